What follows belongs to an exercise in optimizing a design on an open flow for small area and a short achievable clock period; a production flow would make more cautious choices.
Where RTL was checked, it was by simulation tests only, not by an equivalence proof against the original.
The runs stand in the order in which they began. Some may have run side by side, so a run need not build on the results above it, and the first need not be the original design.
Some runs may be left out. An edit can pass the tests and still lose a function that they never use.
Only the layout flow was run in run 2; the RTL was not checked for function there.

File: flow/design.v
module output_fifo (clk, reset, data_in, wr_en, capacity, AXIS_TDATA, AXIS_TVALID, AXIS_TREADY);
	parameter OUTW=32, DEPTH=64;
	localparam LOGDEPTH=$clog2(DEPTH);
	input clk, reset, wr_en, AXIS_TREADY;
	input [OUTW-1:0] data_in;
	output logic [OUTW-1:0] AXIS_TDATA;
	output logic AXIS_TVALID;
	output logic [($clog2(DEPTH+1))-1:0] capacity;
	logic clearhead, incrhead, cleartail, clearcap, incrcap, decrcap;
	logic incrtail;
	logic [LOGDEPTH-1:0] counthead;
	logic [LOGDEPTH-1:0] counttail, addr;
	logic rd_en;
	memory_dual_port #(OUTW, DEPTH) memdual(data_in, AXIS_TDATA, counthead, addr, clk, wr_en);
	head #(DEPTH) counterhead (clk, clearhead, incrhead, counthead);
	tail #(DEPTH) countertail (clk, cleartail, incrtail, counttail);
	capacity #(DEPTH) countercapacity (clk, clearcap, incrcap, decrcap, capacity);
	parameter START = 0, OPERATION = 1;
	logic state, nextState;
	always_ff @(posedge clk) begin
		if (reset == 1)
			state <= START;
		else
			state <= nextState;
	end
	always_comb begin
		if (state == START)
			nextState = OPERATION;
		else if (state == OPERATION)
			nextState = OPERATION;
		else 
			nextState = START;
	end
	always_comb begin
		if (rd_en)
			if (counttail==DEPTH-1)
				addr = 0;
			else 
				addr = counttail+1;
		else 
			addr = counttail;
	end
	assign AXIS_TVALID = ((state==OPERATION) && (capacity<DEPTH));
	assign rd_en = (AXIS_TREADY==1 && AXIS_TVALID==1);
	assign clearhead = (state==START);
	assign cleartail = (state==START);
	assign clearcap = (state==START);
	assign incrhead = (state==OPERATION && wr_en==1);
	assign incrtail = (state==OPERATION && rd_en==1);
	assign incrcap = (state==OPERATION && rd_en==1 && wr_en==0);
	assign decrcap = (state==OPERATION && wr_en==1 && rd_en==0);
endmodule 
module memory_dual_port #(
 parameter WIDTH=16, SIZE=64,
 localparam LOGSIZE=$clog2(SIZE)
 )(
 input [WIDTH-1:0] data_in,
 output logic [WIDTH-1:0] data_out,
 input [LOGSIZE-1:0] write_addr, read_addr,
 input clk, wr_en
 );
 logic [SIZE-1:0][WIDTH-1:0] mem;
 always_ff @(posedge clk) begin
 data_out <= mem[read_addr];
 if (wr_en) begin
 mem[write_addr] <= data_in;
 if (read_addr == write_addr)
 data_out <= data_in;
 end
 end
endmodule
module head(clk, clearhead, incrhead, counthead);
	parameter H = 8;
	localparam LOGSIZE = $clog2(H);
	input clk, clearhead, incrhead;
	output logic [LOGSIZE-1:0] counthead;
	always_ff @(posedge clk) begin
		if (clearhead == 1)
			counthead<=0;
		else if (incrhead==1) begin
			if (counthead==H-1)
				counthead<=0;
			else
				counthead<=counthead+1;
		end
	end
endmodule
module tail(clk, cleartail, incrtail, counttail);
	parameter T =8;
	localparam LOGSIZE = $clog2(T);
	input clk, cleartail, incrtail;
	output logic [LOGSIZE-1:0] counttail;
	always_ff @(posedge clk) begin
		if (cleartail == 1)
			counttail<=0;
		else if (incrtail==1) begin
			if (counttail==T-1)
				counttail<=0;
			else
				counttail<=counttail+1;
		end
	end
endmodule	
module capacity(clk, clearcap, incrcap, decrcap, countcap);
	parameter C =8;
	localparam LOGSIZE = $clog2(C);
	input clk, clearcap, incrcap, decrcap;
	output logic [($clog2(C+1))-1:0] countcap;
	always_ff @(posedge clk) begin
		if (clearcap == 1)
			countcap<=C;
		else if (incrcap==1)
			countcap<=countcap+1;
		else if (decrcap==1)
			countcap<=countcap-1;
	end
endmodule	
File: flow/run.sh
#!/bin/bash
# synth_recipe.tcl (not shown) runs the flow's synth.tcl, then flattens the netlist and writes it again
# the make line also repeats each setting of config.mk as NAME=value (left out here)
make -C /OpenROAD-flow-scripts/flow DESIGN_CONFIG=/design/flow/config.mk WORK_HOME=/design/flow/orfs CLKGATE_MAP_FILE= SYNTH_SCRIPT=/design/flow/synth_recipe.tcl finish
File: flow/config.mk
export PLATFORM = sky130hd
export DESIGN_NAME = output_fifo
export DESIGN_NICKNAME = output_fifo
export VERILOG_FILES = /design/flow/design.v
export SDC_FILE = /design/flow/constraint.sdc
export NUM_CORES = 4
export LEC_CHECK = 0
export CAP_MARGIN = 20
export CORE_MARGIN = 2
export CORE_UTILIZATION = 40
export SLEW_MARGIN = 20
File: flow/constraint.sdc
create_clock -name core_clock -period 5.5 [get_ports {clk}]
set_input_delay 1.1000 -clock core_clock [delete_from_list [all_inputs] [get_ports {clk}]]
set_output_delay 1.1000 -clock core_clock [all_outputs]
set_load 0.01 [all_outputs]
==> out/results.tsv, run 1 <==
metric	value	unit
Die Y	534	um
clk slew on worst S/H paths	60	ps
initial DRC count	9175	
RSZ-0062 raised after global routing	false	
final wirelength	351000	um
Yosys cell types	74	
main flop type after synthesis	edfxtp_1	
worst-path fanout max	48	
largest net degree at the start of global routing	197	
Syn Area/Cell	12.5	um^2
Via Count	76383	
Tmin final	5150	ps
post-CTS sizing	0	
Hold Path Origin	countercapacity.countcap[5]$_SDFFE_PN0P_	
worst setup path class	flop to flop	
area of the core	279000	um^2
Gate Count Post-Synth	8967	
Overflow after GRT	0	
GRT Resource Usage Total	0.239	
clock skew	59.4	ps
worst skew pair latency	900	ps
post-CTS setup buffer count	0	
CTS Buf Count	229	
filler cell count in the final layout	25042	
Seq/Total Area, Yosys	0.557	
Initial Util	0.402	
vias in the first global route	74228	
synth warn	5	
commonest cells after routing, fill and taps aside	mux2_2, edfxtp_1, nand2_1, mux2i_1, a31oi_1	
Critical Path RT	6280	ps
Post-Route Setup TNS	0	ps
setup violators final	0	
Synth Register Bits	2100	
PortBufs	75	
clock buffer depth	3	
full die area	285000	um^2
data arrival time of the worst path	5920	ps
Least-Margin Pin Slew	1210	ps
max_slew headroom	0.194	
CP Launch Type	flop	
sink of the worst hold path	countercapacity.countcap[5]$_SDFFE_PN0P_	
critical path cell sequence	ha_1, and3_4, a21o_4, buf_4, mux2_2, o21ai_0, a21boi_0, nor4_1, a31oi_1, a2111o_1	
post-cts hold buffer count	0	
post-synth top area share	0.548	
Min Hold Slack	550	ps
fin. max-slew vios	0	
status	no timing/DRC/antenna violations	
synth-to-layout area growth	11.7	%
root buf cell	clkbuf_16	
fraction of synthesis flops using an asynchronous set or reset pin	0	
Via density	6.03	
slowest cell on the critical path	nor4_1	
initial antenna violation count	16	
worst reg2reg startpoint	countertail.counttail[0]$_SDFFE_PN0P_	
syn_nets	9013	
drc violations	0	
Nets	8779	
Synth area leader	edfxtp_1	
hold depth	2	
Reg-to-Reg End	memdual.data_out[19]$_DFF_P_	
share of cells above drive strength 1	0.333	
dpl hpwl	211000	um
drt wl/cell	27.7	um
first drt pass iteration count	6	
cell area after synthesis	112000	um^2
nature of the critical path endpoint	flop	
Hold Crit Class	flop to flop	
final period utilization	0.935	
Hold Fails Final Rpt	0	
CTS tree	done	
DRT antenna net count	0	
synth top area cells	edfxtp_1, mux2_2, nand2_1	
# rows	194	
io pins	76	
CP max stage delay	970	ps
most common cell after layout, fill and taps aside	mux2_2	
worst r2r path cells	10	
flop-to-flop setup slack	350	ps
die width	534	um
H-tree level count	4	
fmax	0.194	GHz
max_cap viols	0	
routability congestion estimate	0.845	
first-pass GRT wire length	513000	um
CTS sink count	2100	
number of synthesized flops with an enable pin	2048	
-- cells by family after synthesis --
group / count (synthesis) / share of synthesized area
AOI/OAI and AO/OA: 1151 / 0.0646
buffers and inverters: 882 / 0.0341
adders and majority gates: 10 / 0.00118
xor gates and xnor gates: 25 / 0.00214
muxes: 2615 / 0.260
DFF: 2100 / 0.557
and+or+nand+nor: 2184 / 0.0814
-- state kept, by name, summed over array words and instances, names as in the netlist --
| signal | count |
|---|---|
| countercapacity.countcap | 7 |
| countertail.counttail | 6 |
| state | 1 |
| memdual.mem | 2048 |
| counterhead.counthead | 6 |
| memdual.data_out | 32 |
-- worst max-delay path by stage --
stage,from,end,slack [ps],depth (start not counted)
after CTS,countertail.counttail[0]$_SDFFE_PN0P_,memdual.data_out[19]$_DFF_P_,380,10
after global placement,AXIS_TREADY,memdual.data_out[19]$_DFF_P_,-160,10
after floorplan,AXIS_TREADY,countercapacity.countcap[6]$_SDFFE_PN1P_,1840,13
final,countertail.counttail[0]$_SDFFE_PN0P_,memdual.data_out[19]$_DFF_P_,350,10
after global routing,countertail.counttail[0]$_SDFFE_PN0P_,memdual.data_out[19]$_DFF_P_,270,10
after detailed placement,AXIS_TREADY,memdual.data_out[19]$_DFF_P_,-270,10
-- per-stage QoR --
step	setup slack [ps]	instance area [um^2]	util	cells
after detailed placement	-266	118000	0.421	12226
final	355	125000	0.449	12664
after floorplan	1840	112000	-	8967
after global placement	-162	118000	0.421	12223
after CTS	382	125000	0.449	12660
after global routing	272	125000	0.449	12664
-- metal layers --
layer,global-route usage,share of wire,vias up
met5,0,0.00072,-
met4,0.0836,0.035,2
met3,0.0331,0.069,561
met2,0.384,0.47,3061
met1,0.329,0.43,39553
li1,-,-,33206
-- Yosys cell counts, types with 7 or more instances --
master and count:
a32o_1 33, buf_6 8, mux2i_1 355, nand2_1 1482
a21oi_1 257, a2111o_1 19, o22ai_1 68, nor3_1 67
a211o_1 12, and2_1 12, inv_1 11, or4_1 12
ha_1 9, a221oi_1 20, xnor2_1 18, o21bai_1 13
buf_4 23, or3_1 13, and3_1 65, nor4b_1 14
o21ai_0 189, clkbuf_1 445, nand2b_1 8, o31a_1 12
o32ai_1 11, edfxtp_1 2048, a21boi_0 39, a211oi_1 13
nor2_1 218, mux2_2 2157, o21ai_1 64, a21o_1 7
nand3_1 221, mux2_1 91, o211ai_1 23, nor4_1 44
buf_2 294, a311oi_1 52, buf_1 101, mux4_2 12
dfxtp_1 52, o2111ai_1 14, a31oi_1 285
-- final cells by class --
cell class,count,area [um^2],share of cell area
diodes,4,10.0,0.0000799
clock buffers,304,6180,0.0493
multi-input cells,5985,46600,0.372
well taps,3724,4660,0.0372
repair buffers,406,3870,0.0309
flip-flops and latches,2100,62500,0.499
inverters,11,41.3,0.000329
clock inverters,130,1430,0.0114
-- critical path, delay by kind of cell (launching register included) --
family,cells,cell delay [ps]
adder cells (fa/ha/maj),1,410
AND/OR/NAND/NOR,2,1240
buffers and inverters,1,620
AO/OA/AOI/OAI,5,1490
flip-flops,1,750
multiplexers,1,400
Power of run 1 is not shown: the default activity estimate is doubtful for this run.
==> run 2: changes to the inputs <==
==> flow/design.v (replaced) <==
module output_fifo (clk, reset, data_in, wr_en, capacity, AXIS_TDATA, AXIS_TVALID, AXIS_TREADY);
	parameter OUTW=32, DEPTH=64;
	localparam LOGDEPTH=$clog2(DEPTH);
	input clk, reset, wr_en, AXIS_TREADY;
	input [OUTW-1:0] data_in;
	output logic [OUTW-1:0] AXIS_TDATA;
	output logic AXIS_TVALID;
	output logic [($clog2(DEPTH+1))-1:0] capacity;
	logic [OUTW-1:0] sh [0:DEPTH-2];
	logic [LOGDEPTH-1:0] ridx;    
	logic ge2;                    
	wire pop = AXIS_TVALID & AXIS_TREADY;
	wire inc = wr_en & ~pop;
	wire dec = pop & ~wr_en;
	always_ff @(posedge clk)
		if (wr_en) begin
			sh[0] <= data_in;
			for (int i = 1; i < DEPTH-1; i++)
				sh[i] <= sh[i-1];
		end
	always_ff @(posedge clk)
		if (pop | ~AXIS_TVALID)
			AXIS_TDATA <= ge2 ? sh[ridx] : data_in;
	always_ff @(posedge clk) begin
		if (reset) begin
			capacity <= DEPTH;
			AXIS_TVALID <= 1'b0;
			ridx <= DEPTH-2;
			ge2 <= 1'b0;
		end else if (inc) begin
			capacity <= capacity - 1'b1;
			AXIS_TVALID <= 1'b1;
			ridx <= ridx + 1'b1;
			ge2 <= AXIS_TVALID;
		end else if (dec) begin
			capacity <= capacity + 1'b1;
			AXIS_TVALID <= ge2;
			ridx <= ridx - 1'b1;
			ge2 <= ge2 & (ridx != 0);
		end
	end
endmodule
==> run 2 against run 1 <==
Net effect:
- critical path depth down 2
- highest routed layer unchanged
- first-iteration DRC count up 9.8%
- still clean on timing, DRC and antenna
- largest cell class unchanged
- die area down 33%
- synthesized cell count down 55%
==> out/results.tsv, run 2 <==
metric	value	unit
worst reg2reg startpoint	ridx[2]$_SDFFE_PP1P_	
CP Launch Type	flop	
Die Y	438	um
Critical Path Start	ridx[2]$_SDFFE_PP1P_	
synth-to-layout area growth	14.9	%
Least-Margin Pin Slew	1220	ps
area of the multi-input gates	12800	um^2
DRT antenna net count	0	
final wirelength	268000	um
Hold Path Origin	sh[3][10]$_DFFE_PP_	
main flop type after synthesis	edfxtp_1	
slowest cell on the critical path	dfxtp_2	
die width	438	um
post-CTS setup buffer count	0	
Gate Count Post-Synth	4041	
Reg with most FFs	sh	
Commonest cells post-synth	edfxtp_1, a22oi_1, a22o_1	
Overflow after GRT	0	
most common cell after layout, fill and taps aside	edfxtp_1	
initial DRC count	10078	
CTS Buf Count	195	
filler cell count in the final layout	15699	
routability congestion estimate	0.913	
fin area	86400	um^2
data arrival time of the worst path	5130	ps
Post-Route Setup TNS	0	ps
Critical Path RT	6070	ps
area of the core	187000	um^2
post-CTS sizing	0	
synth top area cells	edfxtp_1, a22oi_1, a22o_1	
Tmin final	4560	ps
post-cts hold buffer count	0	
Via Count	46765	
worst skew pair latency	870	ps
worst setup path class	flop to flop	
full die area	192000	um^2
syn_nets	4089	
status	no timing/DRC/antenna violations	
share of cells above drive strength 1	0.119	
# rows	159	
Seq/Total Area, Yosys	0.822	
post-synth top area share	0.818	
Worst Path Buf+Inv	1	
root buf cell	clkbuf_16	
Nets	4267	
Via density	6.80	
Syn Area/Cell	18.6	um^2
Synth area leader	edfxtp_1	
clk slew on worst S/H paths	70	ps
max_slew headroom	0.182	
Hold Crit Class	flop to flop	
Yosys cell types	65	
drt wl/cell	39.0	um
Top Registers	sh: 2016 flops, AXIS_TDATA: 32 flops, capacity: 7 flops	
setup violators final	0	
number of synthesized flops with an enable pin	2048	
clock skew	42.9	ps
CTS tree	done	
count leader, synth	edfxtp_1	
drc violations	0	
fmax	0.219	GHz
Area after DPL	80000	um^2
GRT Resource Usage Total	0.272	
io pins	76	
Crit path max-delay family	simple AND/OR/NAND/NOR gates	
commonest cells after routing, fill and taps aside	edfxtp_1, a22oi_1, a22o_1, clkbuf_16, a221oi_1	
Core Util, Final	0.461	
H-tree level count	4	
Min Hold Slack	425	ps
fin. max-slew vios	0	
clock buffer depth	3	
first-pass GRT wire length	360000	um
max_cap viols	0	
critical path cell sequence	nand2_1, buf_4, nor2_4, nor4_1, nand4_1, or3_4, a2bb2oi_1, o21ai_0	
worst-path fanout max	31	
largest net degree at the start of global routing	200	
nature of the critical path endpoint	flop	
FF+latch area	61800	um^2
max reg flops	2016	
Synth Register Bits	2063	
CTS sink count	2063	
fraction of synthesis flops using an asynchronous set or reset pin	0	
first drt pass iteration count	8	
PortBufs	75	
RSZ-0062 raised after global routing	false	
dpl hpwl	155000	um
initial antenna violation count	13	
synth warn	2	
Hold Fails Final Rpt	0	
cell area after synthesis	75200	um^2
CP max stage delay	820	ps
Initial Util	0.401	
final period utilization	0.829	
vias in the first global route	43632	
==> run 2: cell count changes in the layout (fill, tap and decap cells not counted), moves of 158 or more <==
cell,previous run,this run
nand2_1,1475,123
a22oi_1,0,506
a31oi_1,284,2
o21ai_0,189,31
a21oi_1,255,25
a22o_1,2,210
nand3_1,217,51
a221oi_1,20,195
mux2i_1,355,18
mux2_2,2157,5
==> run 2: cell type report <==
type,instances,share of cell area
Sequential cell,2063,0.715
Inverter,11,0.000507
Clock inverter,131,0.0160
Tap cell,2495,0.0361
Timing Repair Buffer,221,0.0256
Clock buffer,225,0.0586
Antenna cell,5,0.000145
Multi-Input combinational cell,1727,0.148
==> run 2: final timing paths <==
check / endpoint / slack [ps] / cells past startpoint
worst max-delay path: AXIS_TDATA[9]$_DFFE_PP_ / 940 / 8
worst max register to register: AXIS_TDATA[9]$_DFFE_PP_ / 940 / 8
worst min register to register: sh[4][10]$_DFFE_PP_ / 420 / 0
worst min-delay path: sh[4][10]$_DFFE_PP_ / 420 / 0
==> run 2: cell families after synthesis <==
| group | Yosys count | share of synthesized area |
|---|---|---|
| compound gates | 1075 | 0.114 |
| xor+xnor | 9 | 0.00105 |
| fa+ha+maj | 12 | 0.00210 |
| buf+inv | 251 | 0.0150 |
| flops | 2063 | 0.822 |
| mux | 23 | 0.00314 |
| simple gates | 608 | 0.0432 |
==> run 2: stage by stage <==
stage | std cells | setup WS, ps
global placement | 6514 | 1210
global route | 6873 | 1010
detailed placement | 6517 | 1140
floorplan | 4041 | 2410
finish | 6878 | 941
CTS | 6873 | 1110
==> run 2: per-layer routing <==
metal,part of all wire,track usage
met2,0.44,0.404
met3,0.14,0.0764
met5,0.00032,0
met4,0.051,0.122
met1,0.37,0.373
Power of run 2 is not shown: the default activity estimate is doubtful for this run.
==> run 3: changes to the inputs <==
--- a/flow/design.v
+++ b/flow/design.v
@@ -11,2 +11,3 @@
 	logic ge2;                    
+	logic [7:0] hi, lo;           
 	wire pop = AXIS_TVALID & AXIS_TREADY;
@@ -20,5 +21,28 @@
 		end
-	always_ff @(posedge clk)
-		if (pop | ~AXIS_TVALID)
-			AXIS_TDATA <= ge2 ? sh[ridx] : data_in;
+	logic [OUTW-1:0] rd;
+	always_comb begin
+		rd = ge2 ? {OUTW{1'b0}} : data_in;
+		for (int k = 0; k < DEPTH-1; k++)
+			rd = rd | ({OUTW{hi[k/8] & lo[k%8]}} & sh[k]);
+	end
+	logic [OUTW-1:0] head_b;
+	wire load = pop | ~AXIS_TVALID;
+	wire [OUTW-1:0] head_n = load ? rd : ~head_b;
+	always_ff @(posedge clk) begin
+		head_b <= ~head_n;
+		AXIS_TDATA <= head_n;
+	end
+	logic [LOGDEPTH-1:0] ridx_n;
+	logic ge2_n;
+	always_comb begin
+		ridx_n = ridx;
+		ge2_n = ge2;
+		if (inc) begin
+			ridx_n = ridx + 1'b1;
+			ge2_n = AXIS_TVALID;
+		end else if (dec) begin
+			ridx_n = ridx - 1'b1;
+			ge2_n = ge2 & (ridx != 0);
+		end
+	end
 	always_ff @(posedge clk) begin
@@ -29,12 +53,16 @@
 			ge2 <= 1'b0;
-		end else if (inc) begin
-			capacity <= capacity - 1'b1;
-			AXIS_TVALID <= 1'b1;
-			ridx <= ridx + 1'b1;
-			ge2 <= AXIS_TVALID;
-		end else if (dec) begin
-			capacity <= capacity + 1'b1;
-			AXIS_TVALID <= ge2;
-			ridx <= ridx - 1'b1;
-			ge2 <= ge2 & (ridx != 0);
+			hi <= 8'd0;
+			lo <= 8'd0;
+		end else begin
+			if (inc) begin
+				capacity <= capacity - 1'b1;
+				AXIS_TVALID <= 1'b1;
+			end else if (dec) begin
+				capacity <= capacity + 1'b1;
+				AXIS_TVALID <= ge2;
+			end
+			ridx <= ridx_n;
+			ge2 <= ge2_n;
+			hi <= ge2_n ? (8'd1 << ridx_n[5:3]) : 8'd0;
+			lo <= 8'd1 << ridx_n[2:0];
 		end
--- a/flow/config.mk
+++ b/flow/config.mk
@@ -10,2 +10,5 @@
 export CORE_UTILIZATION = 40
+export CTS_CLUSTER_DIAMETER = 100
+export CTS_CLUSTER_SIZE = 30
+export SETUP_SLACK_MARGIN = 3
 export SLEW_MARGIN = 20
==> run 3 against run 2 <==
Net effect:
- still clean on timing, DRC and antenna
- global-route usage fell by 5.1 points
- area after synthesis rose by 3.4%
- fmax rose by 82%
- critical path depth fell by 2
- critical endpoint is now AXIS_TDATA[9]$_DFF_P_
- cell area fell by 1.5%
- utilization fell by 2.0 points
- routed wire length fell by 12%
==> out/results.tsv, run 3 <==
metric	value	unit
full die area	198000	um^2
mux cell area share after synthesis	0.00232	
CTS tree	done	
initial DRC count	9010	
Nets	4506	
final period utilization	0.456	
dpl hpwl	112000	um
Synth Register Bits	2111	
synth-to-layout area growth	9.44	%
simple-gate area share of the yosys netlist	0.0443	
GRT Resource Usage Total	0.221	
synth top area cells	edfxtp_1, a22oi_1, nand3_1	
flop-to-flop setup slack	2990	ps
nature of the critical path endpoint	flop	
routability congestion estimate	0.814	
area of the core	193000	um^2
Post-Route Setup TNS	0	ps
syn_nets	4552	
Overflow after GRT	0	
die width	445	um
post-synth top area share	0.791	
drc violations	0	
clock skew	61.2	ps
root buf cell	clkbuf_16	
first-pass GRT wire length	320000	um
commonest cells after routing, fill and taps aside	edfxtp_1, a22oi_1, nand3_1, a21oi_1, o22ai_1	
first drt pass iteration count	7	
Commonest cells post-synth	edfxtp_1, a22oi_1, nand3_1	
Via density	6.63	
PortBufs	75	
Reg-to-Reg End	AXIS_TDATA[9]$_DFF_P_	
final wirelength	235000	um
clock buffer depth	3	
worst skew pair latency	760	ps
Via Count	46731	
CTS Buf Count	82	
Top Registers	sh: 2016 flops, AXIS_TDATA: 32 flops	
setup violators final	0	
Yosys cell types	68	
drt wl/cell	33.3	um
synth warn	2	
worst reg2reg startpoint	hi[7]$_SDFF_PP0_	
Tmin final	2510	ps
filler cell count in the final layout	16476	
data arrival time of the worst path	3140	ps
worst setup path class	flop to flop	
clk slew on worst S/H paths	110	ps
main flop type after synthesis	edfxtp_1	
Hold Fails Final Rpt	0	
Critical Path RT	6130	ps
Synth area leader	edfxtp_1	
CTS sink count	2111	
Initial Util	0.403	
# rows	161	
Gate Count Post-Synth	4505	
Reg with most FFs	sh	
DRT antenna net count	0	
share of cells above drive strength 1	0.0750	
area of the multi-input gates	13500	um^2
FF+latch area	62900	um^2
main combinational cell family by area after synthesis	compound AO/OA/AOI/OAI gates	
worst r2r path cells	6	
Least-Margin Pin Slew	1080	ps
max reg flops	2016	
Compound-Gate Fraction of Synth Area	0.123	
vias in the first global route	43900	
sink of the worst hold path	AXIS_TDATA[19]$_DFF_P_	
fraction of synthesis flops using an asynchronous set or reset pin	0	
io pins	76	
max_slew headroom	0.278	
RSZ-0062 raised after global routing	true	
status	no timing/DRC/antenna violations	
H-tree level count	3	
max_cap viols	0	
hold depth	1	
number of synthesized flops with an enable pin	2048	
cell area after synthesis	77800	um^2
fmax	0.399	GHz
largest net degree at the start of global routing	178	
Syn Area/Cell	17.3	um^2
worst-path fanout max	15	
initial antenna violation count	11	
most common cell after layout, fill and taps aside	edfxtp_1	
fin. max-slew vios	0	
Seq/Total Area, Yosys	0.807	
Die Y	445	um
Hold Crit Class	flop to flop	
area share of fa/ha/maj cells after synthesis	0.00187	
count leader, synth	edfxtp_1	
CP Launch Type	flop	
Post-Synth XOR/XNOR Area	0.000901	
post-cts hold buffer count	0	
-- run 3: routing by layer --
layer,vias to the layer above,GRT usage,part of all wire,wire (um)
met5,-,0,0.00032,74
met4,4,0.0580,0.030,6990
met1,24343,0.324,0.40,93600
met3,358,0.0433,0.12,28400
li1,18588,-,-,-
met2,3438,0.338,0.45,105000
-- run 3: logic make-up after synthesis --
logic type      count (synthesis)
compound gates               1331
xor+xnor                        8
fa+ha+maj                      11
buf+inv                       390
flops                        2111
mux                            18
simple gates                  636
-- run 3: worst max-delay path by stage --
| stage | start | to | slack [ps] | cells after the start |
|---|---|---|---|---|
| final | hi[7]$_SDFF_PP0_ | AXIS_TDATA[9]$_DFF_P_ | 2990 | 6 |
| after global routing | lo[0]$_SDFF_PP0_ | AXIS_TDATA[31]$_DFF_P_ | 2940 | 6 |
| after CTS | lo[7]$_SDFF_PP0_ | flop | 2980 | 6 |
| after detailed placement | AXIS_TREADY | capacity[6]$_SDFFE_PP1P_ | 1890 | 9 |
| after global placement | AXIS_TREADY | capacity[6]$_SDFFE_PP1P_ | 1940 | 9 |
| after floorplan | AXIS_TREADY | capacity[6]$_SDFFE_PP1P_ | 2870 | 10 |
-- run 3: area by class of cell --
| type | count | area share |
|---|---|---|
| timing repair buffer | 205 | 0.0326 |
| tap | 2526 | 0.0371 |
| multi-input combinational | 2004 | 0.158 |
| antenna | 2 | 0.0000588 |
| sequential | 2111 | 0.739 |
| clock inverter | 10 | 0.00184 |
| clock buffer | 137 | 0.0273 |
| inverter | 55 | 0.00397 |
-- run 3: timing repair --
| item | 4_1_cts | 5_1_grt |
|---|---|---|
| setup endpoints to repair | 127 | 93 |
| cloned | 8 | 6 |
| gates resized for setup | 226 | 36 |
| pin swaps | 0 | 1 |
| setup buffers | 19 | 19 |
-- run 3: metrics by stage --
| step | utilization | setup slack (ps) | std cells | instance area [um^2] | hold WS, ps |
|---|---|---|---|---|---|
| after global routing | 0.441 | 2940 | 7049 | 85100 | 436 |
| after floorplan | - | 2870 | 4505 | 77800 | 404 |
| after global placement | 0.422 | 1940 | 6849 | 81300 | 407 |
| after detailed placement | 0.422 | 1890 | 6849 | 81300 | 411 |
| after CTS | 0.439 | 2980 | 7023 | 84600 | 409 |
| final | 0.442 | 2990 | 7050 | 85100 | 416 |
-- run 3: worst max-delay path: stages (launching register included) --
cell and delay (ps):
dfxtp_4 490, inv_4 420, buf_6 360, o22ai_1 160
nor4_1 370, nand2_1 120, o41a_1 420
Power of run 3 is not shown: the default activity estimate is doubtful for this run.
==> run 4: changes to the inputs <==
--- a/flow/design.v
+++ b/flow/design.v
@@ -22,6 +22,13 @@
 	logic [OUTW-1:0] rd;
+	logic [OUTW-1:0] grp [0:7];
 	always_comb begin
+		for (int g = 0; g < 8; g++) begin
+			grp[g] = {OUTW{1'b0}};
+			for (int j = 0; j < 8; j++)
+				if (g*8+j < DEPTH-1)
+					grp[g] = grp[g] | ({OUTW{lo[j]}} & sh[g*8+j]);
+		end
 		rd = ge2 ? {OUTW{1'b0}} : data_in;
-		for (int k = 0; k < DEPTH-1; k++)
-			rd = rd | ({OUTW{hi[k/8] & lo[k%8]}} & sh[k]);
+		for (int g = 0; g < 8; g++)
+			rd = rd | ({OUTW{hi[g]}} & grp[g]);
 	end
--- a/flow/config.mk
+++ b/flow/config.mk
@@ -9,3 +9,3 @@
 export CORE_MARGIN = 2
-export CORE_UTILIZATION = 40
+export CORE_UTILIZATION = 55
 export CTS_CLUSTER_DIAMETER = 100
==> run 4 against run 3 <==
Net effect:
- via count shrank 14%
- die area fell by 29%
- routed wire length shrank 21%
- area after synthesis decreased by 3.1%
- first-iteration DRC count fell by 28%
- register-to-register slack barely moved
- utilization up 16 points
- synthesized cell count shrank 13%
- non-clock buffer count decreased by 30
- flip-flop and latch count is the same
==> out/results.tsv, run 4 <==
metric	value	unit
vias in the first global route	38277	
largest net degree at the start of global routing	191	
Syn Area/Cell	19.2	um^2
Synth Register Bits	2111	
M1 GR Usage	0.409	
final wirelength	184000	um
area share of fa/ha/maj cells after synthesis	0.00193	
Hold Crit Class	flop to flop	
Via density	7.02	
H-tree level count	3	
DRT antenna net count	0	
Critical Path RT	6090	ps
Seq/Total Area, Yosys	0.833	
M2 GR Usage	0.372	
drc violations	0	
first-pass GRT wire length	264000	um
# rows	135	
setup violators final	0	
routability congestion estimate	0.759	
Tmin final	2500	ps
mux cell area share after synthesis	0.00438	
worst skew pair latency	740	ps
Compound-Gate Fraction of Synth Area	0.127	
simple-gate area share of the yosys netlist	0.0176	
data arrival time of the worst path	3090	ps
first drt pass iteration count	6	
clock skew	40.9	ps
nature of the critical path endpoint	flop	
Reg with most FFs	sh	
count leader, synth	edfxtp_1	
number of synthesized flops with an enable pin	2048	
CP Launch Type	flop	
fin. max-slew vios	0	
Yosys cell types	47	
max_cap viols	0	
share of cells above drive strength 1	0.0691	
Die Y	374	um
Nets	3968	
Top Registers	sh: 2016 flops, AXIS_TDATA: 32 flops	
M3 GR Usage	0.0444	
dpl hpwl	88900	um
drt wl/cell	32.0	um
Overflow after GRT	0	
fraction of synthesis flops using an asynchronous set or reset pin	0	
synth warn	3	
Commonest cells post-synth	edfxtp_1, a22oi_1, clkbuf_1	
full die area	140000	um^2
initial antenna violation count	20	
Post-Route Setup TNS	0	ps
CTS sink count	2111	
main combinational cell family by area after synthesis	compound AO/OA/AOI/OAI gates	
RSZ-0062 raised after global routing	true	
Via Count	40422	
cell area after synthesis	75400	um^2
post-cts hold buffer count	0	
worst-path fanout max	58	
Synth area leader	edfxtp_1	
Hold Fails Final Rpt	0	
Gate Count Post-Synth	3921	
main flop type after synthesis	edfxtp_1	
PortBufs	75	
most common cell after layout, fill and taps aside	edfxtp_1	
Least-Margin Pin Slew	1140	ps
initial DRC count	6464	
fmax	0.400	GHz
GRT Resource Usage Total	0.255	
synth top area cells	edfxtp_1, a22oi_1, a41oi_1	
clk slew on worst S/H paths	110	ps
busiest layer in global routing	met1	
max_slew headroom	0.237	
final period utilization	0.455	
area of the core	136000	um^2
io pins	76	
CTS Buf Count	80	
syn_nets	3968	
status	no timing/DRC/antenna violations	
max reg flops	2016	
commonest cells after routing, fill and taps aside	edfxtp_1, a22oi_1, a41oi_1, clkbuf_16, nand4_1	
post-synth top area share	0.816	
CTS tree	done	
clock buffer depth	3	
Post-Synth XOR/XNOR Area	0.00115	
worst setup path class	flop to flop	
root buf cell	clkbuf_16	
Initial Util	0.555	
die width	374	um
synth-to-layout area growth	7.97	%
[run 4: cell types whose count changed after synthesis, sizes merged, moves of 33 or more]
cell	previous run	this run
nand3	307	34
nor4	89	33
a21oi	187	39
clkbuf	121	184
buf	214	74
a22o	51	0
inv	51	18
a22oi	760	960
o22ai	164	0
a222oi	29	64
a41oi	4	160
[run 4: timing repair]
item                       in CTS  in global routing
buffers inserted               13                 12
gates resized for setup       147                 27
gates cloned                    7                  2
pin swaps                       0                  3
setup endpoints to repair     125                 53
[run 4: final timing paths]
path / start / to / slack, ps / depth (start not counted)
setup / recovery: lo[1]$_SDFF_PP0_ / AXIS_TDATA[16]$_DFF_P_ / 3000 / 6
hold / removal: flop / AXIS_TDATA[31]$_DFF_P_ / 420 / 1
setup reg to reg: lo[1]$_SDFF_PP0_ / AXIS_TDATA[16]$_DFF_P_ / 3000 / 6
hold reg to reg: flop / AXIS_TDATA[31]$_DFF_P_ / 420 / 1
[run 4: metrics by stage]
stage	hold slack, ps	util	setup slack (ps)	area [um^2]	cells
5_1_grt	433	0.599	2970	81400	5760
6_report	424	0.599	3000	81400	5761
4_1_cts	418	0.597	2870	81100	5745
2_1_floorplan	404	-	2900	75400	3921
3_5_place_dp	409	0.576	2090	78200	5586
3_3_place_gp	406	0.576	2080	78200	5586
[run 4: area by class of cell]
type	count	area, um^2
Antenna cell	2	5.00
Clock buffer	134	2270
Timing Repair Buffer	175	2240
Inverter	19	95.1
Fill cell	9869	54400
Clock inverter	5	76.3
Sequential cell	2111	62900
Multi-Input combinational cell	1534	11600
Tap cell	1781	2230
[run 4: worst max-delay path, cell delays in order, from the launching register on]
cell	delay, ps
dfxtp_4	560
buf_12	270
a22oi_1	260
nand4_1	210
a222oi_1	520
and3_4	310
mux2i_1	80
[run 4: kinds of logic (layout without fill, tap and decap cells)]
kind of cell,count (synthesis),count (layout)
adder cells (fa/ha/maj),11,11
XOR/XNOR,9,9
buffers and inverters,277,333
flip-flops,2111,2111
AND/OR/NAND/NOR,234,235
AO/OA/AOI/OAI,1246,1246
multiplexers,33,33
other,0,2
[run 4: metal layers]
| metal | wire length (um) | part of all wire |
|---|---|---|
| met2 | 82000 | 0.45 |
| met5 | 13 | 0.000071 |
| met1 | 82100 | 0.45 |
| met3 | 17000 | 0.092 |
| met4 | 3010 | 0.016 |
Power of run 4 is not shown: the default activity estimate is doubtful for this run.
==> run 5: changes to the inputs <==
--- a/flow/config.mk
+++ b/flow/config.mk
@@ -9,5 +9,5 @@
 export CORE_MARGIN = 2
-export CORE_UTILIZATION = 55
-export CTS_CLUSTER_DIAMETER = 100
-export CTS_CLUSTER_SIZE = 30
+export CORE_UTILIZATION = 65
+export CTS_CLUSTER_DIAMETER = 90
+export CTS_CLUSTER_SIZE = 24
 export SETUP_SLACK_MARGIN = 3
==> run 5 against run 4 <==
Net effect:
- routed wire length decreased by 0.69%
- worst setup slack got worse by 1.8 ps
- global-route usage increased by 4.5 points
- flip-flop and latch count unchanged
- sequential share of layout area increased by 0.090 points
- area after synthesis unchanged
- non-clock buffer count decreased by 14
- die area decreased by 15%
- first-iteration DRC count increased by 4.4%
- utilization increased by 11 points
==> out/results.tsv, run 5 <==
metric	value	unit
commonest cells after routing, fill and taps aside	edfxtp_1, a22oi_1, a41oi_1, clkbuf_16, nand4_1	
CP Launch Type	flop	
fin. max-slew vios	0	
count leader, synth	edfxtp_1	
dpl hpwl	90500	um
Die Y	345	um
Hold Fails Final Rpt	0	
clock skew	25.9	ps
CTS Buf Count	97	
Seq/Total Area, Yosys	0.833	
first drt pass iteration count	8	
data arrival time of the worst path	2950	ps
Tmin final	2500	ps
status	no timing/DRC/antenna violations	
GRT Resource Usage Total	0.300	
slowest cell on the critical path	dfxtp_4	
worst skew pair latency	720	ps
routability congestion estimate	0.822	
fin area	81300	um^2
M1 WL	73000	um
pre-CTS WS	2070	ps
# rows	124	
synth top area cells	edfxtp_1, a22oi_1, a41oi_1	
fin cells	5507	
Overflow after GRT	0	
drt wl/cell	33.2	um
area of the core	115000	um^2
clock buffer depth	3	
met3 wire length	20600	um
fmax	0.400	GHz
Synth Register Bits	2111	
filler cell count in the final layout	6810	
max_cap viols	0	
drc violations	0	
RSZ-0062 raised after global routing	true	
post-cts hold buffer count	0	
Least-Margin Pin Slew	1160	ps
PortBufs	75	
Syn Area/Cell	19.2	um^2
Reg with most FFs	sh	
CTS sink count	2111	
CP max stage delay	720	ps
synth warn	3	
Nets	3970	
Hold Crit Class	flop to flop	
DRT antenna net count	0	
setup violators final	0	
synth-to-layout area growth	7.82	%
worst setup path class	flop to flop	
Initial Util	0.657	
met2 routed WL	84400	um
die width	345	um
final wirelength	183000	um
Via Count	41415	
worst setup margin	3000	ps
clk slew on worst S/H paths	90	ps
Critical Path RT	5950	ps
root buf cell	clkbuf_16	
Yosys cell types	47	
initial antenna violation count	7	
share of cells above drive strength 1	0.0689	
placed cells	5308	
CTS tree	done	
Post-Route Setup TNS	0	ps
largest net degree at the start of global routing	204	
number of synthesized flops with an enable pin	2048	
main flop type after synthesis	edfxtp_1	
max reg flops	2016	
full die area	119000	um^2
Synth area leader	edfxtp_1	
first-pass GRT wire length	263000	um
initial DRC count	6750	
most common cell after layout, fill and taps aside	edfxtp_1	
Highest Signal Layer	met5	
Top Registers	sh: 2016 flops, AXIS_TDATA: 32 flops	
Commonest cells post-synth	edfxtp_1, a22oi_1, clkbuf_1	
Area after DPL	77700	um^2
max_slew headroom	0.226	
vias in the first global route	40386	
Gate Count Post-Synth	3921	
Via density	7.52	
nature of the critical path endpoint	flop	
fraction of synthesis flops using an asynchronous set or reset pin	0	
H-tree level count	3	
post-synth top area share	0.816	
final period utilization	0.455	
cell area after synthesis	75400	um^2
worst-path fanout max	33	
io pins	76	
critical path cell sequence	buf_4, a22oi_1, a41oi_1, nor4_4, and3_2	
syn_nets	3968	
-- run 5: cell counts after synthesis --
Identical to the previous run, type by type.
-- run 5: repair_timing --
| action | 4_1_cts | 5_1_grt |
|---|---|---|
| endpoints found under the hold margin | 0 | 0 |
| pin swaps | 0 | 2 |
| gates cloned | 4 | 4 |
| endpoints found under the setup margin | 138 | 71 |
| setup buffers | 10 | 10 |
| resized for setup | 157 | 23 |
-- run 5: cell type report --
cell class | count | area (um^2) | area share
clock buffer | 166 | 2770 | 0.0341
clock inverter | 2 | 17.5 | 0.000216
tap | 1512 | 1890 | 0.0233
antenna | 3 | 7.51 | 0.0000924
inverter | 19 | 76.3 | 0.000939
sequential | 2111 | 62800 | 0.773
timing repair buffer | 161 | 2060 | 0.0254
multi-input combinational | 1533 | 11600 | 0.143
-- run 5: final timing paths --
check	cells after the start	from	slack, ps	to
hold reg to reg	1	flop	410	AXIS_TDATA[27]$_DFF_P_
setup / recovery	5	lo[5]$_SDFF_PP0_	3000	flop
hold / removal	1	flop	410	AXIS_TDATA[27]$_DFF_P_
setup reg to reg	5	lo[5]$_SDFF_PP0_	3000	flop
-- run 5: critical path, delay by kind of cell, from the launching register on --
kind,cells,cell delay (ps)
AO/OA/AOI/OAI,2,540
buffers and inverters,1,560
flip-flops,1,720
AND/OR/NAND/NOR,2,390
-- run 5: per-stage QoR --
stage	hold slack, ps	util
final	415	0.709
after global routing	441	0.709
after CTS	421	0.707
after detailed placement	412	0.678
after global placement	408	0.678
after floorplan	404	-
-- run 5: cells by family after synthesis --
kind of cell | after synthesis | synth area share
mux | 33 | 0.00438
xor+xnor | 9 | 0.00115
simple gates | 234 | 0.0176
compound gates | 1246 | 0.127
flops | 2111 | 0.833
fa+ha+maj | 11 | 0.00193
buf+inv | 277 | 0.0147
-- run 5: metal layers --
layer,up-vias,global-route usage
met5,-,0
met4,4,0.0848
met3,289,0.0559
met2,2917,0.449
met1,21431,0.462
li1,16774,-
Power of run 5 is not shown: the default activity estimate is doubtful for this run.
==> run 6: changes to the inputs <==
--- a/flow/config.mk
+++ b/flow/config.mk
@@ -12,3 +12,4 @@
 export CTS_CLUSTER_SIZE = 24
-export SETUP_SLACK_MARGIN = 3
+export SETUP_SLACK_MARGIN = 3.2
 export SLEW_MARGIN = 20
+export TNS_END_PERCENT = 5
==> run 6 against run 5 <==
Net effect:
- still clean
- flip-flop and latch count stayed put
- clock-buffer cell count is 7 lower
- fmax is 4.8% higher
- synthesized cell count stayed put
- non-clock buffer count is 25 higher
- routed wire length is 0.78% higher
- worst setup slack better by 110 ps
- critical path depth is 4 lower
- clock skew is 7.5 ps lower
- cell count is 0.27% higher
- register-to-register slack better by 130 ps
- largest cell class unchanged
- highest routed layer unchanged
==> out/results.tsv, run 6 <==
metric	value	unit
status	no timing/DRC/antenna violations	
DRT antenna net count	0	
max reg flops	2016	
RSZ-0062 raised after global routing	true	
clock buffer depth	3	
number of synthesized flops with an enable pin	2048	
Synth Register Bits	2111	
drt wl/cell	33.4	um
H-tree level count	3	
Post-Route Setup TNS	0	ps
setup violators final	0	
Via Count	41543	
largest net degree at the start of global routing	219	
Overflow after GRT	0	
io pins	76	
worst skew pair latency	720	ps
routability congestion estimate	0.822	
Least-Margin Pin Slew	1100	ps
filler cell count in the final layout	6782	
synth-to-layout area growth	8.14	%
Initial Util	0.657	
first-pass GRT wire length	267000	um
hold depth	1	
first drt pass iteration count	6	
initial DRC count	6531	
post-cts hold buffer count	0	
post-synth top area share	0.816	
PortBufs	75	
Synth area leader	edfxtp_1	
data arrival time of the worst path	1290	ps
fmax	0.419	GHz
worst setup path class	flop to output port	
area of the core	115000	um^2
Nets	3995	
Seq/Total Area, Yosys	0.833	
Via density	7.52	
Commonest cells post-synth	edfxtp_1, a22oi_1, clkbuf_1	
max_cap viols	0	
Crit path max-delay family	flip-flops	
Die Y	345	um
die width	345	um
Hold Fails Final Rpt	0	
main flop type after synthesis	edfxtp_1	
vias in the first global route	40383	
Hold Crit Class	flop to flop	
fraction of synthesis flops using an asynchronous set or reset pin	0	
critical path cell sequence	clkdlybuf4s15_2	
most common cell after layout, fill and taps aside	edfxtp_1	
Syn Area/Cell	19.2	um^2
Reg with most FFs	sh	
root buf cell	clkbuf_16	
worst reg2reg startpoint	lo[6]$_SDFF_PP0_	
worst-path fanout max	3	
# rows	124	
Critical Path RT	4400	ps
Critical Path Start	capacity[6]$_SDFFE_PP1P_	
placed cells	5322	
CP Launch Type	flop	
CTS sink count	2111	
dpl hpwl	92800	um
synth warn	3	
final period utilization	0.434	
syn_nets	3968	
fin cells	5522	
Tmin final	2390	ps
worst r2r path cells	5	
clock skew	18.4	ps
Gate Count Post-Synth	3921	
CP max stage delay	350	ps
initial antenna violation count	10	
Worst Path Buf+Inv	1	
clk slew on worst S/H paths	90	ps
final wirelength	184000	um
drc violations	0	
GRT Resource Usage Total	0.306	
share of cells above drive strength 1	0.0813	
max_slew headroom	0.269	
nature of the critical path endpoint	output port	
slowest cell on the critical path	dfxtp_2	
Crit path depth	1	
Yosys cell types	47	
CTS tree	done	
cell area after synthesis	75400	um^2
fin. max-slew vios	0	
CTS Buf Count	97	
Top Registers	sh: 2016 flops, AXIS_TDATA: 32 flops	
count leader, synth	edfxtp_1	
full die area	119000	um^2
commonest cells after routing, fill and taps aside	edfxtp_1, a22oi_1, a41oi_1, clkbuf_16, nand4_1	
synth top area cells	edfxtp_1, a22oi_1, a41oi_1	
run 6: what timing repair did:
action	CTS	global route
setup buffers	21	11
cloned	4	2
setup endpoints to repair	1013	782
gates resized for setup	262	13
hold endpoints to repair	0	0
run 6: stage by stage:
step | util | setup WS [ps] | instance area, um^2 | hold slack [ps]
3_5_place_dp | 0.679 | 2010 | 77900 | 409
6_report | 0.711 | 3110 | 81500 | 413
3_3_place_gp | 0.679 | 2090 | 77900 | 414
2_1_floorplan | - | 2900 | 75400 | 404
4_1_cts | 0.709 | 3080 | 81300 | 416
5_1_grt | 0.711 | 3060 | 81500 | 422
run 6: area by class of cell:
class,count,area (um^2),share of cell area
clock inverter,1,8.76,0.000107
multi-input combinational,1533,11600,0.142
clock buffer,159,2790,0.0342
sequential,2111,62900,0.771
timing repair buffer,186,2270,0.0278
tap,1512,1890,0.0232
inverter,19,86.3,0.00106
antenna,1,2.50,0.0000307
run 6: routing by layer:
metal  part of all wire  track usage  vias up
li1                   -            -    16812
met3               0.11       0.0584      321
met2               0.46        0.466     2876
met4              0.028       0.0899        6
met5            0.00022            0        -
met1               0.40        0.460    21528
run 6: cells by family after synthesis:
logic type | count (synthesis) | share of synthesized area
and+or+nand+nor | 234 | 0.0176
xor gates and xnor gates | 9 | 0.00115
AOI/OAI and AO/OA | 1246 | 0.127
muxes | 33 | 0.00438
adders and majority gates | 11 | 0.00193
buffers and inverters | 277 | 0.0147
DFF | 2111 | 0.833
run 6: path summary, 6_finish.rpt:
path | slack, ps | endpoint
worst max-delay path | 3110 | capacity[6]
worst min-delay path | 410 | AXIS_TDATA[4]$_DFF_P_
worst max register to register | 3130 | flop
worst min register to register | 410 | AXIS_TDATA[4]$_DFF_P_
Power of run 6 is not shown: the default activity estimate is doubtful for this run.
==> run 7: changes to the inputs <==
--- a/flow/design.v
+++ b/flow/design.v
@@ -34,9 +34,7 @@
 	end
-	logic [OUTW-1:0] head_b;
-	wire load = pop | ~AXIS_TVALID;
-	wire [OUTW-1:0] head_n = load ? rd : ~head_b;
-	always_ff @(posedge clk) begin
-		head_b <= ~head_n;
-		AXIS_TDATA <= head_n;
-	end
+	always_ff @(posedge clk)
+		if (reset)
+			AXIS_TDATA <= '0;
+		else if (pop | ~AXIS_TVALID)
+			AXIS_TDATA <= rd;
 	logic [LOGDEPTH-1:0] ridx_n;
==> run 7 against run 6 <==
Net effect:
- cell area fell by 0.93%
- first-iteration DRC count increased by 7.9%
- register-to-register slack improved by 60 ps
- non-clock buffer count decreased by 12
- global-route usage rose by 0.50 points
- flip-flop and latch count is 32 lower
- die area shrank 1.1%
- synthesized cell count is 2.5% higher
- via count up 0.88%
- critical path type unchanged
- routed wire length grew 1.6%
- hold slack improved by 33 ps
==> out/results.tsv, run 7 <==
metric	value	unit
cell area after synthesis	74500	um^2
most common cell after layout, fill and taps aside	edfxtp_1	
met2 routed WL	88100	um
Via density	7.46	
share of cells above drive strength 1	0.0765	
io pins	76	
dpl hpwl	86700	um
filler cell count in the final layout	6954	
GRT Resource Usage Total	0.311	
Seq/Total Area, Yosys	0.829	
Syn Area/Cell	18.6	um^2
final wirelength	187000	um
routability congestion estimate	0.781	
CTS sink count	2079	
Min Hold Slack	446	ps
PortBufs	75	
root buf cell	clkbuf_16	
initial DRC count	7047	
Nets	4074	
first-pass GRT wire length	270000	um
die width	343	um
main flop type after synthesis	edfxtp_1	
Top Registers	sh: 2016 flops, AXIS_TDATA: 32 flops	
synth-to-layout area growth	8.32	%
largest net degree at the start of global routing	213	
n_diodes	0	
data arrival time of the worst path	1340	ps
synth warn	3	
clk slew on worst S/H paths	100	ps
first drt pass iteration count	8	
fin. max-slew vios	0	
clock skew	26.1	ps
drc violations	0	
final period utilization	0.443	
M1 WL	73500	um
Crit path max-delay family	flip-flops	
worst setup path class	flop to output port	
status	no timing/DRC/antenna violations	
fraction of synthesis flops using an asynchronous set or reset pin	0	
clock buffer depth	3	
count leader, synth	edfxtp_1	
H-tree level count	3	
critical path cell sequence	clkdlybuf4s15_2	
Yosys cell types	45	
setup violators final	0	
# rows	124	
vias in the first global route	40840	
post-cts hold buffer count	0	
CP max stage delay	390	ps
Synth area leader	edfxtp_1	
Via Count	41908	
post-synth top area share	0.812	
Hold Crit Class	flop to flop	
Initial Util	0.654	
max_slew headroom	0.238	
worst-path fanout max	2	
Reg with most FFs	sh	
max_cap viols	0	
RSZ-0062 raised after global routing	true	
fin area	80700	um^2
full die area	117000	um^2
initial antenna violation count	7	
Die Y	343	um
Post-Route Setup TNS	0	ps
Critical Path RT	4400	ps
CTS tree	done	
Hold Fails Final Rpt	0	
Area after DPL	76900	um^2
max reg flops	2016	
nature of the critical path endpoint	output port	
met3 wire length	20500	um
CP Launch Type	flop	
slowest cell on the critical path	dfxtp_4	
Gate Count Post-Synth	4018	
fmax	0.410	GHz
Synth Register Bits	2079	
Highest Signal Layer	met5	
synth top area cells	edfxtp_1, a22oi_1, nand4_1	
Least-Margin Pin Slew	1140	ps
DRT antenna net count	0	
syn_nets	4065	
Overflow after GRT	0	
flop-to-flop setup slack	3190	ps
number of synthesized flops with an enable pin	2016	
worst skew pair latency	720	ps
Commonest cells post-synth	edfxtp_1, a22oi_1, nand4_1	
Tmin final	2440	ps
CTS Buf Count	96	
commonest cells after routing, fill and taps aside	edfxtp_1, a22oi_1, nand4_1, clkbuf_16, clkbuf_1	
area of the core	114000	um^2
drt wl/cell	33.3	um
Worst Path Buf+Inv	1	
## run 7: cell types whose count changed after synthesis, sizes merged, moves of 19 or more
cell and delta:
nand4 +160, edfxtp -32, a22oi +64, nor4 -32, clkbuf +26, a21oi +32, o21ai +64, mux2i -32
buf -19, a41oi -160, inv +23
## run 7: timing repair
| item | 4_1_cts | 5_1_grt |
|---|---|---|
| pin swaps | 1 | 1 |
| endpoints found under the setup margin | 609 | 199 |
| gates resized for setup | 275 | 11 |
| endpoints found under the hold margin | 0 | 0 |
| setup buffers | 19 | 20 |
| cloned | 8 | 4 |
## run 7: cell type report
class	count	area (um^2)	area share
Sequential cell	2079	62000	0.767
Multi-Input combinational cell	1633	11600	0.144
Clock buffer	174	2760	0.0342
Timing Repair Buffer	174	2300	0.0285
Tap cell	1512	1890	0.0234
Inverter	43	171	0.00212
Clock inverter	4	37.5	0.000465
## run 7: worst paths after layout
check,from,cells after the start,to
min,sh[15][1]$_DFFE_PP_,0,sh[16][1]$_DFFE_PP_
min reg2reg,sh[15][1]$_DFFE_PP_,0,sh[16][1]$_DFFE_PP_
max reg2reg,AXIS_TVALID$_SDFFE_PP0P_,9,capacity[6]$_SDFFE_PP1P_
max,AXIS_TDATA[8]$_SDFFE_PP0P_,1,AXIS_TDATA[8]
## run 7: logic make-up (layout without fill, tap and decap cells)
kind of cell / count (synthesis) / in the layout / synth area share
AOI/OAI and AO/OA: 1245 / 1245 / 0.123
muxes: 1 / 1 / 0.000134
buffers and inverters: 308 / 395 / 0.0161
adders and majority gates: 11 / 11 / 0.00195
and+or+nand+nor: 365 / 367 / 0.0288
DFF: 2079 / 2079 / 0.829
xor gates and xnor gates: 9 / 9 / 0.00116
## run 7: through the flow
stage,utilization,instances,setup slack (ps)
floorplan,-,4018,2900
global placement,0.675,5390,1720
detailed placement,0.675,5390,1730
CTS,0.705,5595,3040
global route,0.708,5619,3040
finish,0.708,5619,3060
## run 7: metal layers
layer,up-vias,GRT usage
li1,16999,-
met1,21656,0.453
met2,2941,0.488
met3,308,0.0629
met4,4,0.0870
met5,-,0
Power of run 7 is not shown: the default activity estimate is doubtful for this run.
==> run 8: changes to the inputs <==
--- a/flow/config.mk
+++ b/flow/config.mk
@@ -12,2 +12,3 @@
 export CTS_CLUSTER_SIZE = 24
+export PLACE_DENSITY = 0.8
 export SETUP_SLACK_MARGIN = 3.2
==> run 8 against run 7 <==
Net effect:
- still clean on timing, DRC and antenna
- die area is the same
- clock-buffer cell count shrank 12
- hold slack lost 13 ps
- fmax shrank 0.35%
- cell area shrank 0.63%
- register-to-register slack lost 30 ps
- non-clock buffer count shrank 15
==> out/results.tsv, run 8 <==
metric	value	unit
fin. max-slew vios	0	
first-pass GRT wire length	250000	um
Reg with most FFs	sh	
fmax	0.409	GHz
main flop type after synthesis	edfxtp_1	
RSZ-0062 raised after global routing	true	
H-tree level count	3	
worst skew pair latency	720	ps
Top Registers	sh: 2016 flops, AXIS_TDATA: 32 flops	
Commonest cells post-synth	edfxtp_1, a22oi_1, nand4_1	
post-cts hold buffer count	0	
nature of the critical path endpoint	flop	
Initial Util	0.654	
vias in the first global route	39800	
Synth area leader	edfxtp_1	
routability congestion estimate	0.797	
Least-Margin Pin Slew	1100	ps
max reg flops	2016	
max_slew headroom	0.267	
Yosys cell types	45	
worst-path fanout max	12	
Nets	4058	
Critical Path RT	6150	ps
Synth Register Bits	2079	
count leader, synth	edfxtp_1	
Hold Crit Class	flop to flop	
Seq/Total Area, Yosys	0.829	
syn_nets	4065	
synth-to-layout area growth	7.64	%
drt wl/cell	30.8	um
initial DRC count	7473	
share of cells above drive strength 1	0.0721	
# rows	124	
drc violations	0	
Post-Route Setup TNS	0	ps
root buf cell	clkbuf_16	
Via density	7.44	
Gate Count Post-Synth	4018	
PortBufs	75	
post-synth top area share	0.812	
area of the core	114000	um^2
Overflow after GRT	0	
setup violators final	0	
final period utilization	0.445	
number of synthesized flops with an enable pin	2016	
largest net degree at the start of global routing	183	
Die Y	343	um
initial antenna violation count	4	
dpl hpwl	85600	um
CTS Buf Count	96	
Tmin final	2450	ps
worst setup path class	input pin to flop	
io pins	76	
final wirelength	172000	um
commonest cells after routing, fill and taps aside	edfxtp_1, a22oi_1, nand4_1, clkbuf_16, a21oi_1	
full die area	117000	um^2
Syn Area/Cell	18.6	um^2
synth warn	3	
max_cap viols	0	
clock skew	31.9	ps
synth top area cells	edfxtp_1, a22oi_1, nand4_1	
clk slew on worst S/H paths	100	ps
die width	343	um
fraction of synthesis flops using an asynchronous set or reset pin	0	
cell area after synthesis	74500	um^2
CP Launch Type	input pin	
most common cell after layout, fill and taps aside	edfxtp_1	
GRT Resource Usage Total	0.284	
CTS sink count	2079	
data arrival time of the worst path	3090	ps
Via Count	41585	
CTS tree	done	
status	no timing/DRC/antenna violations	
clock buffer depth	3	
Hold Fails Final Rpt	0	
first drt pass iteration count	6	
DRT antenna net count	0	
run 8: cell counts after synthesis:
No cell type changed its count.
run 8: logic make-up after synthesis:
kind of cell    after synthesis  synth area share
simple gates                365            0.0288
mux                           1          0.000134
xor+xnor                      9           0.00116
fa+ha+maj                    11           0.00195
buf+inv                     308            0.0161
compound gates             1245             0.123
flops                      2079             0.829
run 8: final timing paths:
check,start,endpoint,slack [ps],cells past startpoint
max,AXIS_TREADY,capacity[6]$_SDFFE_PP1P_,3050,9
min,sh[7][4]$_DFFE_PP_,sh[8][4]$_DFFE_PP_,430,0
max reg2reg,lo[1]$_SDFF_PP0_,AXIS_TDATA[26]$_SDFFE_PP0P_,3160,7
min reg2reg,sh[7][4]$_DFFE_PP_,sh[8][4]$_DFFE_PP_,430,0
run 8: per-stage QoR:
step	utilization	cells	hold WS [ps]	setup slack, ps	area (um^2)
floorplan	-	4018	426	2900	74600
global route	0.704	5591	450	3040	80200
global placement	0.675	5403	427	2010	77000
detailed placement	0.675	5403	433	1900	77000
finish	0.704	5592	433	3050	80200
CTS	0.702	5584	429	3080	80100
run 8: what timing repair did:
action,CTS,global route
setup endpoints to repair,238,85
cloned,3,0
gates resized for setup,257,16
pin swaps,1,0
setup buffers,12,7
run 8: routing by layer:
| layer | global-route usage | wire, um |
|---|---|---|
| met5 | 0 | 0 |
| met4 | 0.0988 | 5320 |
| met3 | 0.0645 | 22800 |
| met2 | 0.435 | 79900 |
| met1 | 0.410 | 64400 |
run 8: cell type report:
type / instances / area (um^2)
Sequential cell: 2079 / 61900
Multi-Input combinational cell: 1632 / 11600
Clock buffer: 162 / 2710
Clock inverter: 4 / 66.3
Inverter: 43 / 179
Fill cell: 6593 / 33800
Antenna cell: 1 / 2.50
Tap cell: 1512 / 1890
Timing Repair Buffer: 159 / 1850
run 8: worst max-delay path, cell delays in order:
cell and delay [ps]:
clkdlybuf4s15_2 340, nand2_8 80, ha_4 220, ha_1 320, nor2b_1 150, o21a_1 220
o21a_1 220, o211ai_1 240, mux2i_1 210
Power of run 8 is not shown: the default activity estimate is doubtful for this run.
==> run 9: changes to the inputs <==
==> flow/design.v (replaced) <==
module output_fifo (clk, reset, data_in, wr_en, capacity, AXIS_TDATA, AXIS_TVALID, AXIS_TREADY);
	parameter OUTW=32, DEPTH=64;
	localparam LOGDEPTH=$clog2(DEPTH);
	input clk, reset, wr_en, AXIS_TREADY;
	input [OUTW-1:0] data_in;
	output logic [OUTW-1:0] AXIS_TDATA;
	output logic AXIS_TVALID;
	output logic [($clog2(DEPTH+1))-1:0] capacity;
	logic [OUTW-1:0] sh [0:DEPTH-2];
	logic [OUTW-1:0] dq;          
	logic wq;                     
	logic [LOGDEPTH-1:0] r;       
	logic mz;                     
	logic [7:0] hi, lo;           
	wire pop = AXIS_TVALID & AXIS_TREADY;
	wire load = pop | ~AXIS_TVALID;       
	wire inc = wr_en & ~pop;
	wire dec = pop & ~wr_en;
	always_ff @(posedge clk) begin
		dq <= data_in;
		if (wq) begin
			sh[0] <= dq;
			for (int i = 1; i < DEPTH-1; i++)
				sh[i] <= sh[i-1];
		end
	end
	logic [OUTW-1:0] grp [0:7];
	logic [OUTW-1:0] rd;
	always_comb begin
		for (int g = 0; g < 8; g++) begin
			grp[g] = {OUTW{1'b0}};
			for (int j = 0; j < 8; j++)
				if (g*8+j < DEPTH-1)
					grp[g] = grp[g] | ({OUTW{lo[j]}} & sh[g*8+j]);
		end
		rd = {OUTW{1'b0}};
		for (int g = 0; g < 8; g++)
			rd = rd | ({OUTW{hi[g]}} & grp[g]);
		if (mz)
			rd = wq ? dq : data_in;
	end
	always_ff @(posedge clk)
		if (reset)
			AXIS_TDATA <= '0;
		else if (load)
			AXIS_TDATA <= rd;
	logic [LOGDEPTH-1:0] r_n;
	logic mz_n;
	logic up, dn;
	always_comb begin
		dn = load & ~mz;                  
		up = wq & ~(load & mz);           
		r_n = r;
		mz_n = mz;
		if (up & ~dn) begin
			r_n = r + 1'b1;
			mz_n = 1'b0;
		end else if (dn & ~up) begin
			r_n = r - 1'b1;
			mz_n = (r == 0);
		end
	end
	always_ff @(posedge clk) begin
		if (reset) begin
			capacity <= DEPTH;
			AXIS_TVALID <= 1'b0;
			wq <= 1'b0;
			r <= '1;
			mz <= 1'b1;
			hi <= 8'd0;
			lo <= 8'd0;
		end else begin
			if (inc) begin
				capacity <= capacity - 1'b1;
				AXIS_TVALID <= 1'b1;
			end else if (dec) begin
				capacity <= capacity + 1'b1;
				AXIS_TVALID <= ~mz | wq;
			end
			wq <= wr_en & ~(load & mz & ~wq);
			r <= r_n;
			mz <= mz_n;
			hi <= mz_n ? 8'd0 : (8'd1 << r_n[5:3]);
			lo <= mz_n ? 8'd0 : (8'd1 << r_n[2:0]);
		end
	end
endmodule
--- a/flow/config.mk
+++ b/flow/config.mk
@@ -12,3 +12,2 @@
 export CTS_CLUSTER_SIZE = 24
-export PLACE_DENSITY = 0.8
 export SETUP_SLACK_MARGIN = 3.2
==> run 9 against run 8 <==
Net effect:
- still clean
- hold slack worse by 0.89 ps
- routed wire length up 5.6%
- cell count is 0.41% lower
- worst setup slack improved by 86 ps
- first-iteration DRC count shrank 17%
- clock-buffer cell count decreased by 40
- critical path depth decreased by 3
- utilization up 0.14 points
- sequential share of layout area shrank 0.58 points
- critical endpoint is now AXIS_TDATA[28]$_SDFFE_PP0N_
==> out/results.tsv, run 9 <==
metric	value	unit
status	no timing/DRC/antenna violations	
data arrival time of the worst path	3000	ps
Via density	7.49	
initial DRC count	6169	
CP max stage delay	750	ps
GRT Resource Usage Total	0.300	
Overflow after GRT	0	
root buf cell	clkbuf_16	
syn_nets	4057	
Top cell by count, worst path	a22oi_1	
count leader, synth	edfxtp_1	
synth-to-layout area growth	7.95	%
nature of the critical path endpoint	flop	
most common cell after layout, fill and taps aside	edfxtp_1	
Seq/Total Area, Yosys	0.825	
Initial Util	0.653	
worst skew pair latency	720	ps
M2 GR Usage	0.452	
final wirelength	182000	um
max_cap viols	0	
Syn Area/Cell	18.9	um^2
PortBufs	75	
fin. max-slew vios	0	
max_slew headroom	0.246	
Synth area leader	edfxtp_1	
Via Count	41738	
M1 GR Usage	0.463	
synth top area cells	edfxtp_1, a22oi_1, dfxtp_1	
io pins	76	
first-pass GRT wire length	268000	um
CTS tree	done	
DRT antenna net count	0	
drt wl/cell	32.7	um
CTS Buf Count	98	
Top Registers	sh: 2016 flops, AXIS_TDATA: 32 flops, dq: 32 flops	
cell area after synthesis	75700	um^2
Crit path depth	6	
die width	345	um
commonest cells after routing, fill and taps aside	edfxtp_1, a22oi_1, nand4_1, clkbuf_16, dfxtp_1	
CP Launch Type	flop	
# rows	125	
first drt pass iteration count	6	
clock skew	29.8	ps
Synth Register Bits	2112	
slowest cell on the critical path	dfxtp_4	
clk slew on worst S/H paths	100	ps
Post-Route Setup TNS	0	ps
initial antenna violation count	7	
worst-path fanout max	54	
M3 GR Usage	0.0591	
dpl hpwl	90200	um
final period utilization	0.429	
Hold Crit Class	flop to flop	
Critical Path RT	6130	ps
Reg with most FFs	sh	
Crit path max-delay family	flip-flops	
H-tree level count	3	
fraction of synthesis flops using an asynchronous set or reset pin	0	
CTS sink count	2112	
fmax	0.424	GHz
worst r2r path cells	6	
full die area	119000	um^2
routability congestion estimate	0.801	
hold depth	0	
synth warn	3	
Hold Fails Final Rpt	0	
vias in the first global route	40800	
Yosys cell types	53	
Tmin final	2360	ps
area of the core	116000	um^2
largest net degree at the start of global routing	219	
Least-Margin Pin Slew	1130	ps
clock buffer depth	3	
main flop type after synthesis	edfxtp_1	
RSZ-0062 raised after global routing	true	
Gate Count Post-Synth	4011	
Commonest cells post-synth	edfxtp_1, a22oi_1, nand4_1	
worst setup path class	flop to flop	
share of cells above drive strength 1	0.0935	
max reg flops	2016	
post-synth top area share	0.800	
Nets	4066	
critical path cell sequence	buf_8, a22oi_1, nand4_1, a22oi_1, and4_2, o22ai_1	
Worst Path Buf+Inv	1	
busiest layer in global routing	met1	
setup violators final	0	
number of synthesized flops with an enable pin	2016	
drc violations	0	
filler cell count in the final layout	6937	
Die Y	345	um
-- run 9: changes by cell type after synthesis, sizes merged, moves of 33 or more --
cell,before,now
mux2,0,33
a22oi,1024,1120
o21ai,70,0
a21oi,71,7
dfxtp,63,96
buf,55,171
clkbuf,210,97
-- run 9: cell type report --
cell class	instances	area [um^2]	share of cell area
Sequential cell	2112	62600	0.766
Multi-Input combinational cell	1622	12200	0.150
Clock buffer	122	2660	0.0325
Timing Repair Buffer	176	2260	0.0277
Tap cell	1524	1910	0.0233
Clock inverter	2	38.8	0.000475
Inverter	10	37.5	0.000459
Antenna cell	1	2.50	0.0000306
-- run 9: through the flow --
stage / util / area, um^2 / instances / hold WS, ps / worst slack (ps)
5_1_grt: 0.705 / 81700 / 5569 / 449 / 3070
2_1_floorplan: - / 75900 / 4011 / 409 / -11890
4_1_cts: 0.704 / 81600 / 5564 / 436 / 3120
3_3_place_gp: 0.674 / 78100 / 5400 / 415 / 1740
6_report: 0.705 / 81700 / 5569 / 433 / 3140
3_5_place_dp: 0.674 / 78100 / 5400 / 415 / 1550
-- run 9: metal layers --
layer | wire [um] | vias up
met5 | 28 | -
met4 | 3830 | 4
met3 | 19700 | 259
met2 | 83800 | 2796
met1 | 74700 | 21661
li1 | - | 17018
-- run 9: path summary, 6_finish.rpt --
kind,to,from,slack [ps]
min reg2reg,sh[0][23]$_DFFE_PP_,dq[23]$_DFF_P_,430
max reg2reg,AXIS_TDATA[28]$_SDFFE_PP0N_,lo[6]$_SDFF_PP0_,3140
max,AXIS_TDATA[28]$_SDFFE_PP0N_,lo[6]$_SDFF_PP0_,3140
min,sh[0][23]$_DFFE_PP_,dq[23]$_DFF_P_,430
-- run 9: repair_timing --
action	4_1_cts	5_1_grt
hold endpoints to repair	0	0
setup buffers	33	2
resized for setup	288	7
hold buffers	0	0
setup endpoints to repair	1785	483
pin swaps	3	3
cloned	7	1
-- run 9: logic make-up after synthesis --
logic type               after synthesis  share of synthesized area
AO/OA/AOI/OAI                       1205                      0.120
XOR/XNOR                              12                    0.00139
buffers and inverters                278                     0.0163
multiplexers                          36                    0.00531
AND/OR/NAND/NOR                      358                     0.0296
flip-flops                          2112                      0.825
adder cells (fa/ha/maj)               10                    0.00175
Power of run 9 is not shown: the default activity estimate is doubtful for this run.
==> run 10: changes to the inputs <==
==> flow/flow/run.sh (new file) <==
#!/bin/bash
set -euo pipefail
bash standard.sh MATCH_CELL_FOOTPRINT=0 finish > standard_make.log 2>&1
==> flow/standard.sh (new file) <==
#!/bin/bash
# synth_recipe.tcl (not shown) runs the flow's synth.tcl, then flattens the netlist and writes it again
# the make line also repeats each setting of config.mk as NAME=value (left out here)
make -C /OpenROAD-flow-scripts/flow DESIGN_CONFIG=/design/flow/config.mk WORK_HOME=/design/flow/orfs CLKGATE_MAP_FILE= SYNTH_SCRIPT=/design/flow/synth_recipe.tcl "${@:-finish}"
removed: flow/run.sh
==> run 10 against run 9 <==
Net effect:
- die area is the same
- highest routed layer unchanged
- clock skew shrank 1.6 ps
- hold slack lost 2.2 ps
- flip-flop and latch count is the same
- critical path type unchanged
- register-to-register slack gained 30 ps
==> out/results.tsv, run 10 <==
metric	value	unit
synth top area cells	edfxtp_1, a22oi_1, dfxtp_1	
vias in the first global route	40769	
FF+latch area	62600	um^2
first-pass GRT wire length	268000	um
synth warn	3	
slowest cell on the critical path	dfxtp_4	
Crit path max-delay family	compound AO/OA/AOI/OAI gates	
CTS sink count	2112	
GRT Resource Usage Total	0.300	
root buf cell	clkbuf_16	
PortBufs	75	
initial DRC count	6336	
max reg flops	2016	
final period utilization	0.424	
clk slew on worst S/H paths	100	ps
full die area	119000	um^2
synth-to-layout area growth	7.86	%
# rows	125	
Nets	4064	
Overflow after GRT	0	
Hold Crit Class	flop to flop	
critical path cell sequence	buf_12, a222oi_1, nand3_1, a22oi_1, and4_1, o22ai_1	
clock skew	28.2	ps
nature of the critical path endpoint	flop	
pre-CTS WS	1550	ps
worst skew pair latency	720	ps
number of synthesized flops with an enable pin	2016	
data arrival time of the worst path	2900	ps
Synth area leader	edfxtp_1	
largest net degree at the start of global routing	219	
CP Launch Type	flop	
first drt pass iteration count	9	
commonest cells after routing, fill and taps aside	edfxtp_1, a22oi_1, nand4_1, clkbuf_16, dfxtp_1	
share of cells above drive strength 1	0.0923	
Initial Util	0.653	
worst setup path class	flop to flop	
fin cells	5567	
setup violators final	0	
Seq/Total Area, Yosys	0.825	
CTS Buf Count	98	
most common cell after layout, fill and taps aside	edfxtp_1	
CP max stage delay	490	ps
Critical Path RT	6070	ps
io pins	76	
fmax	0.429	GHz
main flop type after synthesis	edfxtp_1	
post-synth top area share	0.800	
syn_nets	4057	
Top Registers	sh: 2016 flops, AXIS_TDATA: 32 flops, dq: 32 flops	
RSZ-0062 raised after global routing	true	
dpl hpwl	90200	um
worst setup margin	3170	ps
Syn Area/Cell	18.9	um^2
Yosys cell types	53	
die width	345	um
drt wl/cell	32.6	um
filler cell count in the final layout	6951	
count leader, synth	edfxtp_1	
area of the core	116000	um^2
CTS tree	done	
fin. max-slew vios	0	
Commonest cells post-synth	edfxtp_1, a22oi_1, nand4_1	
Post-Route Setup TNS	0	ps
placed cells	5400	
Via density	7.48	
Gate Count Post-Synth	4011	
routability congestion estimate	0.801	
max_cap viols	0	
Least-Margin Pin Slew	1070	ps
H-tree level count	3	
worst-path fanout max	55	
final wirelength	182000	um
cell area after synthesis	75700	um^2
Reg with most FFs	sh	
fraction of synthesis flops using an asynchronous set or reset pin	0	
status	no timing/DRC/antenna violations	
DRT antenna net count	0	
drc violations	0	
Hold Fails Final Rpt	0	
Worst Path Buf+Inv	1	
Synth Register Bits	2112	
Tmin final	2330	ps
initial antenna violation count	5	
Via Count	41635	
area of the multi-input gates	12200	um^2
max_slew headroom	0.284	
clock buffer depth	3	
Die Y	345	um
-- run 10: cell counts after synthesis --
Identical to the previous run, type by type.
-- run 10: worst paths after layout --
| check | startpoint | to | slack [ps] | cells after the start |
|---|---|---|---|---|
| max | lo[1]$_SDFF_PP0_ | AXIS_TDATA[29]$_SDFFE_PP0N_ | 3170 | 6 |
| min reg2reg | dq[23]$_DFF_P_ | sh[0][23]$_DFFE_PP_ | 430 | 0 |
| min | dq[23]$_DFF_P_ | sh[0][23]$_DFFE_PP_ | 430 | 0 |
| max reg2reg | lo[1]$_SDFF_PP0_ | AXIS_TDATA[29]$_SDFFE_PP0N_ | 3170 | 6 |
-- run 10: routing by layer --
| metal | part of all wire | track usage | routed length [um] |
|---|---|---|---|
| met5 | 0.00015 | 0 | 27 |
| met2 | 0.46 | 0.448 | 83000 |
| met3 | 0.11 | 0.0603 | 19400 |
| met4 | 0.022 | 0.0724 | 4060 |
| met1 | 0.41 | 0.463 | 75200 |
-- run 10: what timing repair did --
item | in CTS | in global routing
pin swaps | 4 | 2
gates cloned | 7 | 1
setup endpoints to repair | 1785 | 493
hold buffers | 0 | 0
endpoints found under the hold margin | 0 | 0
gates resized for setup | 240 | 10
setup buffers | 29 | 4
-- run 10: worst register-to-register path: stages, from the launching register on --
cell	delay (ps)
dfxtp_4	490
buf_12	290
a222oi_1	370
nand3_1	130
a22oi_1	340
and4_1	450
o22ai_1	120
-- run 10: through the flow --
stage	instance area (um^2)	hold WS, ps	utilization
floorplan	75900	409	-
finish	81600	430	0.704
global placement	78100	415	0.674
detailed placement	78100	415	0.674
CTS	81500	436	0.703
global route	81600	449	0.704
-- run 10: area by class of cell --
class	instances	area share
timing repair buffer	174	0.0269
multi-input combinational	1622	0.150
antenna	1	0.0000307
clock inverter	2	0.000475
clock buffer	122	0.0326
tap	1524	0.0234
inverter	10	0.000460
sequential	2112	0.766
-- run 10: logic make-up (layout without fill, tap and decap cells) --
logic type               Yosys count  count (layout)  share of synthesized area
multiplexers                      36              36                    0.00531
flip-flops                      2112            2112                      0.825
AND/OR/NAND/NOR                  358             359                     0.0296
buffers and inverters            278             308                     0.0163
XOR/XNOR                          12              12                    0.00139
other                              0               1                          0
AO/OA/AOI/OAI                   1205            1205                      0.120
adder cells (fa/ha/maj)           10              10                    0.00175
Power of run 10 is not shown: the default activity estimate is doubtful for this run.
==> run 11: changes to the inputs <==
==> flow/flow/run.sh (replaced) <==
#!/bin/bash
set -euo pipefail
bash standard.sh MATCH_CELL_FOOTPRINT=0 \
  "CTS_ARGS=-sink_clustering_enable -repair_clock_nets -sink_clustering_size 24 -sink_clustering_max_diameter 90 -dont_use_dummy_load" \
  finish > standard_make.log 2>&1
--- a/flow/config.mk
+++ b/flow/config.mk
@@ -12,3 +12,3 @@
 export CTS_CLUSTER_SIZE = 24
-export SETUP_SLACK_MARGIN = 3.2
+export SETUP_SLACK_MARGIN = 3.35
 export SLEW_MARGIN = 20
==> run 11 against run 10 <==
Net effect:
- still clean on timing, DRC and antenna
- clock skew up 29 ps
- flip-flop and latch count unchanged
- worst setup slack better by 23 ps
- non-clock buffer count up 28
- clock-buffer cell count down 24
- register-to-register slack better by 70 ps
- die area unchanged
- fmax up 1.0%
- highest routed layer unchanged
==> out/results.tsv, run 11 <==
metric	value	unit
Hold Fails Final Rpt	0	
Top Registers	sh: 2016 flops, AXIS_TDATA: 32 flops, dq: 32 flops	
clk slew on worst S/H paths	90	ps
most common cell after layout, fill and taps aside	edfxtp_1	
share of cells above drive strength 1	0.101	
Hold Crit Class	flop to flop	
flop-to-flop setup slack	3240	ps
H-tree level count	3	
M2 GR Usage	0.454	
initial antenna violation count	6	
critical path cell sequence	buf_6	
max_slew headroom	0.274	
Hold Path Origin	sh[40][31]$_DFFE_PP_	
clock buffer depth	3	
Reg-to-Reg End	AXIS_TDATA[29]$_SDFFE_PP0N_	
Core Util, Final	0.706	
fraction of synthesis flops using an asynchronous set or reset pin	0	
Reg with most FFs	sh	
synth warn	3	
worst-path fanout max	2	
commonest cells after routing, fill and taps aside	edfxtp_1, a22oi_1, nand4_1, clkbuf_16, buf_4	
Syn Area/Cell	18.9	um^2
initial DRC count	6523	
Synth Register Bits	2112	
Crit path max-delay family	flip-flops	
Least-Margin Pin Slew	1090	ps
Die Y	345	um
max_cap viols	0	
Synth area leader	edfxtp_1	
PortBufs	75	
CTS sink count	2112	
data arrival time of the worst path	1210	ps
Post-Route Setup TNS	0	ps
first drt pass iteration count	6	
io pins	76	
root buf cell	clkbuf_16	
final period utilization	0.420	
GRT Resource Usage Total	0.306	
n_diodes	0	
RSZ-0062 raised after global routing	true	
setup violators final	0	
placed cells	5400	
Yosys cell types	53	
status	no timing/DRC/antenna violations	
Gate Count Post-Synth	4011	
hold depth	0	
M1 GR Usage	0.473	
filler cell count in the final layout	6934	
Initial Util	0.653	
busiest layer in global routing	met1	
M3 GR Usage	0.0637	
synth-to-layout area growth	8.15	%
worst r2r path cells	8	
largest net degree at the start of global routing	219	
fin. max-slew vios	0	
post-synth top area share	0.800	
count leader, synth	edfxtp_1	
first-pass GRT wire length	272000	um
drc violations	0	
vias in the first global route	41088	
Overflow after GRT	0	
DRT antenna net count	0	
max reg flops	2016	
Worst Path Buf+Inv	1	
Via Count	42106	
post-cts hold buffer count	0	
routability congestion estimate	0.801	
Seq/Total Area, Yosys	0.825	
cell area after synthesis	75700	um^2
CTS Buf Count	98	
worst setup path class	flop to output port	
dpl hpwl	90200	um
worst reg2reg startpoint	lo[0]$_SDFF_PP0_	
Area after DPL	78100	um^2
fmax	0.433	GHz
fin cells	5568	
worst skew pair latency	710	ps
syn_nets	4057	
CTS tree	done	
clock skew	56.7	ps
Critical Path RT	4400	ps
nature of the critical path endpoint	output port	
full die area	119000	um^2
synth top area cells	edfxtp_1, a22oi_1, dfxtp_1	
CP max stage delay	380	ps
drt wl/cell	33.3	um
final wirelength	185000	um
main flop type after synthesis	edfxtp_1	
area of the core	116000	um^2
CP Launch Type	flop	
Via density	7.56	
fin area	81900	um^2
sink of the worst hold path	sh[41][31]$_DFFE_PP_	
die width	345	um
slowest cell on the critical path	dfxtp_2	
Critical Path Start	AXIS_TDATA[10]$_SDFFE_PP0N_	
Commonest cells post-synth	edfxtp_1, a22oi_1, nand4_1	
Tmin final	2310	ps
# rows	125	
Nets	4092	
number of synthesized flops with an enable pin	2016	
==> run 11: changes by cell type in the layout (fill, tap and decap cells not counted), moves of 3 or more <==
| cell | previous run | this run |
|---|---|---|
| buf_8 | 9 | 3 |
| buf_16 | 11 | 15 |
| buf_4 | 38 | 56 |
| buf_6 | 29 | 38 |
| clkbuf_1 | 18 | 0 |
| dfxtp_4 | 17 | 20 |
| and4_4 | 12 | 19 |
| and4_1 | 13 | 8 |
| dfxtp_1 | 43 | 39 |
| buf_12 | 28 | 32 |
| a22oi_1 | 1119 | 1113 |
| buf_2 | 4 | 1 |
| a22oi_2 | 1 | 7 |
==> run 11: worst max-delay path by stage <==
| stage | to | cells past startpoint |
|---|---|---|
| final | AXIS_TDATA[10] | 1 |
| after global routing | AXIS_TDATA[30] | 1 |
| after CTS | AXIS_TDATA[28] | 1 |
| after detailed placement | AXIS_TDATA[13]$_SDFFE_PP0N_ | 4 |
| after global placement | AXIS_TDATA[4]$_SDFFE_PP0N_ | 4 |
| after floorplan | hi[1]$_SDFF_PP0_ | 4 |
==> run 11: layout make-up <==
| type | count | area [um^2] | share of cell area |
|---|---|---|---|
| Clock buffer | 98 | 2450 | 0.0300 |
| Timing Repair Buffer | 202 | 2610 | 0.0318 |
| Multi-Input combinational cell | 1622 | 12300 | 0.150 |
| Inverter | 10 | 37.5 | 0.000459 |
| Sequential cell | 2112 | 62600 | 0.765 |
| Tap cell | 1524 | 1910 | 0.0233 |
==> run 11: cell families (layout without fill, tap and decap cells) <==
| family | Yosys count | after routing | synth area share |
|---|---|---|---|
| and+or+nand+nor | 358 | 359 | 0.0296 |
| muxes | 36 | 36 | 0.00531 |
| AOI/OAI and AO/OA | 1205 | 1205 | 0.120 |
| xor gates and xnor gates | 12 | 12 | 0.00139 |
| DFF | 2112 | 2112 | 0.825 |
| adders and majority gates | 10 | 10 | 0.00175 |
| buffers and inverters | 278 | 310 | 0.0163 |
==> run 11: routing by layer <==
layer	up-vias	share of wire
met5	-	0.00015
li1	17037	-
met2	2957	0.45
met3	253	0.12
met4	4	0.024
met1	21855	0.41
==> run 11: what timing repair did <==
item / in CTS / in global routing
gates resized for setup: 280 / 11
pin swaps: 8 / 1
endpoints found under the setup margin: 2014 / 184
cloned: 13 / 0
setup buffers: 54 / 2
==> run 11: metrics by stage <==
| step | setup WS [ps] | hold slack (ps) |
|---|---|---|
| floorplan | -11890 | 409 |
| global placement | 1740 | 415 |
| detailed placement | 1550 | 415 |
| CTS | 3160 | 406 |
| global route | 3160 | 412 |
| finish | 3190 | 410 |
Power of run 11 is not shown: the default activity estimate is doubtful for this run.
==> run 12: changes to the inputs <==
==> flow/flow/run.sh (replaced) <==
#!/bin/bash
set -euo pipefail
bash standard.sh MATCH_CELL_FOOTPRINT=0 \
  "CTS_ARGS=-sink_clustering_enable -repair_clock_nets -sink_clustering_size 27 -sink_clustering_max_diameter 95 -dont_use_dummy_load" \
  finish > standard_make.log 2>&1
--- a/flow/config.mk
+++ b/flow/config.mk
@@ -10,5 +10,5 @@
 export CORE_UTILIZATION = 65
-export CTS_CLUSTER_DIAMETER = 90
-export CTS_CLUSTER_SIZE = 24
-export SETUP_SLACK_MARGIN = 3.35
+export CTS_CLUSTER_DIAMETER = 95
+export CTS_CLUSTER_SIZE = 27
+export SETUP_SLACK_MARGIN = 3.3
 export SLEW_MARGIN = 20
==> run 12 against run 11 <==
Net effect:
- still clean
- synthesized cell count stayed put
- via count is 1.9% lower
- cell count is 0.47% lower
- hold slack worse by 7.3 ps
- die area stayed put
- clock skew is 5.4 ps lower
- first-iteration DRC count is 10% lower
- critical path depth stayed put
- flip-flop and latch count stayed put
- area after synthesis stayed put
- global-route usage is 0.52 points lower
- sequential share of layout area is 0.49 points higher
- critical path type unchanged
==> out/results.tsv, run 12 <==
metric	value	unit
max_cap viols	0	
Top Registers	sh: 2016 flops, AXIS_TDATA: 32 flops, dq: 32 flops	
Hold Crit Class	flop to flop	
nature of the critical path endpoint	output port	
main flop type after synthesis	edfxtp_1	
fraction of synthesis flops using an asynchronous set or reset pin	0	
Yosys cell types	53	
max reg flops	2016	
share of cells above drive strength 1	0.0918	
Worst Path Buf+Inv	1	
Min Hold Slack	402	ps
n_diodes	0	
Synth area leader	edfxtp_1	
max_slew headroom	0.272	
io pins	76	
Tmin final	2310	ps
die width	345	um
mux cell area share after synthesis	0.00531	
CTS Buf Count	88	
worst-path fanout max	2	
dpl hpwl	90200	um
RSZ-0062 raised after global routing	true	
CP max stage delay	390	ps
Critical Path RT	4400	ps
pre-CTS WS	1550	ps
fmax	0.432	GHz
final period utilization	0.420	
final wirelength	182000	um
worst setup path class	flop to output port	
fin. max-slew vios	0	
M1 GR Usage	0.439	
drc violations	0	
clk slew on worst S/H paths	100	ps
area of the core	116000	um^2
filler cell count in the final layout	6984	
DRT antenna net count	0	
area share of fa/ha/maj cells after synthesis	0.00175	
M2 GR Usage	0.447	
clock buffer depth	3	
clock skew	51.3	ps
Nets	4066	
full die area	119000	um^2
# rows	125	
worst setup margin	3190	ps
first-pass GRT wire length	267000	um
GRT Resource Usage Total	0.301	
Compound-Gate Fraction of Synth Area	0.120	
data arrival time of the worst path	1210	ps
Commonest cells post-synth	edfxtp_1, a22oi_1, nand4_1	
CP Launch Type	flop	
worst skew pair latency	700	ps
cell area after synthesis	75700	um^2
M3 GR Usage	0.0957	
Post-Route Setup TNS	0	ps
post-synth top area share	0.800	
initial antenna violation count	7	
Die Y	345	um
Least-Margin Pin Slew	1090	ps
setup violators final	0	
Synth Register Bits	2112	
syn_nets	4057	
Seq/Total Area, Yosys	0.825	
Syn Area/Cell	18.9	um^2
simple-gate area share of the yosys netlist	0.0296	
most common cell after layout, fill and taps aside	edfxtp_1	
Via density	7.45	
root buf cell	clkbuf_16	
slowest cell on the critical path	dfxtp_2	
Reg with most FFs	sh	
status	no timing/DRC/antenna violations	
first drt pass iteration count	8	
Post-Synth XOR/XNOR Area	0.00139	
Overflow after GRT	0	
busiest layer in global routing	met2	
synth-to-layout area growth	7.44	%
fin cells	5542	
main combinational cell family by area after synthesis	compound AO/OA/AOI/OAI gates	
Gate Count Post-Synth	4011	
Via Count	41289	
H-tree level count	3	
post-cts hold buffer count	0	
CTS sink count	2112	
synth top area cells	edfxtp_1, a22oi_1, dfxtp_1	
Hold Fails Final Rpt	0	
Initial Util	0.653	
routability congestion estimate	0.801	
CTS tree	done	
initial DRC count	5859	
synth warn	3	
largest net degree at the start of global routing	219	
critical path cell sequence	buf_6	
commonest cells after routing, fill and taps aside	edfxtp_1, a22oi_1, nand4_1, clkbuf_16, dfxtp_1	
count leader, synth	edfxtp_1	
PortBufs	75	
number of synthesized flops with an enable pin	2016	
placed cells	5400	
vias in the first global route	40579	
drt wl/cell	32.9	um
Crit path max-delay family	flip-flops	
run 12: path summary, 6_finish.rpt:
path                               startpoint                         end  slack (ps)  depth (start not counted)
hold reg to reg          sh[55][31]$_DFFE_PP_        sh[56][31]$_DFFE_PP_         400                          0
setup reg to reg             lo[6]$_SDFF_PP0_  AXIS_TDATA[3]$_SDFFE_PP0N_        3260                          6
setup / recovery  AXIS_TDATA[10]$_SDFFE_PP0N_              AXIS_TDATA[10]        3190                          1
hold / removal           sh[55][31]$_DFFE_PP_        sh[56][31]$_DFFE_PP_         400                          0
run 12: per-layer routing:
| layer | wire length, um | vias to the layer above |
|---|---|---|
| met2 | 82400 | 2659 |
| met4 | 4090 | 4 |
| li1 | - | 16976 |
| met5 | 20 | - |
| met1 | 72200 | 21396 |
| met3 | 23800 | 254 |
run 12: final cells by class:
cell class	count	area [um^2]	share of cell area
well taps	1524	1910	0.0234
repair buffers	186	2360	0.0290
multi-input cells	1622	12200	0.151
clock buffers	88	2200	0.0271
inverters	10	37.5	0.000462
flip-flops and latches	2112	62600	0.769
run 12: metrics by stage:
stage | util | cell area, um^2
5_1_grt | 0.702 | 81300
3_5_place_dp | 0.674 | 78100
4_1_cts | 0.701 | 81300
6_report | 0.702 | 81300
3_3_place_gp | 0.674 | 78100
2_1_floorplan | - | 75900
run 12: kinds of logic after synthesis:
group	count (synthesis)
mux	36
buf+inv	278
xor+xnor	12
simple gates	358
flops	2112
fa+ha+maj	10
compound gates	1205
run 12: what timing repair did:
| item | in CTS | in global routing |
|---|---|---|
| gates cloned | 9 | 0 |
| pin swaps | 5 | 1 |
| setup endpoints to repair | 1989 | 92 |
| endpoints found under the hold margin | 0 | 0 |
| buffers inserted | 43 | 1 |
| gates resized for setup | 223 | 23 |
Power of run 12 is not shown: the default activity estimate is doubtful for this run.
==> run 13: changes to the inputs <==
--- a/flow/design.v
+++ b/flow/design.v
@@ -14,2 +14,3 @@
 	logic [7:0] hi, lo;           
+	logic [($clog2(DEPTH+1))-1:0] cap_m1, cap_p1;    
 	wire pop = AXIS_TVALID & AXIS_TREADY;
@@ -65,2 +66,4 @@
 			capacity <= DEPTH;
+			cap_m1 <= DEPTH-1;
+			cap_p1 <= DEPTH+1;
 			AXIS_TVALID <= 1'b0;
@@ -73,6 +76,10 @@
 			if (inc) begin
-				capacity <= capacity - 1'b1;
+				capacity <= cap_m1;
+				cap_m1 <= cap_m1 - 1'b1;
+				cap_p1 <= capacity;
 				AXIS_TVALID <= 1'b1;
 			end else if (dec) begin
-				capacity <= capacity + 1'b1;
+				capacity <= cap_p1;
+				cap_p1 <= cap_p1 + 1'b1;
+				cap_m1 <= capacity;
 				AXIS_TVALID <= ~mz | wq;
==> flow/flow/run.sh (replaced) <==
#!/bin/bash
set -euo pipefail
bash standard.sh MATCH_CELL_FOOTPRINT=0 \
  "CTS_ARGS=-sink_clustering_enable -repair_clock_nets -sink_clustering_size 24 -sink_clustering_max_diameter 90 -dont_use_dummy_load" \
  finish > standard_make.log 2>&1
--- a/flow/config.mk
+++ b/flow/config.mk
@@ -10,5 +10,5 @@
 export CORE_UTILIZATION = 65
-export CTS_CLUSTER_DIAMETER = 95
-export CTS_CLUSTER_SIZE = 27
-export SETUP_SLACK_MARGIN = 3.3
+export CTS_CLUSTER_DIAMETER = 90
+export CTS_CLUSTER_SIZE = 24
+export SETUP_SLACK_MARGIN = 3.35
 export SLEW_MARGIN = 20
==> run 13 against run 12 <==
Net effect:
- still clean on timing, DRC and antenna
- clock-buffer cell count up 10
- register-to-register slack got worse by 360 ps
- clock skew shrank 4.0 ps
- hold slack improved by 25 ps
- fmax shrank 11%
- area after synthesis rose by 0.53%
- flip-flop and latch count up 14
- routed wire length increased by 5.1%
- first-iteration DRC count up 18%
- critical path type is now flop to flop
==> out/results.tsv, run 13 <==
metric	value	unit
Reg-to-Reg End	AXIS_TDATA[30]$_SDFFE_PP0N_	
die width	346	um
Top Registers	sh: 2016 flops, AXIS_TDATA: 32 flops, dq: 32 flops	
# rows	125	
worst skew pair latency	720	ps
hold depth	0	
worst setup path class	flop to flop	
vias in the first global route	42549	
CP Launch Type	flop	
post-synth top area share	0.796	
Commonest cells post-synth	edfxtp_1, a22oi_1, nand4_1	
clock skew	47.3	ps
max reg flops	2016	
Reg with most FFs	sh	
drt wl/cell	33.6	um
Least-Margin Pin Slew	1080	ps
io pins	76	
fin area	83400	um^2
full die area	120000	um^2
RSZ-0062 raised after global routing	true	
Overflow after GRT	0	
Initial Util	0.655	
routability congestion estimate	0.820	
Hold Path Origin	sh[22][16]$_DFFE_PP_	
Syn Area/Cell	18.6	um^2
most common cell after layout, fill and taps aside	edfxtp_1	
count leader, synth	edfxtp_1	
largest net degree at the start of global routing	207	
Critical Path Start	lo[0]$_SDFF_PP0_	
CTS sink count	2126	
Critical Path RT	6070	ps
initial DRC count	6924	
Yosys cell types	53	
CTS tree	done	
Area after DPL	78700	um^2
CTS Buf Count	98	
root buf cell	clkbuf_16	
Via Count	43216	
Die Y	346	um
Seq/Total Area, Yosys	0.825	
clk slew on worst S/H paths	100	ps
Post-Route Setup TNS	0	ps
dpl hpwl	91200	um
number of synthesized flops with an enable pin	2016	
area of the core	116000	um^2
Synth area leader	edfxtp_1	
post-cts hold buffer count	0	
final period utilization	0.473	
DRT antenna net count	0	
GRT Resource Usage Total	0.315	
final wirelength	192000	um
initial antenna violation count	8	
fraction of synthesis flops using an asynchronous set or reset pin	0	
main flop type after synthesis	edfxtp_1	
syn_nets	4138	
PortBufs	75	
status	no timing/DRC/antenna violations	
synth warn	3	
Tmin final	2600	ps
sink of the worst hold path	sh[23][16]$_DFFE_PP_	
Synth Register Bits	2126	
max_cap viols	0	
first drt pass iteration count	7	
commonest cells after routing, fill and taps aside	edfxtp_1, a22oi_1, nand4_1, clkbuf_16, buf_4	
synth top area cells	edfxtp_1, a22oi_1, dfxtp_1	
Gate Count Post-Synth	4096	
max_slew headroom	0.282	
worst-path fanout max	13	
fin. max-slew vios	0	
Hold Fails Final Rpt	0	
flop-to-flop setup slack	2900	ps
nature of the critical path endpoint	flop	
filler cell count in the final layout	6844	
cell area after synthesis	76100	um^2
clock buffer depth	3	
Hold Crit Class	flop to flop	
fmax	0.384	GHz
worst reg2reg startpoint	lo[0]$_SDFF_PP0_	
setup violators final	0	
first-pass GRT wire length	280000	um
drc violations	0	
Nets	4218	
share of cells above drive strength 1	0.113	
Via density	7.58	
synth-to-layout area growth	9.62	%
worst r2r path cells	7	
H-tree level count	3	
data arrival time of the worst path	3180	ps
## run 13: cell types whose count changed after synthesis, sizes merged, moves of 4 or more
cell,before,now
a21oi,7,19
and4,32,1
buf,171,28
clkbuf,97,250
dfxtp,96,110
nand2b,1,13
nand4,224,256
nor2,13,28
o21ai,0,14
o22ai,32,5
o2bb2ai,0,32
xor2,6,2
## run 13: repair_timing
action / 4_1_cts / 5_1_grt
pin swaps: 45 / 24
gates cloned: 36 / 2
buffers inserted: 60 / 10
gates resized for setup: 297 / 17
endpoints found under the setup margin: 1552 / 894
## run 13: cell families (layout without fill, tap and decap cells)
group / after synthesis / after routing / share of synthesized area
flops: 2126 / 2126 / 0.825
compound gates: 1244 / 1245 / 0.123
simple gates: 389 / 391 / 0.0302
buf+inv: 285 / 360 / 0.0144
mux: 37 / 37 / 0.00539
xor+xnor: 9 / 9 / 0.00104
fa+ha+maj: 6 / 6 / 0.000987
other cells: 0 / 3 / 0
## run 13: area by class of cell
cell class | instances | area [um^2] | share of cell area
Sequential cell | 2126 | 62900 | 0.754
Multi-Input combinational cell | 1688 | 12600 | 0.151
Timing Repair Buffer | 255 | 3550 | 0.0425
Clock buffer | 98 | 2450 | 0.0294
Tap cell | 1524 | 1910 | 0.0229
Inverter | 7 | 30.0 | 0.000360
Antenna cell | 3 | 7.51 | 0.0000900
## run 13: worst max path at each step
stage	cells after the start	slack, ps	to
final	7	2900	AXIS_TDATA[30]$_SDFFE_PP0N_
after CTS	6	3110	AXIS_TDATA[30]$_SDFFE_PP0N_
after global routing	6	3010	AXIS_TDATA[30]$_SDFFE_PP0N_
after global placement	7	1910	lo[0]$_SDFF_PP0_
after detailed placement	7	1780	lo[0]$_SDFF_PP0_
after floorplan	5	-10710	AXIS_TDATA[22]$_SDFFE_PP0N_
## run 13: metrics by stage
| stage | cells | setup slack (ps) | utilization | hold slack [ps] |
|---|---|---|---|---|
| global placement | 5492 | 1910 | 0.677 | 410 |
| finish | 5701 | 2900 | 0.718 | 427 |
| CTS | 5686 | 3110 | 0.716 | 432 |
| floorplan | 4096 | -10710 | - | 403 |
| detailed placement | 5492 | 1780 | 0.677 | 411 |
| global route | 5698 | 3010 | 0.718 | 442 |
## run 13: worst max-delay path, stage by stage (launching register included)
cell,delay (ps)
dfxtp_4,480
buf_16,220
buf_4,160
a22oi_1,190
nand4_1,130
a22oi_1,330
nand4_1,610
o2bb2ai_2,320
## run 13: metal layers
layer / part of all wire / global-route usage
met5: 0.00034 / 0
met4: 0.030 / 0.0948
met3: 0.12 / 0.0749
met2: 0.46 / 0.476
met1: 0.39 / 0.464
Power of run 13 is not shown: the default activity estimate is doubtful for this run.
==> run 14: changes to the inputs <==
==> flow/flow/run.sh (replaced) <==
#!/bin/bash
set -euo pipefail
bash standard.sh MATCH_CELL_FOOTPRINT=0 \
  "CTS_ARGS=-sink_clustering_enable -repair_clock_nets -sink_clustering_size 27 -sink_clustering_max_diameter 95 -dont_use_dummy_load" \
  finish > standard_make.log 2>&1
--- a/flow/config.mk
+++ b/flow/config.mk
@@ -10,5 +10,5 @@
 export CORE_UTILIZATION = 65
-export CTS_CLUSTER_DIAMETER = 90
-export CTS_CLUSTER_SIZE = 24
-export SETUP_SLACK_MARGIN = 3.35
+export CTS_CLUSTER_DIAMETER = 95
+export CTS_CLUSTER_SIZE = 27
+export SETUP_SLACK_MARGIN = 3.3
 export SLEW_MARGIN = 20
==> run 14 against run 13 <==
Net effect:
- register-to-register slack gained 130 ps
- critical path depth down 1
- largest cell class unchanged
- routed wire length shrank 1.0%
- utilization shrank 0.44 points
==> out/results.tsv, run 14 <==
metric	value	unit
Via Count	43123	
cell area after synthesis	76100	um^2
max_slew headroom	0.273	
post-cts hold buffer count	0	
first drt pass iteration count	9	
final period utilization	0.449	
fraction of synthesis flops using an asynchronous set or reset pin	0	
commonest cells after routing, fill and taps aside	edfxtp_1, a22oi_1, nand4_1, clkbuf_16, buf_4	
Syn Area/Cell	18.6	um^2
filler cell count in the final layout	6921	
FF+latch area	62900	um^2
synth top area cells	edfxtp_1, a22oi_1, dfxtp_1	
clock buffer depth	3	
Least-Margin Pin Slew	1090	ps
PortBufs	75	
Top Registers	sh: 2016 flops, AXIS_TDATA: 32 flops, dq: 32 flops	
vias in the first global route	42288	
syn_nets	4138	
CTS tree	done	
GRT Resource Usage Total	0.306	
drt wl/cell	33.4	um
synth warn	3	
CTS Buf Count	88	
initial DRC count	6632	
worst reg2reg startpoint	lo[6]$_SDFF_PP0_	
final wirelength	190000	um
Nets	4198	
routability congestion estimate	0.820	
Die Y	346	um
worst-path fanout max	50	
Yosys cell types	53	
Tmin final	2470	ps
n_diodes	0	
DRT antenna net count	0	
fmax	0.405	GHz
H-tree level count	3	
drc violations	0	
Critical Path RT	6070	ps
nature of the critical path endpoint	flop	
Core Util, Final	0.713	
first-pass GRT wire length	275000	um
Hold Fails Final Rpt	0	
Reg with most FFs	sh	
# rows	125	
hold depth	0	
Critical Path Start	lo[6]$_SDFF_PP0_	
initial antenna violation count	5	
CP max stage delay	580	ps
Gate Count Post-Synth	4096	
data arrival time of the worst path	3040	ps
main flop type after synthesis	edfxtp_1	
Commonest cells post-synth	edfxtp_1, a22oi_1, nand4_1	
area of the core	116000	um^2
worst skew pair latency	710	ps
CP Launch Type	flop	
full die area	120000	um^2
Synth Register Bits	2126	
Overflow after GRT	0	
Seq/Total Area, Yosys	0.825	
Post-Route Setup TNS	0	ps
count leader, synth	edfxtp_1	
number of synthesized flops with an enable pin	2016	
most common cell after layout, fill and taps aside	edfxtp_1	
die width	346	um
slowest cell on the critical path	nand4_1	
Hold Crit Class	flop to flop	
Area after DPL	78700	um^2
CTS sink count	2126	
worst r2r path cells	6	
synth-to-layout area growth	8.95	%
fin. max-slew vios	0	
Via density	7.59	
fin area	82900	um^2
RSZ-0062 raised after global routing	true	
critical path cell sequence	buf_16, a22oi_1, nand4_1, a22oi_1, nand4_1, o2bb2ai_2	
max_cap viols	0	
Min Hold Slack	435	ps
Synth area leader	edfxtp_1	
worst setup path class	flop to flop	
post-synth top area share	0.796	
share of cells above drive strength 1	0.104	
dpl hpwl	91200	um
Hold Path Origin	dq[21]$_DFF_P_	
area of the multi-input gates	12500	um^2
setup violators final	0	
clk slew on worst S/H paths	100	ps
largest net degree at the start of global routing	207	
max reg flops	2016	
clock skew	32.3	ps
status	no timing/DRC/antenna violations	
io pins	76	
root buf cell	clkbuf_16	
Initial Util	0.655	
## run 14: worst paths after layout
kind,end,slack [ps]
worst max-delay path,AXIS_TDATA[15]$_SDFFE_PP0N_,3030
worst min-delay path,sh[0][21]$_DFFE_PP_,440
worst max register to register,AXIS_TDATA[15]$_SDFFE_PP0N_,3030
worst min register to register,sh[0][21]$_DFFE_PP_,440
## run 14: through the flow
step           worst slack, ps  instances
6_report                  3030       5678
5_1_grt                   2990       5678
4_1_cts                   3080       5657
3_5_place_dp              1780       5492
3_3_place_gp              1910       5492
2_1_floorplan           -10710       4096
## run 14: cell families (layout without fill, tap and decap cells)
| group | after synthesis | in the layout | synth area share |
|---|---|---|---|
| compound gates | 1244 | 1245 | 0.123 |
| xor+xnor | 9 | 9 | 0.00104 |
| fa+ha+maj | 6 | 6 | 0.000987 |
| buf+inv | 285 | 340 | 0.0144 |
| flops | 2126 | 2126 | 0.825 |
| mux | 37 | 37 | 0.00539 |
| simple gates | 389 | 391 | 0.0302 |
## run 14: final cells by class
| class | instances | area share |
|---|---|---|
| Sequential cell | 2126 | 0.758 |
| Clock buffer | 88 | 0.0266 |
| Multi-Input combinational cell | 1688 | 0.151 |
| Inverter | 7 | 0.000362 |
| Tap cell | 1524 | 0.0230 |
| Timing Repair Buffer | 245 | 0.0408 |
## run 14: worst max-delay path: cells and delay by family, from the launching register on
| family | cells | cell delay [ps] |
|---|---|---|
| buf+inv | 1 | 210 |
| simple gates | 2 | 730 |
| compound gates | 3 | 840 |
| flops | 1 | 450 |
## run 14: metal layers
metal  routed length, um  GRT usage  share of wire  up-vias
met2               87600      0.465           0.46     3145
met3               22600     0.0681           0.12      301
li1                    -          -              -    17418
met5                  11          0       0.000058        -
met4                5090     0.0887          0.027        2
met1               74400      0.455           0.39    22257
## run 14: what timing repair did
item                       4_1_cts  5_1_grt
cloned                          27        9
pin swaps                       28       36
buffers inserted                50       12
setup endpoints to repair     1300     1048
resized for setup              261       32
Power of run 14 is not shown: the default activity estimate is doubtful for this run.

[re-timing with driven ports]
Ports are ideal in the flow. The routed layouts listed here were re-timed in OpenROAD. Step 1, drivers: a clkbuf_16 drives clk and a buf_2 each remaining input, both assumed. Step 2 adds t to the input delays and takes it off the output delays; t is the mean of the earliest and latest rising clock arrival at the registers after step 1. Input paths then give back, and output paths get back, about the clock's delay inside the block. Three values: no drivers, after step 1, after step 2; two values: the first two.
run | t (ns) | slack for setup (ns) | worst slew at a driven data input, ns | cell pins on the clock port's net
run 1 | 0.969 | 0.355 / 0.355 / -0.346 | 0.21 | 1
run 2 | 0.938 | 0.941 / 0.941 / 0.941 | 0.11 | 1
run 3 | 0.811 | 2.994 / 2.971 / 2.196 | 0.20 | 1
run 4 | 0.794 | 2.999 / 2.967 / 2.172 | 0.28 | 1
run 5 | 0.779 | 2.998 / 2.969 / 2.203 | 0.25 | 1
run 6 | 0.786 | 3.111 / 2.996 / 2.210 | 0.30 | 1
run 7 | 0.793 | 3.061 / 2.954 / 2.161 | 0.23 | 1
run 8 | 0.774 | 3.053 / 2.950 / 2.176 | 0.29 | 1
run 9 | 0.794 | 3.139 / 3.087 / 2.426 | 0.07 | 1
run 10 | 0.792 | 3.166 / 3.098 / 2.510 | 0.07 | 1
run 11 | 0.768 | 3.190 / 3.109 / 2.541 | 0.07 | 1
run 12 | 0.762 | 3.188 / 3.107 / 2.578 | 0.07 | 1
run 13 | 0.776 | 2.898 / 2.898 / 2.585 | 0.08 | 1
run 14 | 0.780 | 3.030 / 3.030 / 2.596 | 0.07 | 1
Met with ideal ports but missed after step 2: setup timing in run 1. The setup slack of run 6, which loses most, moves by -0.115 ns with the drivers and by -0.901 ns with both steps.
